This design comes from an exercise in tuning for small area on the open sky130 flow, not from production work. Only simulation tests tie the RTL to the original design; equivalence was not proved. Runs are listed by start time; runs that overlapped did not see each other's results, and the first one shown may already differ from the original design. Some runs may be left out. An edit can pass the tests and still lose a function that they never use.

<file path="design/flow/run.sh">
#!/bin/bash
# synth_recipe.tcl (not shown) runs the flow's synth.tcl, then flattens the netlist and writes it again
# the make line also repeats each setting of config.mk as NAME=value (left out here)
make -C /OpenROAD-flow-scripts/flow DESIGN_CONFIG=/design/flow/config.mk WORK_HOME=/design/flow/orfs CLKGATE_MAP_FILE= SYNTH_SCRIPT=/design/flow/synth_recipe.tcl finish
</file>
<file path="design/flow/config.mk">
export PLATFORM = sky130hd
export DESIGN_NAME = top
export DESIGN_NICKNAME = top
export VERILOG_FILES = /design/flow/design.v
export SDC_FILE = /design/flow/constraint.sdc
export NUM_CORES = 4
export LEC_CHECK = 0
export CAP_MARGIN = 20
export CORE_MARGIN = 2
export CORE_UTILIZATION = 40
export SLEW_MARGIN = 20
</file>
<file path="design/flow/constraint.sdc">
create_clock -name core_clock -period 10.0 [get_ports {clk}]
set_input_delay 2.0000 -clock core_clock [delete_from_list [all_inputs] [get_ports {clk}]]
set_output_delay 2.0000 -clock core_clock [all_outputs]
set_load 0.01 [all_outputs]
</file>
<file path="design/flow/design.v">
`timescale 1ns / 1ps
module seven_segment(
    input [3:0] sayac,
    output reg [6:0] segment
    );
    always@ (sayac) begin
        case (sayac)        
            4'd0: segment <= ~7'b0111111;
            4'd1: segment <= ~7'b0000110;
            4'd2: segment <= ~7'b1011011;
            4'd3: segment <= ~7'b1001111;
            4'd4: segment <= ~7'b1100110;
            4'd5: segment <= ~7'b1101101;
            4'd6: segment <= ~7'b1111101;
            4'd7: segment <= ~7'b0000111;
            4'd8: segment <= ~7'b1111111;
            4'd9: segment <= ~7'b1101111;               
            default segment <= ~7'b0000000;
        endcase
    end
endmodule
`timescale 1ns / 1ps
module bcd_incrementor(
input clk,
input rst,
input incr_i,
input rst_i,
output reg [3:0] birler_o, onlar_o
    );
    parameter [3:0] birler_lim = 4'd9, onlar_lim = 4'd9;
    always@ (posedge clk) begin
        if (incr_i == 1'b1) begin
            if (birler_o == birler_lim) begin
                if (onlar_o == onlar_lim) begin
                    birler_o <= 4'b0;
                    onlar_o <= 4'b0;
                end
                else begin
                    birler_o <= 4'b0;
                    onlar_o <= onlar_o + 4'b1;
                end
            end
            else begin
                birler_o <= birler_o + 1'b1; 
            end    
        end
        if (rst_i == 1'b1 || rst == 1'b1) begin
            birler_o <= 4'b0;
            onlar_o <= 4'b0;
        end
    end    
endmodule
`timescale 1ns / 1ps
module debouncer(
input clk,
input rst,
input signal_i,
output reg signal_o
    );
    parameter clock_freq = 100000000,
              debounce_time = 1000,
              initial_value = 1'b0;
    localparam timerlim = clock_freq / debounce_time;
		localparam s_initial = 3'b000,
				   s_zero = 3'b001,
				   s_zero_to_one = 3'b010,
				   s_one = 3'b011,
				   s_one_to_zero = 3'b100;				   
		reg [2:0] state;
    reg [16:0] timer;
	reg timer_en, timer_tick;
    always@ (posedge clk) begin
        case (state)
            s_initial: begin
                if (initial_value == 1'b0)
                    state = s_zero;
                else
                    state = s_one;
            end
            s_zero: begin
                signal_o <= 1'b0;
                if (signal_i == 1'b1)
                    state <= s_zero_to_one;
            end
            s_zero_to_one: begin
                signal_o <= 1'b0;
                timer_en <= 1'b1;
                if (timer_tick == 1'b1) begin
                    state <= s_one;
                    timer_en <= 1'b0;
                end
                if (signal_i == 1'b0) begin
                    state <= s_zero;
                    timer_en <= 1'b0;
                end
            end
            s_one: begin
                signal_o <= 1'b1;
                if (signal_i == 1'b0)
                    state <= s_one_to_zero;
            end
            s_one_to_zero: begin
                signal_o <= 1'b1;
                timer_en <= 1'b1;
                if (timer_tick == 1'b1) begin
                    state <= s_zero;
                    timer_en <= 1'b0;
                end
                if (signal_i == 1'b1) begin
                    state <= s_one;
                    timer_en <= 1'b0;
                end
            end
        endcase
        if (timer_en == 1'b1) begin
            if (timer == (timerlim - 1)) begin
                timer_tick <= 1'b1;
                timer <= 17'b0;
            end    
            else begin
                timer_tick <= 1'b0;
                timer <= timer + 17'b1;
            end
        end       
        else begin
            timer <= 17'b0;
            timer_tick <= 1'b0;
        end    
        if (rst == 1'b1) begin
            state <= s_initial;
            signal_o <= initial_value;
            timer <= 17'b0;
            timer_en <= 1'b0;
            timer_tick <= 1'b0;
        end
    end 
endmodule
`timescale 1ns / 1ps
module top(
input clk,
input rst,
input reset_i,
input start_i,
output reg [6:0] seven_seg_o,
output [3:0] anodes_o
    );
    localparam clock_freq = 100000,
               c_saliselim = clock_freq / 100,
               c_saliseCount_lim = 100,
               c_saniyeCount_lim = 60,
			   debounce_time = 1000,
			   initial_value = 1'b0;
    localparam [31:0] c_timerlim_1ms = clock_freq / 1000;
    reg [31:0] timer_1ms;
    reg [19:0] saliseTimer;
    reg [6:0] saliseCount;
    reg [5:0] saniyeCount;	
    wire start_deb, reset_deb;
    debouncer #(.clock_freq(clock_freq), .debounce_time(debounce_time), .initial_value(initial_value)) start_debouncer(.clk(clk), .rst(rst), .signal_i(start_i), .signal_o(start_deb));
    debouncer #(.clock_freq(clock_freq), .debounce_time(debounce_time), .initial_value(initial_value)) reset_debouncer(.clk(clk), .rst(rst), .signal_i(reset_i), .signal_o(reset_deb));
    reg increment_salise, increment_saniye;
    wire [3:0] birler_salise, onlar_salise, birler_saniye, onlar_saniye; 
    bcd_incrementor #(.birler_lim(4'd9), .onlar_lim(4'd9)) salise_incr(clk, rst, increment_salise, reset_deb, birler_salise, onlar_salise);
    bcd_incrementor #(.birler_lim(4'd9), .onlar_lim(4'd5)) saniye_incr(clk, rst, increment_saniye, reset_deb, birler_saniye, onlar_saniye);
    wire [6:0] salise_birler_7seg, salise_onlar_7seg;
    wire [6:0] saniye_birler_7seg, saniye_onlar_7seg;
    reg [3:0] anodes;
    seven_segment display_salise_birler(birler_salise, salise_birler_7seg);
    seven_segment display_salise_onlar(onlar_salise, salise_onlar_7seg);
    seven_segment display_saniye_birler(birler_saniye, saniye_birler_7seg);
    seven_segment display_saniye_onlar(onlar_saniye, saniye_onlar_7seg);
    reg start_deb_prev, run_en;
    always@ (posedge clk) begin
        start_deb_prev <= start_deb;
        if (start_deb == 1'b1 && start_deb_prev == 1'b0) begin
            run_en = ~run_en;
        end
        increment_salise <= 1'b0;
        increment_saniye <= 1'b0;
        if (run_en == 1'b1) begin
            if (saliseTimer == c_saliselim - 1'b1) begin
                increment_salise <= 1'b1;
                saliseTimer <= 20'b0;
                if (saliseCount == c_saliseCount_lim - 1'b1) begin
                    saliseCount <= 7'b0;
                    increment_saniye <= 1'b1;
                    if (saniyeCount == c_saniyeCount_lim - 1'b1) begin
                        saniyeCount <= 1'b0;
                    end
                    else begin
                        saniyeCount <= saniyeCount + 1'b1;
                    end
                end
                else begin
                    saliseCount <= saliseCount + 1'b1;
                end
            end
            else begin
                saliseTimer <= saliseTimer + 20'b1;
            end
        end
        if (reset_deb == 1'b1) begin
            saliseTimer <= 20'b0;
            saliseCount <= 7'b0;
            saniyeCount <= 6'b0;
        end
        if (rst == 1'b1) begin
            start_deb_prev <= 1'b0;
            run_en = 1'b0;
            increment_salise <= 1'b0;
            increment_saniye <= 1'b0;
            saliseTimer <= 20'b0;
            saliseCount <= 7'b0;
            saniyeCount <= 6'b0;
        end
    end
    always@ (posedge clk) begin
        if (rst == 1'b1) begin
		  seven_seg_o <= ~7'b0000000;
		end
        else if (anodes[0] == 1'b0) begin
		  seven_seg_o <= salise_birler_7seg;
		end
	    else if (anodes[1] == 1'b0) begin
		  seven_seg_o <= salise_onlar_7seg;
		end
	    else if (anodes[2] == 1'b0) begin
		  seven_seg_o <= saniye_birler_7seg;
		end
	    else if (anodes[3] == 1'b0) begin	
		  seven_seg_o <= saniye_onlar_7seg;
		end	    	
	    else begin
		  seven_seg_o	<= ~7'b0000000;
	    end
    end
    always@ (posedge clk) begin
        if (rst == 1'b1) begin
            timer_1ms <= 32'b0;
            anodes <= 4'b1110;
        end
        else if (timer_1ms == c_timerlim_1ms - 32'b1) begin
            timer_1ms <= 32'b0;
            anodes <= (anodes << 1) | (anodes >> 3);
        end
        else begin
            timer_1ms <= timer_1ms + 32'b1;
        end
    end
    assign anodes_o = anodes;
endmodule
</file>
==> results of run 1 <==
-- flip-flops by register name, indices dropped and copies added (netlist names), 3 cells and up --
register / cells
anodes: 4
salise_incr.birler_o: 4
reset_debouncer.state: 3
timer_1ms: 32
saniye_incr.birler_o: 4
saniye_birler_7seg: 7
salise_incr.onlar_o: 4
saliseCount: 7
start_debouncer.state: 3
saliseTimer: 20
seven_seg_o: 7
saniye_onlar_7seg: 7
salise_birler_7seg: 7
reset_debouncer.timer: 17
start_debouncer.timer: 17
saniye_incr.onlar_o: 4
salise_onlar_7seg: 7
-- per-stage QoR --
stage / util [%] / cells / hold slack, ns / instance area [sq um] / worst slack (ns)
4_1_cts: 45.6 / 1122 / 0.465 / 8530 / 5.85
2_1_floorplan: - / 864 / 0.425 / 7620 / 6.45
5_1_grt: 45.6 / 1122 / 0.479 / 8530 / 5.60
3_3_place_gp: 42.5 / 1090 / 0.445 / 7950 / 5.46
3_5_place_dp: 42.5 / 1090 / 0.450 / 7950 / 5.42
6_report: 45.6 / 1122 / 0.459 / 8530 / 5.88
-- layout make-up --
class / instances / area [sq um] / share of cell area, %
Inverter: 33 / 124 / 1.45
Timing Repair Buffer: 17 / 163 / 1.91
Clock inverter: 13 / 125 / 1.47
Sequential cell: 164 / 3280 / 38.5
Tap cell: 234 / 293 / 3.43
Multi-Input combinational cell: 642 / 4090 / 47.9
Clock buffer: 19 / 453 / 5.31
-- per-layer routing --
metal | vias to the layer above | GRT usage (%) | part of all wire, %
li1 | 3040 | - | -
met1 | 2669 | 20.9 | 51
met2 | 54 | 24.1 | 45
met3 | 18 | 3.23 | 2.4
met4 | 0 | 5.89 | 1.6
met5 | - | 0 | 0
-- cell usage in the layout, fill, tap and decap left out, drive strengths merged, types with 14 or more instances in the layout --
cell type,count
dfxtp,164
nor2,119
nand2,51
a21oi,50
nand3,49
xor2,48
o21ai,41
inv,36
ha,33
xnor2,33
nand4,23
nor4,22
nor3,21
nand2b,19
clkbuf,19
clkdlybuf4s50,14
-- logic make-up after synthesis --
family,synth area share [%]
XOR/XNOR,9.41
buffers and inverters,3.25
adder cells (fa/ha/maj),5.42
multiplexers,2.00
flip-flops,43.1
AND/OR/NAND/NOR,26.0
AO/OA/AOI/OAI,10.8
-- cells in the mapped netlist, types with 13 or more instances --
master / number / area share, %
nand2b_1: 19 / 1.6
dfxtp_1: 164 / 43
ha_1: 33 / 5.4
nor3_1: 17 / 1.1
clkbuf_1: 14 / 0.69
mux2i_1: 13 / 1.7
inv_1: 31 / 1.5
a21oi_1: 50 / 3.3
nand4_1: 23 / 1.9
o21ai_0: 40 / 2.6
nor2_1: 117 / 5.8
xor2_1: 48 / 5.5
nand3_1: 49 / 3.2
nor4_1: 21 / 1.7
nand2_1: 50 / 2.5
xnor2_1: 32 / 3.7
nor2b_1: 13 / 1.1
-- critical path: cells and delay by family --
| kind | cells | cell delay, ns |
|---|---|---|
| AOI/OAI and AO/OA | 1 | 0.10 |
| buffers and inverters | 3 | 0.90 |
| and+or+nand+nor | 3 | 1.41 |
-- path summary, 6_finish.rpt --
path | end
max | saniye_birler_7seg[6]$_DFF_P_
min | reset_debouncer.timer[0]$_SDFF_PP0_
max reg2reg | saniye_onlar_7seg[3]$_DFF_P_
min reg2reg | reset_debouncer.timer[0]$_SDFF_PP0_
==> run notes, run 1 <==
* Setup crit start: rst
* Num CTS Buffers at 17
* Worst Setup Path Type: in2reg
* Final HPWL DP at 9800 um
* Final hold violation count at 0
* Longest Clk Path Bufs at 2
* Avg WL per Cell at 13.0 um
* Startpoint Class: primary input
* Gr usage total at between 10% and 20%
* Worst-margin pin slew at approximately 0.80 ns
* #FFs+latches synth at around 160
* GPL Wtd Cong at 0.778
* H-tree depth at 4
* Layout cell share with drive strength beyond 1 at 6.53%
* EDFF count, synth at 0
* Die Span X at 142 um
* Layout area overhead at 11.9%
* Async SR Flop Fraction at 0%
* TritonCTS clock tree: built
* Row count at 50
* Synth Area per Inst at roughly 8.8 sq um
* Worst-path clk slew at roughly 0.060 ns
* Setup violations, final at 0
* Hold Path Stages at 1
* Avg Vias per Cell at around 5.2
* Clock Latency Late Sink at about 0.43 ns
* Fin crit share at about two fifths
* Worst-path cell chain: clkdlybuf4s50_1 > buf_4 > nor2_1 > buf_4 > nand3_1 > nor3_1 > a21oi_1
* Final Slew Violations at 0
* Ports at 15
* DR DRC count at 0
* Hold Crit Start: reset_debouncer.timer[0]$_SDFF_PP0_
* Yosys cell types at 64
* CP Capture Type: flop
* CTS Sinks at approximately 160
* Slowest cell delay on critical path at roughly 0.57 ns
* R2R setup slack at approximately 7.5 ns
* Initial antenna violation count at 0
* MaxCap Viol Count at 0
* Syn Inst Count at about 860
* # fillers at 1790
* Post-CTS Resized at 0
* Die Y at about 140 um
* CTS Hold Bufs at 0
* RSZ-0062 raised after global routing: false
* Final antenna-violating net count at 0
* Hold crit path type: reg2reg
* Final worst path period need at 4.12 ns
* Die Area at around 20000 sq um
* Final WL at 14600 um
* Syn Nets at roughly 900
* Max transition margin at between 40 and 50%
* Status: complete, no violations
* Core area at between 15000 and 20000 sq um
* DR iter-0 viols at roughly 300
* Antenna cell count at 0
* Pin count of the biggest net entering global routing at 33
* Share of the yosys chip area belonging to registers at around 43%
* Synth Warn # at 5
* Worst Reg-to-Reg Cells at 8
* Worst EP required at around 10 ns
* Vias at 5781
* Postcts setup bufs at 0
* Setup TNS at 0 ns
* CTS root buf: clkbuf_16
* Clock skew at 0.00867 ns
* Mapped Area at between 7000 and 8000 sq um
* CP max-delay cell: nor2_1
* Layout Nets at between 900 and 1000
* CP max FO at 32
* GR Overflow Total at 0
* Drt pass-1 iters at 4
* Port buffer count at 14
* Cell mode on critical path: buf_4
* First-pass GRT wire length at 25400 um
* CP arrival at around 4.4 ns
* Vias in the first global route at between 5000 and 6000
* Synth Flop Type: dfxtp_1
* Fmax at 242 MHz
* Starting Density at about two fifths
* RR Startpoint: saniye_incr.birler_o[0]$_SDFFE_PP0P_
Power of run 1 is not shown: the default activity estimate is doubtful for this run.
==> run 2, diff against run 1 <==
==> design/flow/design.v (replaced) <==
`timescale 1ns / 1ps
module seven_segment(
    input [3:0] sayac,
    output reg [6:0] segment
    );
    always @(*) begin
        case (sayac)
            4'd0: segment = ~7'b0111111;
            4'd1: segment = ~7'b0000110;
            4'd2: segment = ~7'b1011011;
            4'd3: segment = ~7'b1001111;
            4'd4: segment = ~7'b1100110;
            4'd5: segment = ~7'b1101101;
            4'd6: segment = ~7'b1111101;
            4'd7: segment = ~7'b0000111;
            4'd8: segment = ~7'b1111111;
            4'd9: segment = ~7'b1101111;
            default segment = 7'bxxxxxxx;
        endcase
    end
endmodule
`timescale 1ns / 1ps
module bcd_incrementor(
input clk,
input rst,
input incr_i,
input rst_i,
output reg [3:0] h1, h10, s1,
output reg [2:0] s10
    );
    always @(posedge clk) begin
        if (rst || rst_i) begin
            h1 <= 4'd0; h10 <= 4'd0; s1 <= 4'd0; s10 <= 3'd0;
        end else if (incr_i) begin
            if (h1 != 4'd9) h1 <= h1 + 4'd1;
            else begin
                h1 <= 4'd0;
                if (h10 != 4'd9) h10 <= h10 + 4'd1;
                else begin
                    h10 <= 4'd0;
                    if (s1 != 4'd9) s1 <= s1 + 4'd1;
                    else begin
                        s1 <= 4'd0;
                        s10 <= (s10 == 3'd5) ? 3'd0 : s10 + 3'd1;
                    end
                end
            end
        end
    end
endmodule
`timescale 1ns / 1ps
module debouncer #(parameter AGE2 = 1) (
input clk,
input rst,
input signal_i,
output reg lvl,
output init,
output a1,
output a2
    );
    localparam [6:0] C_LAST = 7'd101, C_ST = 7'd127, C_INIT = 7'd126,
                     C_A1 = 7'd125, C_A2S = 7'd124, C_A2T = 7'd123;
    reg [6:0] cnt;
    assign init = (cnt == C_INIT);
    assign a1 = (cnt == C_A1);
    assign a2 = AGE2 && (cnt == C_A2S || cnt == C_A2T);
    wire same = (signal_i == lvl);
    always @(posedge clk) begin
        if (rst) begin
            cnt <= C_INIT;
            lvl <= 1'b0;
        end else begin
            case (cnt)
                C_INIT: cnt <= C_ST;
                C_ST, C_A2S: cnt <= same ? C_ST : 7'd0;
                C_A1: cnt <= same ? (AGE2 ? C_A2S : C_ST) : (AGE2 ? C_A2T : 7'd0);
                C_A2T: cnt <= same ? C_ST : 7'd1;
                default: begin
                    if (same) cnt <= C_ST;
                    else if (cnt == C_LAST) begin
                        cnt <= C_A1;
                        lvl <= ~lvl;
                    end else cnt <= cnt + 7'd1;
                end
            endcase
        end
    end
endmodule
`timescale 1ns / 1ps
module top(
input clk,
input rst,
input reset_i,
input start_i,
output [6:0] seven_seg_o,
output [3:0] anodes_o
    );
    wire s_lvl, s_init, s_a1, r_lvl, r_a1, r_a2;
    debouncer #(.AGE2(0)) start_debouncer(.clk(clk), .rst(rst), .signal_i(start_i),
        .lvl(s_lvl), .init(s_init), .a1(s_a1), .a2());
    debouncer #(.AGE2(1)) reset_debouncer(.clk(clk), .rst(rst), .signal_i(reset_i),
        .lvl(r_lvl), .init(), .a1(r_a1), .a2(r_a2));
    wire clr   = r_lvl ^ r_a1;            
    wire clr_d = r_lvl ^ (r_a1 | r_a2);   
    reg run, inc, inc_d;
    reg [9:0] pre;
    always @(posedge clk) begin
        if (rst) begin
            run <= 1'b0; inc <= 1'b0; inc_d <= 1'b0; pre <= 10'd0;
        end else begin
            run <= run ^ (s_a1 & s_lvl);
            inc <= run && pre == 10'd999;
            inc_d <= inc;
            if (clr) pre <= 10'd0;
            else if (run) pre <= (pre == 10'd999) ? 10'd0 : pre + 10'd1;
        end
    end
    wire [3:0] h1, h10, s1;
    wire [2:0] s10;
    bcd_incrementor digits(.clk(clk), .rst(rst), .incr_i(inc_d), .rst_i(clr_d),
        .h1(h1), .h10(h10), .s1(s1), .s10(s10));
    reg [6:0] tm;
    reg [1:0] k;
    always @(posedge clk) begin
        if (rst) begin
            tm <= 7'd0; k <= 2'd0;
        end else if (tm == 7'd99) begin
            tm <= 7'd0; k <= k + 2'd1;
        end else tm <= tm + 7'd1;
    end
    assign anodes_o = ~(4'b0001 << k);
    wire [1:0] kp = k - {1'b0, (tm == 7'd0) & ~s_init};
    reg [3:0] dig;
    always @(*) begin
        case (kp)
            2'd0: dig = h1;
            2'd1: dig = h10;
            2'd2: dig = s1;
            default: dig = {1'b0, s10};
        endcase
    end
    wire [6:0] seg;
    seven_segment dec(.sayac(dig), .segment(seg));
    assign seven_seg_o = s_init ? 7'h7F : seg;
endmodule
==> run 2 against run 1 <==
Register-to-register slack gained 0.61 ns. Cell area is 60% lower. Cell count fell by 58%. Clock skew rose by 0.0030 ns. Highest routed layer unchanged.
==> run notes, run 2 <==
* Syn Nets at 385 (-57%)
* Vias in the first global route at 2155 (-60%)
* Dominant cells by area after synthesis: dfxtp_1 (35%), ha_1 (8.6%), xnor2_1 (6.6%), nor2_1 (6.3%), o21ai_0 (3.4%)
* CP Capture Type: primary output
* Longest Clk Path Bufs at 2 (unchanged)
* Die Area at 8340 sq um (-59%)
* Final WL at 5480 um (-62%)
* Synth Warn # at 5 (unchanged)
* Layout area overhead at 11.2%
* Clock skew at 0.0116 ns (+0.00295 ns)
* Worst-path cell chain: and4_1 > nand3_1 > and4_1 > ha_1 > xor2_2 > mux4_1 > inv_1 > ha_1 > nand2_1 > o21ai_0 > o21ai_0 > clkdlybuf4s50_1
* Initial antenna violation count at 0 (unchanged)
* Layout Nets at 396 (-57%)
* GR Layer Usage met2 at 22.5% (-1.6 points)
* Final Slew Violations at 0 (unchanged)
* Final antenna-violating net count at 0 (unchanged)
* Setup TNS at 0 ns (unchanged)
* Top reg by flops: pre
* Clock Latency Late Sink at 0.31 ns (-0.12 ns)
* DR DRC count at 0 (unchanged)
* Final Cell Area at 3390 sq um (-60%)
* Met3 GRT Util at 2.74% (-0.49 points)
* GR Layer Usage met1 at 18.3% (-2.6 points)
* Fmax at 166 MHz (-31%)
* Hold Crit Start: inc$_SDFF_PP0_
* CTS Hold Bufs at 0 (unchanged)
* Dpl ws at 4.30 ns (-1.13 ns)
* Drt pass-1 iters at 4 (unchanged)
* Placed cells at 463 (-58%)
* Status: complete, no violations
* Mux contribution to synthesized area at 4.10% (+2.1 points)
* Avg Vias per Cell at 5.09 (-1.1%)
* #FFs+latches synth at 53 (-68%)
* Worst-margin pin slew at 0.709 ns (-0.0936 ns)
* Mapped Area at 3050 sq um (-60%)
* Starting Density at 41.6% (+0.85 points)
* Gr usage total at 13.9% (-1.5 points)
* CP arrival at 4.01 ns (-0.40 ns)
* DR iter-0 viols at 111 (-63%)
* Post-synth top area share at 34.8% (-8.3 points)
* # fillers at 724 (-60%)
* EDFF count, synth at 0 (unchanged)
* Adder and majority cell fraction of the synthesized area at 8.62% (+3.2 points)
* MaxCap Viol Count at 0 (unchanged)
* Final hold violation count at 0 (unchanged)
* Synth Flop Type: dfxtp_1
* Max reg flops at 10 (-69%)
* Num CTS Buffers at 5 (-12)
* Vias at 2399 (-59%)
* Syn Inst Count at 360 (-58%)
* RR Startpoint: reset_debouncer.cnt[1]$_SDFF_PP1_
* Async SR Flop Fraction at 0% (unchanged)
* Postcts setup bufs at 0 (unchanged)
* Synth Area per Inst at 8.47 sq um (-4.0%)
* Final setup margin at 3.99 ns (-1.88 ns)
* First-pass GRT wire length at 9690 um (-62%)
* CTS Sinks at 53 (-68%)
* Post-Synth XOR/XNOR Area at 10.6% (+1.2 points)
* H-tree depth at 2 (-2)
* Setup violations, final at 0 (unchanged)
* Area leader, netlist: dfxtp_1
* Port buffer count at 14 (unchanged)
* Most frequent cell after synthesis: dfxtp_1
* Startpoint Class: flop
* Worst-path clk slew at 0.10 ns (+0.04 ns)
* Yosys cell types at 51 (-20%)
* RSZ-0062 raised after global routing: false
* Placed standard-cell area at 3270 sq um (-59%)
* TritonCTS clock tree: built
* Post-CTS Resized at 0 (unchanged)
* Die Span X at 91.3 um (-36%)
* Pin count of the biggest net entering global routing at 18 (-45%)
* Fin crit share at 60.1% (+19 points)
* CTS root buf: clkbuf_8
* Die Y at 91.3 um (-36%)
* Hold crit path type: reg2reg
* Commonest non-fill, non-tap cell in the layout: dfxtp_1
* Slowest cell delay on critical path at 0.65 ns (+0.08 ns)
* CP Buf/Inv Count at 2 (-1)
* CP max-delay cell: mux4_1
* GPL Wtd Cong at 0.779 (+0.14%)
* Max transition margin at 52.6% (+6.3 points)
* Core area at 7330 sq um (-61%)
* Ports at 15 (unchanged)
* Worst EP required at 8.00 ns (-2.28 ns)
* Setup crit start: start_debouncer.cnt[3]$_SDFF_PP1_
* Post-synthesis simple-gate area fraction at 24.9% (-1.1 points)
* Avg WL per Cell at 11.6 um (-10%)
* Share of the yosys chip area belonging to registers at 34.8% (-8.3 points)
* Final HPWL DP at 4100 um (-58%)
* Synth top cells by count: dfxtp_1 (53), nor2_1 (51), inv_1 (23), nand2_1 (23), xnor2_1 (23)
* Largest family of logic cells by synthesized area: simple AND/OR/NAND/NOR gates
* Final non-filler cell total at 471 (-58%)
* Worst Setup Path Type: reg2out
* Layout cell share with drive strength beyond 1 at 4.84% (-1.7 points)
* Most frequent cells in the layout: dfxtp_1 (53), nor2_1 (51), inv_1 (23), nand2_1 (23), xnor2_1 (23)
* Row count at 31 (-38%)
* GR Overflow Total at 0 (unchanged)
* Antenna cell count at 0 (unchanged)
* CP delay by family, top: simple AND/OR/NAND/NOR gates
* Compound-gate portion of the synthesized area at 12.7% (+1.9 points)
* Final worst path period need at 6.01 ns (+1.88 ns)
* GRT Max-Usage Layer: met2
* CP max FO at 9 (-72%)
[run 2: metrics by stage]
stage	utilization [%]	hold slack [ns]
floorplan	-	0.414
global placement	44.6	0.431
detailed placement	44.6	0.434
CTS	46.2	0.473
global route	46.2	0.483
finish	46.2	0.464
[run 2: cell families (layout without fill, tap and decap cells)]
kind of cell	Yosys count	after routing
DFF	53	53
buffers and inverters	33	45
xor gates and xnor gates	36	36
muxes	8	8
adders and majority gates	21	21
and+or+nand+nor	147	147
AOI/OAI and AO/OA	62	62
[run 2: final cells by class]
cell class | instances | area [sq um] | share of cell area (%)
inverters | 23 | 86.3 | 2.55
clock buffers | 6 | 82.6 | 2.44
clock inverters | 2 | 37.5 | 1.11
well taps | 99 | 124 | 3.65
repair buffers | 14 | 140 | 4.13
multi-input cells | 274 | 1860 | 54.8
flip-flops and latches | 53 | 1060 | 31.3
[run 2: per-layer routing]
metal	part of all wire, %	wire, um	vias up
met5	0	0	-
met4	1.5	80	0
met3	2.9	160	8
met2	45	2450	29
met1	51	2790	1099
li1	-	-	1263
[run 2: path summary, 6_finish.rpt]
| check | cells past startpoint | slack [ns] | endpoint |
|---|---|---|---|
| worst max-delay path | 12 | 3.99 | seven_seg_o[3] |
| worst min-delay path | 1 | 0.46 | inc_d$_SDFF_PP0_ |
| worst max register to register | 5 | 8.06 | digits.h1[2]$_SDFFE_PP0P_ |
| worst min register to register | 1 | 0.46 | inc_d$_SDFF_PP0_ |
Power of run 2 is not shown: the default activity estimate is doubtful for this run.
==> run 3, diff against run 2 <==
==> design/flow/design.v (replaced) <==
`timescale 1ns / 1ps
module seven_segment(
    input [3:0] sayac,
    output reg [6:0] segment
    );
    always @(*) begin
        case (sayac)
            4'd0: segment = ~7'b0111111;
            4'd1: segment = ~7'b0000110;
            4'd2: segment = ~7'b1011011;
            4'd3: segment = ~7'b1001111;
            4'd4: segment = ~7'b1100110;
            4'd5: segment = ~7'b1101101;
            4'd6: segment = ~7'b1111101;
            4'd7: segment = ~7'b0000111;
            4'd8: segment = ~7'b1111111;
            4'd9: segment = ~7'b1101111;
            default segment = ~7'b0000000;
        endcase
    end
endmodule
`timescale 1ns / 1ps
module bcd_incrementor(
input clk,
input rst,
input incr_i,
input rst_i,
output reg [3:0] h1, h10, s1,
output reg [2:0] s10
    );
    always @(posedge clk) begin
        if (rst || rst_i) begin
            h1 <= 4'd0; h10 <= 4'd0; s1 <= 4'd0; s10 <= 3'd0;
        end else if (incr_i) begin
            if (h1 != 4'd9) h1 <= h1 + 4'd1;
            else begin
                h1 <= 4'd0;
                if (h10 != 4'd9) h10 <= h10 + 4'd1;
                else begin
                    h10 <= 4'd0;
                    if (s1 != 4'd9) s1 <= s1 + 4'd1;
                    else begin
                        s1 <= 4'd0;
                        s10 <= (s10 == 3'd5) ? 3'd0 : s10 + 3'd1;
                    end
                end
            end
        end
    end
endmodule
`timescale 1ns / 1ps
module debouncer(
input clk,
input rst,
input signal_i,
output reg signal_o,
output a1
    );
    localparam [6:0] C_INIT = 7'b1100100, C_ST = 7'b1001000;
    reg [6:0] cnt;
    assign a1 = ~(cnt[6] | cnt[4] | cnt[2] | cnt[1] | cnt[0]);
    wire same = ~(signal_i ^ signal_o ^ a1);
    wire [6:0] nxt = {cnt[5:0], cnt[6] ^ cnt[5] ^ a1};
    always @(posedge clk) begin
        if (rst) begin
            cnt <= C_INIT;
            signal_o <= 1'b0;
        end else begin
            cnt <= same ? C_ST : nxt;
            signal_o <= signal_o ^ a1;
        end
    end
endmodule
`timescale 1ns / 1ps
module top(
input clk,
input rst,
input reset_i,
input start_i,
output [6:0] seven_seg_o,
output [3:0] anodes_o
    );
    wire start_deb, start_a1, reset_deb;
    debouncer start_debouncer(.clk(clk), .rst(rst), .signal_i(start_i), .signal_o(start_deb), .a1(start_a1));
    debouncer reset_debouncer(.clk(clk), .rst(rst), .signal_i(reset_i), .signal_o(reset_deb), .a1());
    reg run;
    always @(posedge clk)
        if (rst) run <= 1'b0;
        else run <= run ^ (start_a1 & ~start_deb);
    localparam [9:0] P0 = 10'b0000111000;
    reg [9:0] pre;
    wire tick = ~pre[0] & ~pre[1] & ~pre[2] & pre[3] & pre[4] & pre[5] & ~pre[6] & ~pre[7] & ~pre[8] & pre[9];
    always @(posedge clk)
        if (rst || reset_deb || (tick && !run)) pre <= P0;
        else if (run) pre <= {pre[8:0], pre[9] ^ pre[6] ^ tick};
    wire [3:0] h1, h10, s1;
    wire [2:0] s10;
    bcd_incrementor digits(.clk(clk), .rst(rst), .incr_i(tick), .rst_i(reset_deb),
        .h1(h1), .h10(h10), .s1(s1), .s10(s10));
    localparam [6:0] Q0 = 7'b1100011;
    reg [6:0] tm;
    reg [1:0] k;
    wire wrap = tm[0] & ~tm[1] & ~tm[2] & ~tm[3] & tm[4] & tm[5];
    always @(posedge clk)
        if (rst) begin
            tm <= Q0; k <= 2'd0;
        end else begin
            tm <= {tm[5:0], tm[6] ^ tm[5] ^ wrap};
            k <= k + {1'b0, wrap};
        end
    assign anodes_o = ~(4'b0001 << k);
    reg [3:0] dig;
    always @(posedge clk)
        if (rst) dig <= 4'd15;
        else case (k)
            2'd0: dig <= h1;
            2'd1: dig <= h10;
            2'd2: dig <= s1;
            default: dig <= {1'b0, s10};
        endcase
    seven_segment dec(.sayac(dig), .segment(seven_seg_o));
endmodule
==> run 3 against run 2 <==
Clock skew down 0.00091 ns. Largest cell class unchanged. Still clean. Synthesized area down 15%. Synthesized cell count down 23%. Via count down 20%. Die area down 15%. Critical endpoint is now seven_seg_o[4]$_DFF_P_. Wire length down 14%. Cell area down 12%. Sequential share of layout area up 7.8 points. Core utilization up 0.75 points. Clock-buffer cell count up 6. Hold slack worse by 0.038 ns.
==> run notes, run 3 <==
* Status: complete, no violations
* Final antenna-violating net count at 0 (unchanged)
* Final HPWL DP at 3240 um (-21%)
* Port buffer count at 14 (unchanged)
* Fin crit share at 40.1% (-20 points)
* Levels on crit path at 5 (-7)
* Syn Inst Count at 276 (-23%)
* Hold Crit Start: start_debouncer.cnt[3]$_SDFF_PP0_
* Final hold violation count at 0 (unchanged)
* Worst EP required at 10.27 ns (+2.27 ns)
* Die Area at 7110 sq um (-15%)
* Max transition margin at 46.6% (-6.0 points)
* Row count at 29 (-6.5%)
* TritonCTS clock tree: built
* GR Overflow Total at 0 (unchanged)
* Layout Nets at 301 (-24%)
* Antenna cell count at 0 (unchanged)
* R2R setup slack at 7.79 ns (-0.27 ns)
* CP arrival at 4.28 ns (+0.27 ns)
* Worst-path cell chain: clkdlybuf4s50_1 > clkinv_1 > o221ai_2 > mux2_2 > a22oi_1
* DR DRC count at 0 (unchanged)
* Avg WL per Cell at 12.6 um (+8.4%)
* Post-CTS Resized at 0 (unchanged)
* RSZ-0062 raised after global routing: false
* Drt pass-1 iters at 4 (unchanged)
* Mapped Area at 2580 sq um (-15%)
* Layout cell share with drive strength beyond 1 at 10.5% (+5.7 points)
* Worst Reg-to-Reg Cells at 6 (+1)
* #FFs+latches synth at 58 (+9.4%)
* CP Buf/Inv Count at 2 (unchanged)
* Synth Flop Type: dfxtp_1
* GPL Wtd Cong at 0.738 (-5.3%)
* Num CTS Buffers at 9 (+4)
* Async SR Flop Fraction at 0% (unchanged)
* Postcts setup bufs at 0 (unchanged)
* EDFF count, synth at 0 (unchanged)
* Top reg by flops: pre
* Starting Density at 40.9% (-0.69 points)
* Fmax at 249 MHz (+50%)
* # fillers at 620 (-14%)
* DR iter-0 viols at 149 (+34%)
* Avg Vias per Cell at 5.18 (+1.6%)
* Startpoint Class: primary input
* Gr usage total at 14.5% (+0.58 points)
* CTS Sinks at 58 (+9.4%)
* Initial antenna violation count at 0 (unchanged)
* Synth top cells by count: dfxtp_1 (58), nor2_1 (21), nand2_1 (19)
* Ports at 15 (unchanged)
* Multi-input gate area at 1330 sq um (-28%)
* Layout area overhead at 14.9%
* Area leader, netlist: dfxtp_1
* Clock Latency Late Sink at 0.34 ns (+0.03 ns)
* H-tree depth at 3 (+1)
* Synth Area per Inst at 9.36 sq um (+10%)
* Setup violations, final at 0 (unchanged)
* RR Startpoint: k[0]$_SDFF_PP0_
* Hold Path Sink: start_debouncer.cnt[4]$_SDFF_PP0_
* Worst Setup Path Type: in2reg
* Die Y at 84.4 um (-7.6%)
* Most frequent cells in the layout: dfxtp_1 (58), nor2_1 (21), nand2_1 (19)
* Core area at 6310 sq um (-14%)
* FF-to-FF End: seven_seg_o[5]$_DFF_P_
* Setup TNS at 0 ns (unchanged)
* Pin count of the biggest net entering global routing at 24 (+6)
* Vias in the first global route at 1736 (-19%)
* CTS root buf: clkbuf_8
* Die Span X at 84.4 um (-7.6%)
* Yosys cell types at 47 (-7.8%)
* Final worst path period need at 4.01 ns (-2.00 ns)
* Share of the yosys chip area belonging to registers at 45.0% (+10 points)
* Hold crit path type: reg2reg
* Max reg flops at 10 (unchanged)
* Register Area at 1160 sq um (+9.4%)
* CP max FO at 23 (+14)
* CTS Hold Bufs at 0 (unchanged)
* Hold Path Stages at 1 (unchanged)
* MaxCap Viol Count at 0 (unchanged)
* Syn Nets at 287 (-25%)
* Worst-path clk slew at 0.07 ns (-0.03 ns)
* Worst-margin pin slew at 0.798 ns (+0.0892 ns)
* First-pass GRT wire length at 8020 um (-17%)
* Synth Warn # at 4 (-1)
* Most frequent cell after synthesis: dfxtp_1
* Final WL at 4690 um (-14%)
* CP max-delay cell: clkdlybuf4s50_1
* Slowest cell delay on critical path at 0.98 ns (+0.33 ns)
* Longest Clk Path Bufs at 2 (unchanged)
* Vias at 1926 (-20%)
* CP delay by family, top: buffers and inverters
* Dominant cells by area after synthesis: dfxtp_1 (45%), ha_1 (3.4%), a21oi_1 (3.3%), nor2b_1 (3.1%), nor2_1 (3.1%)
* Final Slew Violations at 0 (unchanged)
* Commonest non-fill, non-tap cell in the layout: dfxtp_1
* CP Capture Type: flop
* Clock skew at 0.0107 ns (-0.000906 ns)
* Post-synth top area share at 45.0% (+10 points)
## run 3: cell types whose count changed in the layout (fill, tap and decap cells not counted), sizes merged, moves of 5 or more
cell    previous run  this run
inv               23        11
and4               7         1
ha                21         7
xnor2             23         5
nor2              51        21
dfxtp             53        58
or4                0         5
nand2b             3         8
clkbuf             6        12
o21ai             25        10
xor2              13         5
nand3             19         2
or2                2         8
## run 3: stage by stage
stage / instance area [sq um] / hold slack, ns / setup WS (ns) / util, % / cells
2_1_floorplan: 2580 / 0.405 / 6.89 / - / 276
5_1_grt: 2970 / 0.439 / 5.77 / 47.0 / 372
3_5_place_dp: 2780 / 0.413 / 5.59 / 44.0 / 356
6_report: 2970 / 0.426 / 5.99 / 47.0 / 372
4_1_cts: 2970 / 0.429 / 5.94 / 47.0 / 372
3_3_place_gp: 2780 / 0.409 / 5.65 / 44.0 / 356
## run 3: cell type report
cell class              count  share of cell area (%)
multi-input cells         195                    45.0
flip-flops and latches     58                    39.1
clock buffers              12                    5.57
repair buffers             14                    4.72
well taps                  77                    3.25
inverters                  12                    1.52
clock inverters             4                   0.844
## run 3: kinds of logic (layout without fill, tap and decap cells)
family	count (synthesis)	after routing	synth area share, %
AO/OA/AOI/OAI	49	49	12.1
XOR/XNOR	11	11	4.26
adder cells (fa/ha/maj)	7	7	3.39
buffers and inverters	23	42	3.39
flip-flops	58	58	45.0
multiplexers	11	11	5.77
AND/OR/NAND/NOR	117	117	26.2
## run 3: how the worst max path moves through the flow
stage	startpoint	end	slack, ns
finish	rst	seven_seg_o[4]$_DFF_P_	5.99
global route	rst	seven_seg_o[4]$_DFF_P_	5.77
CTS	rst	seven_seg_o[4]$_DFF_P_	5.94
detailed placement	rst	seven_seg_o[4]$_DFF_P_	5.59
global placement	rst	seven_seg_o[4]$_DFF_P_	5.65
floorplan	rst	seven_seg_o[5]$_DFF_P_	6.89
## run 3: routing by layer
metal	global-route usage (%)	share of wire, %	vias up
li1	-	-	1011
met1	19.0	50	865
met2	21.3	43	41
met3	4.52	5.2	9
met4	7.79	2.4	0
met5	0	0	-
Power of run 3 is not shown: the default activity estimate is doubtful for this run.
==> run 4, diff against run 3 <==
--- a/design/flow/config.mk
+++ b/design/flow/config.mk
@@ -8,4 +8,5 @@
 export CAP_MARGIN = 20
 export CORE_MARGIN = 2
 export CORE_UTILIZATION = 40
+export CTS_BUF_LIST = sky130_fd_sc_hd__clkbuf_4
 export SLEW_MARGIN = 20
==> run 4 against run 3 <==
Die area unchanged. Non-clock buffer count unchanged. Wire length about the same. Flip-flop and latch count unchanged. Still clean on timing, DRC and antenna. First-iteration DRC count unchanged. Cell count unchanged. Setup slack better by 0.056 ns. Synthesized area unchanged. Core utilization down 1.4 points. Maximum frequency up 1.4%.
==> run notes, run 4 <==
* Status: complete, no violations
* Placed cells at 356 (unchanged)
* Starting Density at 40.9% (unchanged)
* Antenna cell count at 0 (unchanged)
* Max reg flops at 10 (unchanged)
* Setup TNS at 0 ns (unchanged)
* Die Span X at 84.4 um (unchanged)
* Avg Vias per Cell at 5.16 (-0.42%)
* Avg WL per Cell at 12.6 um (about the same)
* CP arrival at 4.29 ns (about the same)
* EDFF count, synth at 0 (unchanged)
* #FFs+latches synth at 58 (unchanged)
* Area leader, netlist: dfxtp_1
* CP Capture Type: flop
* Final Slew Violations at 0 (unchanged)
* Layout area overhead at 11.5%
* Gr usage total at 14.4% (-0.10 points)
* GR Overflow Total at 0 (unchanged)
* Register Area at 1160 sq um (unchanged)
* Multi-input gate area at 1330 sq um (unchanged)
* Final HPWL DP at 3240 um (unchanged)
* Post-CTS Resized at 0 (unchanged)
* GR Layer Usage met1 at 18.9% (-0.12 points)
* Die Y at 84.4 um (unchanged)
* Final antenna-violating net count at 0 (unchanged)
* Critical path destination: seven_seg_o[4]$_DFF_P_
* Setup crit start: rst
* Syn Nets at 287 (unchanged)
* Ports at 15 (unchanged)
* Dominant cells by area after synthesis: dfxtp_1 (45%), ha_1 (3.4%), a21oi_1 (3.3%), nor2b_1 (3.1%), nor2_1 (3.1%)
* R2R setup slack at 7.79 ns (about the same)
* CTS Hold Bufs at 0 (unchanged)
* Post-synth top area share at 45.0% (unchanged)
* First-pass GRT wire length at 8010 um (-0.17%)
* TritonCTS clock tree: built
* GPL Wtd Cong at 0.738 (unchanged)
* Synth top cells by count: dfxtp_1 (58), nor2_1 (21), nand2_1 (19)
* Yosys cell types at 47 (unchanged)
* Most frequent cell after synthesis: dfxtp_1
* Vias in the first global route at 1736 (unchanged)
* # fillers at 629 (+1.5%)
* GR Layer Usage met2 at 21.1% (-0.22 points)
* Synth Area per Inst at 9.36 sq um (unchanged)
* Met3 GRT Util at 3.93% (-0.59 points)
* Num CTS Buffers at 9 (unchanged)
* Final WL at 4690 um (about the same)
* CP max FO at 23 (unchanged)
* Clock skew at 0.0128 ns (+0.00212 ns)
* Postcts setup bufs at 0 (unchanged)
* Synth Flop Type: dfxtp_1
* FF-to-FF End: seven_seg_o[5]$_DFF_P_
* Final hold violation count at 0 (unchanged)
* Worst Reg-to-Reg Cells at 6 (unchanged)
* Top reg by flops: pre
* Worst-margin pin slew at 0.803 ns (+0.00480 ns)
* Max transition margin at 46.3% (-0.32 points)
* Fmax at 253 MHz (+1.4%)
* Placed standard-cell area at 2780 sq um (unchanged)
* RSZ-0062 raised after global routing: false
* Share of the yosys chip area belonging to registers at 45.0% (unchanged)
* Most frequent cells in the layout: dfxtp_1 (58), nor2_1 (21), nand2_1 (19)
* Die Area at 7110 sq um (unchanged)
* Drt pass-1 iters at 4 (unchanged)
* Setup violations, final at 0 (unchanged)
* Core area at 6310 sq um (unchanged)
* Initial antenna violation count at 0 (unchanged)
* Mapped Area at 2580 sq um (unchanged)
* Layout Nets at 301 (unchanged)
* Final non-filler cell total at 372 (unchanged)
* Worst Setup Path Type: in2reg
* CTS Sinks at 58 (unchanged)
* Layout cell share with drive strength beyond 1 at 9.49% (-1.0 points)
* Longest Clk Path Bufs at 2 (unchanged)
* Startpoint Class: primary input
* DR iter-0 viols at 149 (unchanged)
* Pin count of the biggest net entering global routing at 24 (unchanged)
* Row count at 29 (unchanged)
* Hold crit path type: reg2reg
* Fin crit share at 39.6% (-0.56 points)
* Worst EP required at 10.34 ns (+0.07 ns)
* DR DRC count at 0 (unchanged)
* Clock Latency Late Sink at 0.41 ns (+0.07 ns)
* CTS root buf: clkbuf_4
* Synth Warn # at 4 (unchanged)
* GRT Max-Usage Layer: met2
* RR Startpoint: k[0]$_SDFF_PP0_
* MaxCap Viol Count at 0 (unchanged)
* Final worst path period need at 3.96 ns (-0.0563 ns)
* Worst-path clk slew at 0.10 ns (+0.03 ns)
* Port buffer count at 14 (unchanged)
* Vias at 1918 (-0.42%)
* Final Cell Area at 2880 sq um (-2.9%)
* Commonest non-fill, non-tap cell in the layout: dfxtp_1
* H-tree depth at 3 (unchanged)
* Syn Inst Count at 276 (unchanged)
* Async SR Flop Fraction at 0% (unchanged)
-- run 4: worst min-delay path by stage --
stage | from | endpoint | slack [ns] | cells past startpoint
detailed placement | start_debouncer.cnt[3]$_SDFF_PP0_ | start_debouncer.cnt[4]$_SDFF_PP0_ | 0.41 | 1
finish | start_debouncer.cnt[3]$_SDFF_PP0_ | start_debouncer.cnt[4]$_SDFF_PP0_ | 0.43 | 1
global route | start_debouncer.cnt[3]$_SDFF_PP0_ | start_debouncer.cnt[4]$_SDFF_PP0_ | 0.45 | 1
global placement | start_debouncer.cnt[3]$_SDFF_PP0_ | start_debouncer.cnt[4]$_SDFF_PP0_ | 0.41 | 1
floorplan | tm[0]$_SDFF_PP1_ | tm[1]$_SDFF_PP1_ | 0.41 | 1
CTS | reset_debouncer.cnt[1]$_SDFF_PP0_ | reset_debouncer.cnt[2]$_SDFF_PP1_ | 0.44 | 2
-- run 4: critical path, cell delays in order --
cell             delay (ns)
clkdlybuf4s50_1        0.99
clkinv_1               0.45
o221ai_2               0.31
mux2_2                 0.40
a22oi_1                0.12
-- run 4: metal layers --
layer,share of wire (%),vias up
met4,2.4,0
met2,43,27
met1,51,869
li1,-,1012
met3,3.7,10
met5,0,-
-- run 4: layout make-up --
type                            count  share of cell area, %
Multi-Input combinational cell    195                   46.3
Clock inverter                      7                   1.26
Tap cell                           77                   3.34
Clock buffer                        9                   2.35
Sequential cell                    58                   40.3
Inverter                           12                   1.56
Timing Repair Buffer               14                   4.87
-- run 4: metrics by stage --
step                      utilization, %  worst slack [ns]  hold slack [ns]
after floorplan                        -              6.89            0.405
after global placement              44.0              5.65            0.409
after detailed placement            44.0              5.59            0.413
after CTS                           45.6              6.02            0.436
after global routing                45.6              5.86            0.447
final                               45.6              6.04            0.434
-- run 4: logic make-up (layout without fill, tap and decap cells) --
logic type               after synthesis  in the layout  share of synthesized area [%]
AND/OR/NAND/NOR                      117            117                           26.2
flip-flops                            58             58                           45.0
AO/OA/AOI/OAI                         49             49                           12.1
buffers and inverters                 23             42                           3.39
XOR/XNOR                              11             11                           4.26
multiplexers                          11             11                           5.77
adder cells (fa/ha/maj)                7              7                           3.39
Power of run 4 is not shown: the default activity estimate is doubtful for this run.
==> run 5, diff against run 4 <==
--- a/design/flow/config.mk
+++ b/design/flow/config.mk
@@ -8,5 +8,7 @@
 export CAP_MARGIN = 20
 export CORE_MARGIN = 2
 export CORE_UTILIZATION = 40
-export CTS_BUF_LIST = sky130_fd_sc_hd__clkbuf_4
+export CTS_BUF_LIST = sky130_fd_sc_hd__clkbuf_8
+export CTS_CLUSTER_DIAMETER = 500
+export CTS_CLUSTER_SIZE = 100
 export SLEW_MARGIN = 20
==> run 5 against run 4 <==
Maximum frequency decreased by 1.4%. Still clean. Hold slack worse by 0.0081 ns. Sequential share of layout area fell by 1.2 points. Die area is the same. Wire length about the same. Cell count did not move. Largest cell class unchanged. First-iteration DRC count is the same.
==> run notes, run 5 <==
* Avg WL per Cell at 12.6 um (about the same)
* Synth top cells by count: dfxtp_1 (58), nor2_1 (21), nand2_1 (19)
* Startpoint Class: primary input
* Max reg flops at 10 (unchanged)
* Vias in the first global route at 1736 (unchanged)
* Num CTS Buffers at 9 (unchanged)
* Worst-margin pin slew at 0.798 ns (-0.00480 ns)
* Drt pass-1 iters at 4 (unchanged)
* TritonCTS clock tree: built
* RSZ-0062 raised after global routing: false
* Most frequent cells in the layout: dfxtp_1 (58), nor2_1 (21), nand2_1 (19)
* Pin count of the biggest net entering global routing at 24 (unchanged)
* CP max-delay cell: clkdlybuf4s50_1
* Avg Vias per Cell at 5.18 (+0.42%)
* Status: complete, no violations
* Hold Crit Start: start_debouncer.cnt[3]$_SDFF_PP0_
* Ports at 15 (unchanged)
* Die Area at 7110 sq um (unchanged)
* Setup TNS at 0 ns (unchanged)
* CP Capture Type: flop
* Clock skew at 0.0107 ns (-0.00212 ns)
* H-tree depth at 3 (unchanged)
* Fin crit share at 40.1% (+0.56 points)
* CTS Hold Bufs at 0 (unchanged)
* Port buffer count at 14 (unchanged)
* Longest Clk Path Bufs at 2 (unchanged)
* Final worst path period need at 4.01 ns (+0.0563 ns)
* EDFF count, synth at 0 (unchanged)
* Die Span X at 84.4 um (unchanged)
* Worst-path cell chain: clkdlybuf4s50_1 > clkinv_1 > o221ai_2 > mux2_2 > a22oi_1
* Fmax at 249 MHz (-1.4%)
* Worst-path clk slew at 0.07 ns (-0.03 ns)
* Core area at 6310 sq um (unchanged)
* Max transition margin at 46.6% (+0.32 points)
* Most frequent cell after synthesis: dfxtp_1
* Share of the yosys chip area belonging to registers at 45.0% (unchanged)
* Mapped Area at 2580 sq um (unchanged)
* Multi-input gate area at 1330 sq um (unchanged)
* Setup violations, final at 0 (unchanged)
* Layout area overhead at 14.9%
* Worst Setup Path Type: in2reg
* #FFs+latches synth at 58 (unchanged)
* Async SR Flop Fraction at 0% (unchanged)
* Syn Nets at 287 (unchanged)
* RR Startpoint: k[0]$_SDFF_PP0_
* Final hold violation count at 0 (unchanged)
* Worst EP required at 10.27 ns (-0.07 ns)
* CTS root buf: clkbuf_8
* Area leader, netlist: dfxtp_1
* CP max FO at 23 (unchanged)
* DR iter-0 viols at 149 (unchanged)
* Final WL at 4690 um (about the same)
* GR Overflow Total at 0 (unchanged)
* CP arrival at 4.28 ns (about the same)
* Row count at 29 (unchanged)
* MaxCap Viol Count at 0 (unchanged)
* Final antenna-violating net count at 0 (unchanged)
* CP Buf/Inv Count at 2 (unchanged)
* Die Y at 84.4 um (unchanged)
* Top reg by flops: pre
* Layout Nets at 301 (unchanged)
* Commonest non-fill, non-tap cell in the layout: dfxtp_1
* Gr usage total at 14.5% (+0.10 points)
* Synth Warn # at 4 (unchanged)
* CTS Sinks at 58 (unchanged)
* DR DRC count at 0 (unchanged)
* Antenna cell count at 0 (unchanged)
* R2R setup slack at 7.79 ns (about the same)
* Post-CTS Resized at 0 (unchanged)
* First-pass GRT wire length at 8020 um (+0.17%)
* Initial antenna violation count at 0 (unchanged)
* Vias at 1926 (+0.42%)
* Final Slew Violations at 0 (unchanged)
* Clock Latency Late Sink at 0.34 ns (-0.07 ns)
* Yosys cell types at 47 (unchanged)
* Syn Inst Count at 276 (unchanged)
* Starting Density at 40.9% (unchanged)
* Layout cell share with drive strength beyond 1 at 10.5% (+1.0 points)
* Synth Area per Inst at 9.36 sq um (unchanged)
* Hold crit path type: reg2reg
* Slowest cell delay on critical path at 0.98 ns (about the same)
* Worst Reg-to-Reg Cells at 6 (unchanged)
* CP delay by family, top: buffers and inverters
* Register Area at 1160 sq um (unchanged)
* FF-to-FF End: seven_seg_o[5]$_DFF_P_
* Setup crit start: rst
* Post-synth top area share at 45.0% (unchanged)
* Synth Flop Type: dfxtp_1
* Final HPWL DP at 3240 um (unchanged)
* Hold Path Stages at 1 (unchanged)
* GPL Wtd Cong at 0.738 (unchanged)
* Hold Path Sink: start_debouncer.cnt[4]$_SDFF_PP0_
* Postcts setup bufs at 0 (unchanged)
* Dominant cells by area after synthesis: dfxtp_1 (45%), ha_1 (3.4%), a21oi_1 (3.3%), nor2b_1 (3.1%), nor2_1 (3.1%)
* # fillers at 620 (-1.4%)
## run 5: cell counts after synthesis
No cell type changed its count.
## run 5: layer usage
| metal | up-vias | track usage, % | wire (um) |
|---|---|---|---|
| met5 | - | 0 | 0 |
| met4 | 0 | 7.79 | 114 |
| met3 | 9 | 4.52 | 244 |
| met2 | 41 | 21.3 | 1990 |
| met1 | 865 | 19.0 | 2330 |
| li1 | 1011 | - | - |
## run 5: cell type report
| type | count | share of cell area (%) |
|---|---|---|
| Clock buffer | 12 | 5.57 |
| Clock inverter | 4 | 0.844 |
| Inverter | 12 | 1.52 |
| Multi-Input combinational cell | 195 | 45.0 |
| Sequential cell | 58 | 39.1 |
| Tap cell | 77 | 3.25 |
| Timing Repair Buffer | 14 | 4.72 |
## run 5: how the worst max path moves through the flow
stage	end	slack, ns	depth (start not counted)
after global routing	seven_seg_o[4]$_DFF_P_	5.77	5
after CTS	seven_seg_o[4]$_DFF_P_	5.94	5
after global placement	seven_seg_o[4]$_DFF_P_	5.65	5
after floorplan	seven_seg_o[5]$_DFF_P_	6.89	6
after detailed placement	seven_seg_o[4]$_DFF_P_	5.59	5
final	seven_seg_o[4]$_DFF_P_	5.99	5
## run 5: logic make-up after synthesis
family,Yosys count,synth area share [%]
simple gates,117,26.2
flops,58,45.0
buf+inv,23,3.39
mux,11,5.77
fa+ha+maj,7,3.39
compound gates,49,12.1
xor+xnor,11,4.26
## run 5: stage by stage
step,setup WS [ns],util [%],cells,cell area (sq um),hold WS (ns)
finish,5.99,47.0,372,2970,0.426
global route,5.77,47.0,372,2970,0.439
CTS,5.94,47.0,372,2970,0.429
detailed placement,5.59,44.0,356,2780,0.413
global placement,5.65,44.0,356,2780,0.409
floorplan,6.89,-,276,2580,0.405
Power of run 5 is not shown: the default activity estimate is doubtful for this run.
==> run 6, diff against run 5 <==
--- a/design/flow/config.mk
+++ b/design/flow/config.mk
@@ -8,7 +8,7 @@
 export CAP_MARGIN = 20
 export CORE_MARGIN = 2
 export CORE_UTILIZATION = 40
-export CTS_BUF_LIST = sky130_fd_sc_hd__clkbuf_8
+export CTS_BUF_LIST = sky130_fd_sc_hd__clkbuf_16
 export CTS_CLUSTER_DIAMETER = 500
 export CTS_CLUSTER_SIZE = 100
 export SLEW_MARGIN = 20
==> run 6 against run 5 <==
Clock-buffer cell count fell by 3. Cell count unchanged. Core utilization is 1.1 points higher. Global-route usage is 0.15 points higher. Largest cell class unchanged.
==> run notes, run 6 <==
* Post-Synth XOR/XNOR Area at 4.26% (unchanged)
* #FFs+latches synth at 58 (unchanged)
* Hold Crit Start: start_debouncer.cnt[3]$_SDFF_PP0_
* H-tree depth at 3 (unchanged)
* CP arrival at 4.30 ns (+0.02 ns)
* Startpoint Class: primary input
* Pin count of the biggest net entering global routing at 24 (unchanged)
* Setup violations, final at 0 (unchanged)
* Most frequent cells in the layout: dfxtp_1 (58), nor2_1 (21), nand2_1 (19)
* Mapped Area at 2580 sq um (unchanged)
* Final non-filler cell total at 372 (unchanged)
* TritonCTS clock tree: built
* Syn Inst Count at 276 (unchanged)
* Gr usage total at 14.6% (+0.15 points)
* Multi-input gate area at 1330 sq um (unchanged)
* Yosys cell types at 47 (unchanged)
* Dominant cells by area after synthesis: dfxtp_1 (45%), ha_1 (3.4%), a21oi_1 (3.3%), nor2b_1 (3.1%), nor2_1 (3.1%)
* Vias at 1954 (+1.5%)
* CP Buf/Inv Count at 2 (unchanged)
* GR Overflow Total at 0 (unchanged)
* # fillers at 608 (-1.9%)
* Placed cells at 356 (unchanged)
* Commonest non-fill, non-tap cell in the layout: dfxtp_1
* Initial antenna violation count at 0 (unchanged)
* Share of the yosys chip area belonging to registers at 45.0% (unchanged)
* Final hold slack at 0.422 ns (-0.00438 ns)
* Placed standard-cell area at 2780 sq um (unchanged)
* Fin crit share at 40.6% (+0.47 points)
* Core area at 6310 sq um (unchanged)
* Worst-path clk slew at 0.05 ns (-0.02 ns)
* Synth Area per Inst at 9.36 sq um (unchanged)
* First-pass GRT wire length at 8160 um (+1.6%)
* Final hold violation count at 0 (unchanged)
* Synth top cells by count: dfxtp_1 (58), nor2_1 (21), nand2_1 (19)
* Slowest cell delay on critical path at 1.00 ns (+0.02 ns)
* Compound-gate portion of the synthesized area at 12.1% (unchanged)
* CTS root buf: clkbuf_16
* Syn Nets at 287 (unchanged)
* Final Cell Area at 3040 sq um (+2.4%)
* Max reg flops at 10 (unchanged)
* Worst Setup Path Type: in2reg
* CP max-delay cell: clkdlybuf4s50_1
* CTS Hold Bufs at 0 (unchanged)
* Die Span X at 84.4 um (unchanged)
* Clock skew at 0.00639 ns (-0.00432 ns)
* Hold Path Sink: start_debouncer.cnt[4]$_SDFF_PP0_
* RSZ-0062 raised after global routing: false
* Final worst path period need at 4.06 ns (+0.0471 ns)
* RR Startpoint: k[0]$_SDFF_PP0_
* Post-synth top area share at 45.0% (unchanged)
* Port buffer count at 14 (unchanged)
* Hold crit path type: reg2reg
* Worst Reg-to-Reg Cells at 6 (unchanged)
* CTS Sinks at 58 (unchanged)
* Area leader, netlist: dfxtp_1
* Setup TNS at 0 ns (unchanged)
* Mux contribution to synthesized area at 5.77% (unchanged)
* Adder and majority cell fraction of the synthesized area at 3.39% (unchanged)
* Final HPWL DP at 3240 um (unchanged)
* Avg Vias per Cell at 5.25 (+1.5%)
* Async SR Flop Fraction at 0% (unchanged)
* Largest family of logic cells by synthesized area: simple AND/OR/NAND/NOR gates
* Synth Flop Type: dfxtp_1
* GPL Wtd Cong at 0.738 (unchanged)
* CP max FO at 23 (unchanged)
* Layout area overhead at 17.6%
* R2R setup slack at 7.77 ns (-0.02 ns)
* CP delay by family, top: buffers and inverters
* Longest Clk Path Bufs at 2 (unchanged)
* Register Area at 1160 sq um (unchanged)
* Clock Latency Late Sink at 0.32 ns (-0.02 ns)
* Starting Density at 40.9% (unchanged)
* Layout Nets at 301 (unchanged)
* Die Y at 84.4 um (unchanged)
* Post-CTS Resized at 0 (unchanged)
* Row count at 29 (unchanged)
* Worst-margin pin slew at 0.814 ns (+0.0158 ns)
* Max transition margin at 45.6% (-1.1 points)
* Worst EP required at 10.25 ns (-0.02 ns)
* Top reg by flops: pre
* Post-synthesis simple-gate area fraction at 26.2% (unchanged)
* MaxCap Viol Count at 0 (unchanged)
* Hold Path Stages at 1 (unchanged)
* DR DRC count at 0 (unchanged)
* Vias in the first global route at 1742 (+0.35%)
* Worst-path cell chain: clkdlybuf4s50_1 > clkinv_1 > o221ai_2 > mux2_2 > a22oi_1
* Final WL at 4720 um (+0.75%)
* EDFF count, synth at 0 (unchanged)
* Most frequent cell after synthesis: dfxtp_1
* Die Area at 7110 sq um (unchanged)
* Ports at 15 (unchanged)
* Final Slew Violations at 0 (unchanged)
* Final antenna-violating net count at 0 (unchanged)
* Status: complete, no violations
* Avg WL per Cell at 12.7 um (+0.75%)
* Num CTS Buffers at 9 (unchanged)
* Drt pass-1 iters at 4 (unchanged)
* Fmax at 246 MHz (-1.2%)
* Postcts setup bufs at 0 (unchanged)
* FF-to-FF End: seven_seg_o[5]$_DFF_P_
* Antenna cell count at 0 (unchanged)
* Synth Warn # at 4 (unchanged)
* CP Capture Type: flop
* Levels on crit path at 5 (unchanged)
* Layout cell share with drive strength beyond 1 at 9.49% (-1.0 points)
* DR iter-0 viols at 159 (+6.7%)
[run 6: cell types whose count changed in the layout (fill, tap and decap cells not counted), sizes merged]
cell / delta
clkbuf: -3
clkinv: +3
[run 6: area by class of cell]
type,instances,area share (%)
multi-input cells,195,43.9
flip-flops and latches,58,38.2
clock buffers,9,7.41
repair buffers,14,4.61
well taps,77,3.17
inverters,12,1.48
clock inverters,7,1.19
[run 6: stage by stage]
step	utilization [%]	setup WS, ns
floorplan	-	6.89
global placement	44.0	5.65
CTS	48.1	5.91
finish	48.1	5.94
detailed placement	44.0	5.59
global route	48.1	5.75
[run 6: cells by family (layout without fill, tap and decap cells)]
| family | count (synthesis) | in the layout |
|---|---|---|
| compound gates | 49 | 49 |
| buf+inv | 23 | 42 |
| simple gates | 117 | 117 |
| xor+xnor | 11 | 11 |
| flops | 58 | 58 |
| mux | 11 | 11 |
| fa+ha+maj | 7 | 7 |
[run 6: routing by layer]
layer	GRT usage [%]	share of wire, %	vias to the layer above
li1	-	-	1013
met1	19.3	49	888
met2	21.5	44	43
met3	5.11	5.0	10
met4	6.93	2.1	0
met5	0	0	-
[run 6: worst max path at each step]
stage          startpoint                endpoint  slack, ns
5_1_grt               rst  seven_seg_o[4]$_DFF_P_       5.75
6_report              rst  seven_seg_o[4]$_DFF_P_       5.94
4_1_cts               rst  seven_seg_o[4]$_DFF_P_       5.91
2_1_floorplan         rst  seven_seg_o[5]$_DFF_P_       6.89
3_3_place_gp          rst  seven_seg_o[4]$_DFF_P_       5.65
3_5_place_dp          rst  seven_seg_o[4]$_DFF_P_       5.59
Power of run 6 is not shown: the default activity estimate is doubtful for this run.
==> run 7, diff against run 6 <==
--- a/design/flow/config.mk
+++ b/design/flow/config.mk
@@ -8,7 +8,7 @@
 export CAP_MARGIN = 20
 export CORE_MARGIN = 2
 export CORE_UTILIZATION = 40
-export CTS_BUF_LIST = sky130_fd_sc_hd__clkbuf_16
-export CTS_CLUSTER_DIAMETER = 500
-export CTS_CLUSTER_SIZE = 100
+export CTS_BUF_LIST = sky130_fd_sc_hd__clkbuf_4
+export CTS_CLUSTER_DIAMETER = 100
+export CTS_CLUSTER_SIZE = 30
 export SLEW_MARGIN = 20
==> run 7 against run 6 <==
Non-clock buffer count is the same. Clock skew grew 0.0064 ns. Critical path depth is the same. Via count shrank 1.8%. Sequential share of layout area grew 2.1 points. Flip-flop and latch count is the same. Maximum frequency grew 2.6%. Register-to-register slack gained 0.02 ns. Cell area shrank 5.2%. Global-route usage shrank 0.25 points. Cell count is the same. Synthesized cell count is the same. Critical endpoint unchanged.
==> run notes, run 7 <==
* Status: complete, no violations
* Final antenna-violating net count at 0 (unchanged)
* Mapped Area at 2580 sq um (unchanged)
* Layout area overhead at 11.5%
* CP max FO at 23 (unchanged)
* Setup crit start: rst
* Largest family of logic cells by synthesized area: simple AND/OR/NAND/NOR gates
* Worst-path cell chain: clkdlybuf4s50_1 > clkinv_1 > o221ai_2 > mux2_2 > a22oi_1
* Syn Nets at 287 (unchanged)
* Hold Crit Start: start_debouncer.cnt[3]$_SDFF_PP0_
* Register Area at 1160 sq um (unchanged)
* Setup TNS at 0 ns (unchanged)
* Worst EP required at 10.34 ns (+0.09 ns)
* Starting Density at 40.9% (unchanged)
* CTS root buf: clkbuf_4
* Final Slew Violations at 0 (unchanged)
* Final hold violation count at 0 (unchanged)
* H-tree depth at 3 (unchanged)
* TritonCTS clock tree: built
* Max transition margin at 46.3% (+0.73 points)
* First-pass GRT wire length at 8010 um (-1.8%)
* RSZ-0062 raised after global routing: false
* Syn Inst Count at 276 (unchanged)
* Ports at 15 (unchanged)
* Placed cells at 356 (unchanged)
* Avg Vias per Cell at 5.16 (-1.8%)
* Most frequent cell after synthesis: dfxtp_1
* Post-Synth XOR/XNOR Area at 4.26% (unchanged)
* Pin count of the biggest net entering global routing at 24 (unchanged)
* Post-synthesis simple-gate area fraction at 26.2% (unchanged)
* Avg WL per Cell at 12.6 um (-0.66%)
* Post-CTS Resized at 0 (unchanged)
* GPL Wtd Cong at 0.738 (unchanged)
* Commonest non-fill, non-tap cell in the layout: dfxtp_1
* Slowest cell delay on critical path at 0.99 ns (about the same)
* Levels on crit path at 5 (unchanged)
* Final non-filler cell total at 372 (unchanged)
* #FFs+latches synth at 58 (unchanged)
* Setup violations, final at 0 (unchanged)
* Clock skew at 0.0128 ns (+0.00645 ns)
* # fillers at 629 (+3.5%)
* CP arrival at 4.29 ns (about the same)
* CP delay by family, top: buffers and inverters
* Die Y at 84.4 um (unchanged)
* CP Capture Type: flop
* Gr usage total at 14.4% (-0.25 points)
* Multi-input gate area at 1330 sq um (unchanged)
* R2R setup slack at 7.79 ns (+0.02 ns)
* Worst-margin pin slew at 0.803 ns (-0.0110 ns)
* Clock Latency Late Sink at 0.41 ns (+0.09 ns)
* Port buffer count at 14 (unchanged)
* Row count at 29 (unchanged)
* CP Buf/Inv Count at 2 (unchanged)
* Synth Area per Inst at 9.36 sq um (unchanged)
* CTS Hold Bufs at 0 (unchanged)
* RR Startpoint: k[0]$_SDFF_PP0_
* Layout Nets at 301 (unchanged)
* Initial antenna violation count at 0 (unchanged)
* Mux contribution to synthesized area at 5.77% (unchanged)
* Drt pass-1 iters at 4 (unchanged)
* Final worst path period need at 3.96 ns (-0.103 ns)
* Antenna cell count at 0 (unchanged)
* Layout cell share with drive strength beyond 1 at 9.49% (unchanged)
* Die Area at 7110 sq um (unchanged)
* Post-synth top area share at 45.0% (unchanged)
* Top reg by flops: pre
* Final WL at 4690 um (-0.66%)
* Final HPWL DP at 3240 um (unchanged)
* CP max-delay cell: clkdlybuf4s50_1
* Worst Reg-to-Reg Cells at 6 (unchanged)
* GR Overflow Total at 0 (unchanged)
* Hold crit path type: reg2reg
* DR iter-0 viols at 149 (-6.3%)
* MaxCap Viol Count at 0 (unchanged)
* Fmax at 253 MHz (+2.6%)
* Die Span X at 84.4 um (unchanged)
* Area leader, netlist: dfxtp_1
* Most frequent cells in the layout: dfxtp_1 (58), nor2_1 (21), nand2_1 (19)
* Fin crit share at 39.6% (-1.0 points)
* Worst Setup Path Type: in2reg
* Startpoint Class: primary input
* Dominant cells by area after synthesis: dfxtp_1 (45%), ha_1 (3.4%), a21oi_1 (3.3%), nor2b_1 (3.1%), nor2_1 (3.1%)
* Num CTS Buffers at 9 (unchanged)
* Synth Warn # at 4 (unchanged)
* Share of the yosys chip area belonging to registers at 45.0% (unchanged)
* Async SR Flop Fraction at 0% (unchanged)
* Core area at 6310 sq um (unchanged)
* CTS Sinks at 58 (unchanged)
* Yosys cell types at 47 (unchanged)
* Synth Flop Type: dfxtp_1
* Compound-gate portion of the synthesized area at 12.1% (unchanged)
* Longest Clk Path Bufs at 2 (unchanged)
* Postcts setup bufs at 0 (unchanged)
* Adder and majority cell fraction of the synthesized area at 3.39% (unchanged)
* Worst-path clk slew at 0.10 ns (+0.05 ns)
* FF-to-FF End: seven_seg_o[5]$_DFF_P_
* Vias at 1918 (-1.8%)
* Max reg flops at 10 (unchanged)
* EDFF count, synth at 0 (unchanged)
* DR DRC count at 0 (unchanged)
* Critical path destination: seven_seg_o[4]$_DFF_P_
* Vias in the first global route at 1736 (-0.34%)
* Synth top cells by count: dfxtp_1 (58), nor2_1 (21), nand2_1 (19)
run 7: cell types whose count changed in the layout (fill, tap and decap cells not counted):
cell       change
clkbuf_16      -9
clkbuf_4       +9
run 7: worst min-delay path by stage:
stage | end | cells past startpoint
finish | start_debouncer.cnt[4]$_SDFF_PP0_ | 1
global route | start_debouncer.cnt[4]$_SDFF_PP0_ | 1
CTS | reset_debouncer.cnt[2]$_SDFF_PP1_ | 2
detailed placement | start_debouncer.cnt[4]$_SDFF_PP0_ | 1
global placement | start_debouncer.cnt[4]$_SDFF_PP0_ | 1
floorplan | tm[1]$_SDFF_PP1_ | 1
run 7: logic make-up (layout without fill, tap and decap cells):
kind of cell,count (synthesis),after routing
buffers and inverters,23,42
DFF,58,58
adders and majority gates,7,7
AOI/OAI and AO/OA,49,49
xor gates and xnor gates,11,11
and+or+nand+nor,117,117
muxes,11,11
run 7: layer usage:
metal	global-route usage, %	routed length (um)	vias up
met1	18.9	2380	869
met5	0	0	-
met2	21.1	2030	27
met4	8.66	114	0
met3	3.93	172	10
li1	-	-	1012
run 7: layout make-up:
class,count,area share (%)
clock buffer,9,2.35
tap,77,3.34
clock inverter,7,1.26
timing repair buffer,14,4.87
sequential,58,40.3
multi-input combinational,195,46.3
inverter,12,1.56
run 7: stage by stage:
step / setup slack, ns / hold slack [ns] / util (%) / instance area, sq um
6_report: 6.04 / 0.434 / 45.6 / 2880
5_1_grt: 5.86 / 0.447 / 45.6 / 2880
4_1_cts: 6.02 / 0.436 / 45.6 / 2880
3_5_place_dp: 5.59 / 0.413 / 44.0 / 2780
3_3_place_gp: 5.65 / 0.409 / 44.0 / 2780
2_1_floorplan: 6.89 / 0.405 / - / 2580
Power of run 7 is not shown: the default activity estimate is doubtful for this run.

## static timing again, ports no longer ideal
Ports are ideal in the flow. The routed layouts listed here were re-timed in OpenROAD.
Step 1, drivers: a clkbuf_16 drives clk and a buf_2 each remaining input, both assumed.
Step 2 also shifts input and output timing later by t, the mid clock arrival at the registers, as if the neighbouring blocks saw the same clock.
Slacks: no drivers / after step 1 / after step 2; pairs: no drivers / after step 1.
run	t, ns	setup WS [ns]	latest minus earliest clock arrival (ns)
run 1	0.464	5.875 / 5.898 / 5.434	0.010 / 0.010
run 2	0.331	3.990 / 3.962 / 4.292	0.012 / 0.011
run 3	0.365	5.989 / 5.989 / 5.624	0.011 / 0.010
run 4	0.424	6.045 / 6.043 / 5.619	0.013 / 0.013
run 5	0.365	5.989 / 5.989 / 5.624	0.011 / 0.010
run 6	0.352	5.942 / 5.946 / 5.594	0.006 / 0.006
run 7	0.424	6.045 / 6.043 / 5.619	0.013 / 0.013
After both steps every run listed still meets setup and hold. The setup slack of run 1, which loses most, moves by +0.023 ns with the drivers and by -0.441 ns with both steps.
